Source: an optimization exercise on an open RTL-to-GDS flow (aim: a short achievable clock period and few clock cycles). Production flows keep margins and buffers that such runs may drop. RTL that was checked went through simulation tests only; none was proved equivalent to the original. Runs are listed by start time; runs that overlapped did not see each other's results, and the first one shown may already differ from the original design. The series may have gaps, and a smaller design here may also do less where the tests do not look. For runs 3 to 6, only the layout was checked, not whether the RTL still works. The clock port is modelled as an ideal driver; clocking choices that lean on that would not hold on a real chip.

<file path="flow/run.sh">
#!/bin/bash
# synth_recipe.tcl (not shown) runs the flow's synth.tcl, then flattens the netlist and writes it again
# the make line also repeats each setting of config.mk as NAME=value (left out here)
make -C /OpenROAD-flow-scripts/flow DESIGN_CONFIG=/design/flow/config.mk WORK_HOME=/design/flow/orfs CLKGATE_MAP_FILE= SYNTH_SCRIPT=/design/flow/synth_recipe.tcl finish
</file>
<file path="flow/constraint.sdc">
create_clock -name core_clock -period 180.0 [get_ports {clk}]
set_input_delay 36.0000 -clock core_clock [delete_from_list [all_inputs] [get_ports {clk}]]
set_output_delay 36.0000 -clock core_clock [all_outputs]
set_load 0.01 [all_outputs]
</file>
<file path="flow/config.mk">
export PLATFORM = sky130hd
export DESIGN_NAME = trading_core
export DESIGN_NICKNAME = trading_core
export VERILOG_FILES = /design/flow/design.v
export SDC_FILE = /design/flow/constraint.sdc
export NUM_CORES = 4
export LEC_CHECK = 0
export CAP_MARGIN = 20
export CORE_MARGIN = 2
export CORE_UTILIZATION = 40
export SLEW_MARGIN = 20
</file>
<file path="flow/design.v">
module trading_core #(
    parameter RSI_PERIOD = 14
)(
    input  logic        clk,
    input  logic        rst,
    input  logic [31:0] price_in,
    input  logic        price_valid,
    output logic [1:0]  action,
    output logic        action_valid,
    output logic [15:0] rsi_value
);
    localparam int SPLIT = 8;         
    logic [3:0]  cnt;                 
    logic [31:0] p0;                  
    logic [31:0] chg [0:11];          
    logic [31:0] sg, sl;              
    logic accept;
    assign accept = price_valid;      
    logic [31:0] c_new;
    logic        c_pos, c_neg;
    assign c_new = price_in - p0;
    assign c_neg = c_new[31];
    assign c_pos = !c_new[31] && (price_in != p0);
    logic [31:0] d_pos, d_neg;        
    assign d_pos = (!chg[11][31] && chg[11] != 32'd0) ? chg[11] : 32'd0;
    assign d_neg = chg[11][31] ? (32'd0 - chg[11]) : 32'd0;
    logic [31:0] g, l;                
    assign g = c_pos ? sg + c_new : sg;
    assign l = c_neg ? sl - c_new : sl;
    logic first;
    assign first = (cnt == 4'd0);
    always_ff @(posedge clk) begin
        if (rst) begin
            cnt <= 4'd0;
            sg  <= 32'd0;
            sl  <= 32'd0;
            for (int i = 0; i < 12; i++) chg[i] <= 32'd0;
        end else if (accept) begin
            p0 <= price_in;
            if (cnt != 4'd14) cnt <= cnt + 4'd1;
            if (!first) begin
                chg[0] <= c_new;
                for (int i = 1; i < 12; i++) chg[i] <= chg[i-1];
                sg <= g - d_pos;
                sl <= l - d_neg;
            end
        end
    end
    logic [27:0] ag, al;
    logic [28:0] den;
    assign ag  = g[31:4];
    assign al  = l[31:4];
    assign den = {1'b0, ag} + {1'b0, al};
    logic [28:0] rem_a [0:SPLIT];
    logic [SPLIT-1:0] q_hi;
    always_comb begin
        rem_a[0] = {1'b0, ag};
        for (int i = 0; i < SPLIT; i++) begin
            logic [29:0] t;
            t = {rem_a[i], 1'b0};
            if (t >= {1'b0, den}) begin
                q_hi[SPLIT-1-i] = 1'b1;
                rem_a[i+1] = 29'(t - {1'b0, den});
            end else begin
                q_hi[SPLIT-1-i] = 1'b0;
                rem_a[i+1] = t[28:0];
            end
        end
    end
    logic        r_valid;
    logic        r_al0, r_ag0;
    logic [28:0] r_rem, r_den;
    logic [SPLIT-1:0] r_qhi;
    logic        holding;
    always_ff @(posedge clk) begin
        if (rst) begin
            r_valid <= 1'b0;
        end else begin
            r_valid <= accept && (cnt == 4'd14);
        end
        r_al0 <= (al == 28'd0);
        r_ag0 <= (ag == 28'd0);
        r_rem <= rem_a[SPLIT];
        r_den <= den;
        r_qhi <= q_hi;
    end
    logic [28:0] rem_b [0:16-SPLIT];
    logic [15-SPLIT:0] q_lo;
    always_comb begin
        rem_b[0] = r_rem;
        for (int i = 0; i < 16 - SPLIT; i++) begin
            logic [29:0] t;
            t = {rem_b[i], 1'b0};
            if (t >= {1'b0, r_den}) begin
                q_lo[15-SPLIT-i] = 1'b1;
                rem_b[i+1] = 29'(t - {1'b0, r_den});
            end else begin
                q_lo[15-SPLIT-i] = 1'b0;
                rem_b[i+1] = t[28:0];
            end
        end
    end
    logic [15:0] ratio;
    logic [29:0] prod;
    logic [15:0] rsi;
    assign ratio = {r_qhi, q_lo};
    assign prod  = ratio * 30'd10000;
    assign rsi   = r_al0 ? 16'd10000 : r_ag0 ? 16'd0 : prod[29:16];
    logic buy, sell;
    assign buy  = !holding && rsi < 16'd3000;
    assign sell =  holding && rsi > 16'd7000;
    always_ff @(posedge clk) begin
        if (rst)          holding <= 1'b0;
        else if (r_valid) holding <= buy ? 1'b1 : sell ? 1'b0 : holding;
    end
    assign action_valid = r_valid;
    assign action       = buy ? 2'b01 : sell ? 2'b10 : 2'b00;
    assign rsi_value    = rsi;
endmodule
</file>
==> results of run 1 <==
metal layers:
metal	wire length (microns)	vias up	track usage
li1	-	27580	-
met1	81820	25900	0.3129
met2	86050	1399	0.4148
met3	10090	363	0.03572
met4	8628	2	0.1059
met5	13	-	0
layout make-up:
type / instances / area [sq um] / share of cell area
clock inverters: 22 / 366.6 / 0.005886
clock buffers: 96 / 1988 / 0.03192
inverters: 558 / 2097 / 0.03367
flip-flops and latches: 554 / 11410 / 0.1832
well taps: 1903 / 2381 / 0.03823
multi-input cells: 6449 / 42920 / 0.6891
repair buffers: 125 / 1116 / 0.01792
per-stage QoR:
step,util,worst slack [ns]
after global placement,0.4180,94.96
after floorplan,-,100.43
final,0.4346,94.34
after global routing,0.4346,90.38
after CTS,0.4344,94.65
after detailed placement,0.4180,94.24
Yosys cell counts, types with 16 or more instances:
library cell and n:
a211oi_1 47, o21ai_0 385, o2111ai_1 21, nand3_1 144, nor3_1 137, o31a_1 22, a31oi_1 40, nand2_1 1304
a21boi_0 86, and3_1 62, buf_2 20, and2_1 48, or2_2 28, edfxtp_1 32, dfxtp_1 522, buf_1 38
or3_1 55, fa_1 41, nand4_1 91, a221oi_1 16, xor2_1 130, a21oi_1 954, a21o_1 241, inv_1 540
mux2i_1 34, nor3b_1 22, o211ai_1 47, xnor2_1 314, nand2b_1 81, o31ai_1 76, o21a_1 106, nor2b_1 58
nor2_1 582, ha_1 674, clkbuf_1 231, o21ai_1 17, a211o_1 17, nor4_1 37, o21bai_1 66, mux2_2 112
worst max path at each step:
stage | start | to | slack, ns | depth (start not counted)
3_3_place_gp | price_in[4] | r_rem[12]$_DFF_P_ | 94.96 | 217
2_1_floorplan | price_in[4] | r_rem[13]$_DFF_P_ | 100.43 | 238
4_1_cts | price_in[4] | r_rem[12]$_DFF_P_ | 94.65 | 215
3_5_place_dp | price_in[4] | r_rem[11]$_DFF_P_ | 94.24 | 215
5_1_grt | price_in[14] | r_rem[12]$_DFF_P_ | 90.38 | 219
6_report | price_in[4] | r_rem[12]$_DFF_P_ | 94.34 | 219
logic make-up (layout without fill, tap and decap cells):
logic type,Yosys count,in the layout,synth area share
buffers and inverters,859,801,0.05778
and+or+nand+nor,2729,2729,0.2131
muxes,169,169,0.03319
DFF,554,554,0.1981
xor gates and xnor gates,465,465,0.07554
adders and majority gates,732,732,0.1637
AOI/OAI and AO/OA,2352,2352,0.2585
other,1,2,0.00006510
sequential cells by signal, summed over array words and instances (netlist names):
signal   flops
sl          32
r_den       29
sg          32
holding      1
r_rem       29
cnt          4
r_al0        1
p0          32
r_ag0        1
r_valid      1
r_qhi        8
chg        384
worst register-to-register path, delay by kind of cell (launching register included):
family	cells	cell delay, ns
AO/OA/AOI/OAI	166	34.24
adder cells (fa/ha/maj)	10	3.54
multiplexers	6	2.05
flip-flops	1	0.32
AND/OR/NAND/NOR	23	5.71
buffers and inverters	14	4.19
==> results.ini, run 1 <==
[synth]
netlist_top_cells_area=dfxtp_1, ha_1, nand2_1
synth-seq-cells=554
synth-main-ff-cell=dfxtp_1
synth.distinct_cells=132
synth-async-reset-ratio=0
ys_seq_area_frac=0.1981
synthCells=7861
yosys_warnings=4
synth_top_area_frac=0.1814
syn_avg_cell_area_sq_um=7.328
synth_edf_count=32
syn-cell-area_sq_um=57600
yosysTopAreaCell=dfxtp_1

[cts]
cts-root-buf=clkbuf_16
cts_setup_buffers=0
clock_path_buffers=3
htreeDepth=3
cts_repair_resize_count=0
path_clk_slew_ns=0.06
insertion_delay_ns=0.66
cts_buffers=67
cts_num_sinks=554
cts_tree=done
holdBufCountCts=0

[sta]
fin_skew_ns=0.03994
finalSetupTns_ns=0
fmax_ghz=0.01167
slew_viol_final=0
slew_headroom=0.2956
setup_viol=0
rsz0062_at_grt=no
period_share=0.4759
hold_viol_final=0
holdWs_ns=0.4330
worst_pin_slew_ns=1.057
fin_crit_ns=85.66

[placement]
placed_cell_area_sq_um=59900
dpl.hpwl_microns=144500
io_buffer_count=51
gp_congestion=0.9878
dp.cells=9588

[hold_path]
hold_end=chg[9][20]$_SDFFE_PP0P_
min_from=chg[8][20]$_SDFFE_PP0P_
min_path_type=reg2reg
hold_depth=2

[global_routing]
grt_pass1_vias=51890
overflow=0
grt_max_degree=232
grtUsageTotal=0.2466
grt_pass1_wl_microns=291400
grt_antenna_before_repair=3

[floorplanning]
dieArea_sq_um=147100
initial_core_util=0.4020
die_h_microns=383.5
core_sq_um=143300
rows=139
die_w_microns=383.5
ios=54

[final_layout]
mostFrequentLayoutCell=nand2_1
diodes=0
drive_gt1_frac=0.05882
finalNonFillerCells=9707
mostFrequentLayoutCells=nand2_1, a21oi_1, ha_1
final.fill_count=14860
design_area_sq_um=62280
area_delta_synth_final_pct=8.117
fin_nets=8505

[worst_setup_path]
reg2reg_to=r_rem[12]$_DFF_P_
max_stage_delay_ns=0.67
r2r-start=p0[4]$_DFFE_PP_
cp_slowest_cell=o21a_1
critical_path_class=in2reg
cp_data_arrival_time_ns=86.20
crit_top_cell=o21a_1
worstRegToRegCells=219
cp-end-kind=flip-flop
path_max_fanout=46
required_ns=180.54
crit_buf_inv=14
critPathLaunchType=input port
worst_path_dominant_cell_family=compound AO/OA/AOI/OAI gates
r2r_slack_ns=129.85

[route]
drtIter0Drc=3829
wl_per_cell_microns=19.22
viasPerCell=5.691
first_pass_iters=6
drc_errors=0
vias=55240
ant_nets=0
drt_wl_total_microns=186600

[status]
outcome=no timing/DRC/antenna violations

[job]
drv_cap=0

Testbench counts, summed over its fixed seeds: cycles 3,312.
Power of run 1 is left out: the tool's default activity adds up to more than one toggle a clock period on the data nets, which glitch-free logic cannot reach.
==> inputs of run 2 (changes only) <==
--- a/flow/config.mk
+++ b/flow/config.mk
@@ -5,6 +5,7 @@
 export SDC_FILE = /design/flow/constraint.sdc
 export NUM_CORES = 4
 export LEC_CHECK = 0
+export ABC_CLOCK_PERIOD_IN_PS = 1000
 export CAP_MARGIN = 20
 export CORE_MARGIN = 2
 export CORE_UTILIZATION = 40
==> run 2 against run 1 <==
  * Setup slack stayed put
  * Flip-flop and latch count unchanged
  * Synthesized cell count stayed put
  * Count of clock-buffer cells in the layout unchanged
  * Die area unchanged
  * Final area did not move
  * Sequential share of layout area is the same
  * Hold slack unchanged
  * Utilization unchanged
  * Largest cell class unchanged
  * Highest routed layer unchanged
==> results.ini, run 2 <==
[status]
outcome=no timing/DRC/antenna violations

[cts]
cts_num_sinks=554  ; unchanged
cts_setup_buffers=0  ; unchanged
cts-root-buf=clkbuf_16
htreeDepth=3  ; unchanged
path_clk_slew_ns=0.06  ; about the same
cts_tree=done
holdBufCountCts=0  ; unchanged
cts_repair_resize_count=0  ; unchanged
cts_buffers=67  ; unchanged
insertion_delay_ns=0.66  ; about the same
clock_path_buffers=3  ; unchanged

[route]
first_pass_iters=6  ; unchanged
drc_errors=0  ; unchanged
drt_wl_total_microns=186600  ; unchanged
vias=55240  ; unchanged
wl_per_cell_microns=19.22  ; unchanged
viasPerCell=5.691  ; unchanged
ant_nets=0  ; unchanged
drtIter0Drc=3829  ; unchanged

[global_routing]
grt_antenna_before_repair=3  ; unchanged
grt_pass1_wl_microns=291400  ; unchanged
grtUsageTotal=0.2466  ; unchanged
overflow=0  ; unchanged
grt_pass1_vias=51890  ; unchanged
grt_max_degree=232  ; unchanged

[synth]
synth.distinct_cells=132  ; unchanged
synthTopCellsByCount=nand2_1, a21oi_1, ha_1
synth_top_area_frac=0.1814  ; unchanged
synth-main-ff-cell=dfxtp_1
synth-seq-cells=554  ; unchanged
netlist_top_cells_area=dfxtp_1, ha_1, nand2_1
syn_avg_cell_area_sq_um=7.328  ; unchanged
synth-async-reset-ratio=0  ; unchanged
syn-cell-area_sq_um=57600  ; unchanged
yosys_warnings=4  ; unchanged
synthCells=7861  ; unchanged
yosysTopAreaCell=dfxtp_1
yosysMostFrequentCell=nand2_1
synth_edf_count=32  ; unchanged
ys_seq_area_frac=0.1981  ; unchanged

[sta]
slew_headroom=0.2956  ; unchanged
slew_viol_final=0  ; unchanged
hold_viol_final=0  ; unchanged
rsz0062_at_grt=no
fin_skew_ns=0.03994  ; unchanged
worst_pin_slew_ns=1.057  ; unchanged
setup_viol=0  ; unchanged
period_share=0.4759  ; unchanged
fin_crit_ns=85.66  ; unchanged
fmax_ghz=0.01167  ; unchanged
finalSetupTns_ns=0  ; unchanged

[worst_setup_path]
critPathLaunchType=input port
cp_data_arrival_time_ns=86.20  ; about the same
reg2reg_to=r_rem[12]$_DFF_P_
r2r-start=p0[4]$_DFFE_PP_
crit_top_cell=o21a_1
r2r_slack_ns=129.85  ; about the same
critical_path_class=in2reg
worstRegToRegCells=219  ; unchanged
cp_slowest_cell=o21a_1
path_max_fanout=46  ; unchanged
required_ns=180.54  ; about the same
cp-end-kind=flip-flop
max_stage_delay_ns=0.67  ; about the same

[final_layout]
mostFrequentLayoutCell=nand2_1
drive_gt1_frac=0.05882  ; unchanged
mostFrequentLayoutCells=nand2_1, a21oi_1, ha_1
largest-register=chg
diodes=0  ; unchanged
largest_reg_flops=384  ; unchanged
fin_nets=8505  ; unchanged
final.fill_count=14860  ; unchanged
area_delta_synth_final_pct=8.117  ; unchanged

[floorplanning]
ios=54  ; unchanged
rows=139  ; unchanged
initial_core_util=0.4020  ; unchanged
die_w_microns=383.5  ; unchanged
core_sq_um=143300  ; unchanged
dieArea_sq_um=147100  ; unchanged
die_h_microns=383.5  ; unchanged

[hold_path]
min_path_type=reg2reg
hold_end=chg[9][20]$_SDFFE_PP0P_
hold_depth=2  ; unchanged
min_from=chg[8][20]$_SDFFE_PP0P_

[placement]
dpl.hpwl_microns=144500  ; unchanged
gp_congestion=0.9878  ; unchanged
io_buffer_count=51  ; unchanged

[job]
drv_cap=0  ; unchanged

==> run 2: worst max-delay path: cells and delay by family <==
kind	cells	cell delay, ns
and+or+nand+nor	23	5.67
adders and majority gates	10	3.58
buffers and inverters	14	4.59
muxes	6	2.00
AOI/OAI and AO/OA	166	34.21
==> run 2: layout make-up <==
type	count	area, sq um	share of cell area
well taps	1903	2381	0.03823
clock inverters	22	366.6	0.005886
repair buffers	125	1116	0.01792
clock buffers	96	1988	0.03192
flip-flops and latches	554	11410	0.1832
inverters	558	2097	0.03367
multi-input cells	6449	42920	0.6891
==> run 2: logic make-up (layout without fill, tap and decap cells) <==
| logic type | Yosys count | count (layout) | share of synthesized area |
|---|---|---|---|
| muxes | 169 | 169 | 0.03319 |
| other | 1 | 2 | 0.00006510 |
| xor gates and xnor gates | 465 | 465 | 0.07554 |
| and+or+nand+nor | 2729 | 2729 | 0.2131 |
| adders and majority gates | 732 | 732 | 0.1637 |
| DFF | 554 | 554 | 0.1981 |
| AOI/OAI and AO/OA | 2352 | 2352 | 0.2585 |
| buffers and inverters | 859 | 801 | 0.05778 |
==> run 2: worst max-delay path by stage <==
stage | start | slack [ns] | depth (start not counted) | endpoint
after floorplan | price_in[4] | 100.43 | 238 | r_rem[13]$_DFF_P_
after global placement | price_in[4] | 94.96 | 217 | r_rem[12]$_DFF_P_
after detailed placement | price_in[4] | 94.24 | 215 | r_rem[11]$_DFF_P_
after CTS | price_in[4] | 94.65 | 215 | r_rem[12]$_DFF_P_
after global routing | price_in[14] | 90.38 | 219 | r_rem[12]$_DFF_P_
final | price_in[4] | 94.34 | 219 | r_rem[12]$_DFF_P_
==> run 2: layer usage <==
metal,vias up,GRT usage,wire length [microns]
li1,27580,-,-
met1,25900,0.3129,81820
met2,1399,0.4148,86050
met3,363,0.03572,10090
met4,2,0.1059,8628
met5,-,0,13
==> run 2: through the flow <==
stage               cells    util  hold slack [ns]  instance area (sq um)  setup slack [ns]
finish               9707  0.4346           0.4330                  62280             94.34
global route         9707  0.4346           0.4533                  62280             90.38
CTS                  9706  0.4344           0.4455                  62250             94.65
detailed placement   9588  0.4180           0.4424                  59900             94.24
global placement     9588  0.4180           0.4362                  59900             94.96
floorplan            7862       -           0.4321                  57610            100.43
Power of run 2 is left out for the same reason.
==> inputs of run 3 (changes only) <==
==> flow/design.v (replaced) <==
module trading_core #(
    parameter RSI_PERIOD = 14
)(
    input  logic        clk,
    input  logic        rst,
    input  logic [31:0] price_in,
    input  logic        price_valid,
    output logic [1:0]  action,
    output logic        action_valid,
    output logic [15:0] rsi_value
);
    localparam int SPLIT = 2;         
    logic [3:0]  cnt;                 
    logic [31:0] p0;                  
    logic [31:0] chg [0:11];          
    logic [31:0] sg, sl;              
    logic [31:0] c_new;
    logic        c_pos, c_neg;
    assign c_new = price_in - p0;
    assign c_neg = c_new[31];
    assign c_pos = !c_new[31] && (price_in != p0);
    logic [31:0] d_pos, d_neg;        
    assign d_pos = (!chg[11][31] && chg[11] != 32'd0) ? chg[11] : 32'd0;
    assign d_neg = chg[11][31] ? (32'd0 - chg[11]) : 32'd0;
    logic [31:0] g, l;                
    assign g = c_pos ? sg + c_new : sg;
    assign l = c_neg ? sl - c_new : sl;
    always_ff @(posedge clk) begin
        if (rst) begin
            cnt <= 4'd0;
            sg  <= 32'd0;
            sl  <= 32'd0;
            for (int i = 0; i < 12; i++) chg[i] <= 32'd0;
        end else if (price_valid) begin
            p0 <= price_in;
            if (cnt != 4'd14) cnt <= cnt + 4'd1;
            if (cnt != 4'd0) begin
                chg[0] <= c_new;
                for (int i = 1; i < 12; i++) chg[i] <= chg[i-1];
                sg <= g - d_pos;
                sl <= l - d_neg;
            end
        end
    end
    logic [27:0] ag, al;
    logic [28:0] den;
    assign ag  = g[31:4];
    assign al  = l[31:4];
    assign den = {1'b0, ag} + {1'b0, al};
    logic [33*16-1:0] ma;             
    trading_mult u_mult (.d(den), .m(ma));
    logic [28:0] ra [0:SPLIT];
    logic [3:0]  qa [1:SPLIT];
    assign ra[0] = {1'b0, ag};
    for (genvar i = 0; i < SPLIT; i++) begin : g_a
        trading_step u (.r(ra[i]), .m(ma), .q(qa[i+1]), .ro(ra[i+1]));
    end
    logic        r_valid;
    logic        r_al0, r_ag0;
    logic [28:0] r_r;
    logic [33*16-1:0] r_m;
    logic [4*SPLIT-1:0] r_q;
    logic        holding;
    always_ff @(posedge clk) begin
        if (rst) r_valid <= 1'b0;
        else     r_valid <= price_valid && (cnt == 4'd14);
        r_al0 <= (al == 28'd0);
        r_ag0 <= (ag == 28'd0);
        r_r   <= ra[SPLIT];
        r_m   <= ma;
        for (int i = 0; i < SPLIT; i++) r_q[4*(SPLIT-1-i) +: 4] <= qa[i+1];
    end
    logic [28:0] rb [0:4-SPLIT];
    logic [3:0]  qb [1:4-SPLIT];
    assign rb[0] = r_r;
    for (genvar i = 0; i < 4 - SPLIT; i++) begin : g_b
        trading_step u (.r(rb[i]), .m(r_m), .q(qb[i+1]), .ro(rb[i+1]));
    end
    logic [15:0] ratio;
    always_comb begin
        ratio = {r_q, {(16-4*SPLIT){1'b0}}};
        for (int i = 0; i < 4 - SPLIT; i++) ratio[4*(3-SPLIT-i) +: 4] = qb[i+1];
    end
    logic [29:0] prod;
    logic [15:0] rsi;
    assign prod  = ratio * 30'd10000;
    assign rsi   = r_al0 ? 16'd10000 : r_ag0 ? 16'd0 : {2'b00, prod[29:16]};
    logic buy, sell;
    assign buy  = !holding && rsi < 16'd3000;
    assign sell =  holding && rsi > 16'd7000;
    always_ff @(posedge clk) begin
        if (rst)          holding <= 1'b0;
        else if (r_valid) holding <= buy ? 1'b1 : sell ? 1'b0 : holding;
    end
    assign action_valid = r_valid;
    assign action       = buy ? 2'b01 : sell ? 2'b10 : 2'b00;
    assign rsi_value    = rsi;
endmodule
module trading_mult (
    input  logic [28:0] d,
    output logic [33*16-1:0] m
);
    logic [32:0] d1;
    assign d1    = {4'd0, d};
    assign m[32:0] = '0;
    assign m[33*1 +: 33] = d1;
    assign m[33*2 +: 33] = d1 << 1;
    assign m[33*3 +: 33] = (d1 << 1) + d1;
    assign m[33*4 +: 33] = d1 << 2;
    assign m[33*5 +: 33] = (d1 << 2) + d1;
    assign m[33*6 +: 33] = ((d1 << 1) + d1) << 1;
    assign m[33*7 +: 33] = (d1 << 3) - d1;
    assign m[33*8 +: 33] = d1 << 3;
    assign m[33*9 +: 33] = (d1 << 3) + d1;
    assign m[33*10 +: 33] = ((d1 << 2) + d1) << 1;
    assign m[33*11 +: 33] = (d1 << 3) + (d1 << 1) + d1;
    assign m[33*12 +: 33] = ((d1 << 1) + d1) << 2;
    assign m[33*13 +: 33] = (d1 << 3) + (d1 << 2) + d1;
    assign m[33*14 +: 33] = ((d1 << 3) - d1) << 1;
    assign m[33*15 +: 33] = (d1 << 4) - d1;
endmodule
module trading_step (
    input  logic [28:0] r,
    input  logic [33*16-1:0] m,
    output logic [3:0]  q,
    output logic [28:0] ro
);
    logic [33:0] df [0:15];
    logic [15:0] t;                   
    logic [15:0] sel;                 
    assign df[0] = {1'b0, r, 4'd0};
    assign t[0]  = 1'b1;
    for (genvar k = 1; k < 16; k++) begin : g_k
        assign df[k] = {1'b0, r, 4'd0} - {1'b0, m[33*k +: 33]};
        assign t[k]  = !df[k][33];
    end
    always_comb begin
        for (int k = 0; k < 15; k++) sel[k] = t[k] && !t[k+1];
        sel[15] = t[15];
    end
    always_comb begin
        logic [28:0] a;
        logic [3:0]  b;
        a = '0;
        b = '0;
        for (int k = 0; k < 16; k++) begin
            a = a | ({29{sel[k]}} & df[k][28:0]);
            b = b | ({4{sel[k]}} & 4'(k));
        end
        ro = a;
        q  = b;
    end
endmodule
==> flow/flow/run.sh (new file) <==
#!/bin/bash
# The standard layout (standard.sh), with two synthesis changes: full adders
# are left to ABC instead of being mapped to adder cells first, and ABC maps
# for delay with flow/abc.script. All output goes to flow_make.log.
set -euo pipefail
W=$(pwd)
export FLOW_ABC_SCRIPT=$W/flow/abc.script
bash standard.sh SYNTH_SCRIPT=$W/flow/synth.tcl ADDER_MAP_FILE= finish > $W/flow_make.log 2>&1
==> flow/flow/abc.script (new file) <==
strash
dch -f
map -D 1000
buffer -c
upsize -c -D 1000
dnsize -c -D 1000
==> flow/flow/synth.tcl (new file) <==
# The standard flow's synthesis script (synth_recipe.tcl), with ABC run on this flow's own
# mapping script (FLOW_ABC_SCRIPT) instead of ORFS's abc_speed.script.
proc synth {args} { yosys synth -nofsm -noshare {*}$args }
proc abc {args} {
  set i [lsearch -exact $args -script]
  if { $i >= 0 } { lset args [expr { $i + 1 }] $::env(FLOW_ABC_SCRIPT) }
  yosys abc {*}$args
}
source $::env(SCRIPTS_DIR)/synth.tcl
# left out here: clear keep_hierarchy, flatten, clean up, hide names made inside functions, write 1_2_yosys.v
==> flow/standard.sh (new file) <==
#!/bin/bash
# synth_recipe.tcl (not shown) runs the flow's synth.tcl, then flattens the netlist and writes it again
# the make line also repeats each setting of config.mk as NAME=value (left out here)
make -C /OpenROAD-flow-scripts/flow DESIGN_CONFIG=/design/flow/config.mk WORK_HOME=/design/flow/orfs CLKGATE_MAP_FILE= SYNTH_SCRIPT=/design/flow/synth_recipe.tcl "${@:-finish}"
--- a/flow/config.mk
+++ b/flow/config.mk
@@ -5,7 +5,6 @@
 export SDC_FILE = /design/flow/constraint.sdc
 export NUM_CORES = 4
 export LEC_CHECK = 0
-export ABC_CLOCK_PERIOD_IN_PS = 1000
 export CAP_MARGIN = 20
 export CORE_MARGIN = 2
 export CORE_UTILIZATION = 40
removed: flow/run.sh
==> run 3 against run 2 <==
  * Synthesized area grew to 2.8 times the previous value
  * The flow now stops in global routing
  * Synthesized cell count grew to 3.7 times the previous value
==> results.ini, run 3 <==
[floorplanning]
die_h_microns=634.8  ; +66%
ios=54  ; unchanged
die_w_microns=634.8  ; +66%
initial_core_util=0.4019  ; about the same
rows=231  ; +66%

[synth]
synth-async-reset-ratio=0  ; unchanged
ys_seq_area_frac=0.09825  ; -0.09984
yosysMostFrequentCell=nand2_1
synthTopCellsByCount=nand2_1, nor2_1, inv_1
synth.distinct_cells=130  ; -1.5%
syn_avg_cell_area_sq_um=5.530  ; -25%
synth-main-ff-cell=dfxtp_1
synthCells=28780  ; +270%
synth_edf_count=32  ; unchanged
yosysTopAreaCell=nand2_1
synth-seq-cells=765  ; +38%
synth_top_area_frac=0.1368  ; -0.04463
netlist_top_cells_area=nand2_1, nor2_1, dfxtp_1
yosys_warnings=11  ; +7
syn-cell-area_sq_um=159100  ; +180%

[placement]
dpl.hpwl_microns=1221000  ; +740%
gp_congestion=1.463  ; +48%
dp_slack_ns=125.96  ; +31.72 ns
io_buffer_count=51  ; unchanged

[global_routing]
grtUsageTotal=0.8121
grt_max_degree=204
overflow=2005
grt_pass1_wl_microns=2344000
grt_pass1_vias=257200

[cts]
cts_buffers=101  ; +51%
cts_setup_buffers=0  ; unchanged
cts_repair_resize_count=0  ; unchanged
cts_num_sinks=765  ; +38%
htreeDepth=3  ; unchanged
clock_path_buffers=4  ; +1
holdBufCountCts=0  ; unchanged
cts-root-buf=clkbuf_16

[status]
outcome=aborted with a tool error
tool.error=[ERROR GRT-0116] Global routing finished with congestion. Check the congestion regions in the DRC Viewer.
failing_step=global routing

-- run 3: cell types whose count changed after synthesis, moves of 1139 or more --
cell,delta
a21oi_1,+1139
inv_1,+1817
nand2_1,+4495
nand3_1,+2084
nand4_1,+2034
nor2_1,+4206
o21ai_0,+1475
-- run 3: how the worst max path moves through the flow --
stage            startpoint              end  slack (ns)  cells past startpoint
2_1_floorplan   price_in[6]  r_r[17]$_DFF_P_      136.00                     43
3_3_place_gp   price_in[29]  r_r[26]$_DFF_P_      125.15                     49
3_5_place_dp    price_in[0]  r_r[26]$_DFF_P_      125.96                     54
4_1_cts         price_in[0]  r_r[26]$_DFF_P_      126.80                     54
-- run 3: per-layer routing --
metal  GRT usage  GRT overflow
met4      0.7837           760
met2      0.9285          1135
met1      0.8146            42
met5      0.5097             6
met3      0.7124            62
-- run 3: logic make-up after synthesis --
logic type	Yosys count	share of synthesized area
adder cells (fa/ha/maj)	3	0.0001887
other	1	0.00002356
XOR/XNOR	926	0.06377
AO/OA/AOI/OAI	7108	0.2773
flip-flops	765	0.09825
AND/OR/NAND/NOR	16600	0.4757
buffers and inverters	3375	0.08481
-- run 3: per-stage QoR --
step	area, sq um	hold slack, ns	std cells	utilization
after CTS	172300	0.4528	34090	0.4351
after detailed placement	168800	0.4478	33910	0.4263
after global placement	168600	0.4427	33900	0.4259
after floorplan	159100	0.4302	28780	-
==> inputs of run 4 (changes only) <==
--- a/flow/config.mk
+++ b/flow/config.mk
@@ -8,4 +8,5 @@
 export CAP_MARGIN = 20
 export CORE_MARGIN = 2
 export CORE_UTILIZATION = 40
+export GPL_TIMING_DRIVEN = 0
 export SLEW_MARGIN = 20
==> run 4 against run 3 <==
  * Synthesized area unchanged
  * The run again fails in global routing
  * Synthesized cell count unchanged
==> results.ini, run 4 <==
[status]
outcome=aborted with a tool error
failing_step=global routing
tool.error=[ERROR GRT-0116] Global routing finished with congestion. Check the congestion regions in the DRC Viewer.

[cts]
clock_path_buffers=4  ; unchanged
cts-root-buf=clkbuf_16
cts_buffers=101  ; unchanged
htreeDepth=3  ; unchanged
cts_num_sinks=765  ; unchanged
holdBufCountCts=0  ; unchanged
cts_setup_buffers=0  ; unchanged
cts_repair_resize_count=0  ; unchanged

[global_routing]
overflow=5684
grtUsageTotal=0.8589
grt_pass1_vias=266600
grt_max_degree=28
grt_pass1_wl_microns=2484000

[synth]
synth_edf_count=32  ; unchanged
syn-cell-area_sq_um=159100  ; unchanged
syn_avg_cell_area_sq_um=5.530  ; unchanged
synth-main-ff-cell=dfxtp_1
yosysMostFrequentCell=nand2_1
ys_seq_area_frac=0.09825  ; unchanged
synthCells=28780  ; unchanged
synth.distinct_cells=130  ; unchanged
synth_top_area_frac=0.1368  ; unchanged
yosys_warnings=11  ; unchanged
yosysTopAreaCell=nand2_1
synth-async-reset-ratio=0  ; unchanged
netlist_top_cells_area=nand2_1, nor2_1, dfxtp_1
synth-seq-cells=765  ; unchanged
synthTopCellsByCount=nand2_1, nor2_1, inv_1

[floorplanning]
initial_core_util=0.4019  ; unchanged
ios=54  ; unchanged
die_h_microns=634.8  ; unchanged
die_w_microns=634.8  ; unchanged
rows=231  ; unchanged

[placement]
dpl.hpwl_microns=1303000  ; +6.7%
dp_slack_ns=124.08  ; -1.882 ns
io_buffer_count=50  ; -2.0%
gp_congestion=1.544  ; +5.5%

==> run 4: cell counts after synthesis <==
No cell type changed its count.
==> run 4: how the worst max path moves through the flow <==
| stage | startpoint | end | cells past startpoint | slack [ns] |
|---|---|---|---|---|
| after floorplan | price_in[6] | r_r[17]$_DFF_P_ | 43 | 136.00 |
| after global placement | price_in[27] | r_r[28]$_DFF_P_ | 50 | 120.98 |
| after detailed placement | price_in[27] | r_r[7]$_DFF_P_ | 51 | 124.08 |
| after CTS | price_in[27] | r_r[7]$_DFF_P_ | 51 | 124.90 |
==> run 4: kinds of logic after synthesis <==
kind of cell	share of synthesized area
AND/OR/NAND/NOR	0.4757
AO/OA/AOI/OAI	0.2773
buffers and inverters	0.08481
XOR/XNOR	0.06377
flip-flops	0.09825
adder cells (fa/ha/maj)	0.0001887
other	0.00002356
==> run 4: stage by stage <==
step             util  hold WS (ns)  cell area, sq um  std cells
2_1_floorplan       -        0.4302            159100      28780
3_3_place_gp   0.4197        0.4398            166200      34070
3_5_place_dp   0.4334        0.4464            171600      34300
4_1_cts        0.4423        0.4490            175100      34480
==> run 4: layer usage <==
| metal | overflow | GRT usage |
|---|---|---|
| met5 | 48 | 0.6052 |
| met4 | 1580 | 0.8169 |
| met3 | 420 | 0.7782 |
| met2 | 3269 | 0.9674 |
| met1 | 367 | 0.8574 |
==> inputs of run 5 (changes only) <==
--- a/flow/config.mk
+++ b/flow/config.mk
@@ -7,6 +7,6 @@
 export LEC_CHECK = 0
 export CAP_MARGIN = 20
 export CORE_MARGIN = 2
-export CORE_UTILIZATION = 40
+export CORE_UTILIZATION = 25
 export GPL_TIMING_DRIVEN = 0
 export SLEW_MARGIN = 20
==> run 5 against run 4 <==
  * The flow again stops in global routing
  * Synthesized cell count did not move
  * Synthesized area did not move
==> results.ini, run 5 <==
[global_routing]
grt_pass1_vias=295700
grt_max_degree=28
grt_pass1_wl_microns=2809000
grtUsageTotal=0.6120
overflow=6568

[status]
failing_step=global routing
outcome=aborted with a tool error
tool.error=[ERROR GRT-0116] Global routing finished with congestion. Check the congestion regions in the DRC Viewer.

[cts]
cts_num_sinks=765  ; unchanged
holdBufCountCts=0  ; unchanged
cts_buffers=97  ; -4.0%
htreeDepth=3  ; unchanged
cts_repair_resize_count=0  ; unchanged
clock_path_buffers=4  ; unchanged
cts-root-buf=clkbuf_16
cts_setup_buffers=0  ; unchanged

[synth]
synth-seq-cells=765  ; unchanged
synth_fa_ha_area_frac=0.0001887  ; unchanged
yosysMostFrequentCell=nand2_1
syn-cell-area_sq_um=159100  ; unchanged
synth.distinct_cells=130  ; unchanged
ys_seq_area_frac=0.09825  ; unchanged
yosys_warnings=11  ; unchanged
netlist_top_cells_area=nand2_1, nor2_1, dfxtp_1
synth_edf_count=32  ; unchanged
yosysTopAreaCell=nand2_1
synthSimpleGateAreaFrac=0.4757  ; unchanged
synth_xor_area_frac=0.06377  ; unchanged
synthTopCellsByCount=nand2_1, nor2_1, inv_1
synth-main-ff-cell=dfxtp_1
synthCells=28780  ; unchanged
synth_top_family_by_area=simple AND/OR/NAND/NOR gates
syn_avg_cell_area_sq_um=5.530  ; unchanged
synth-async-reset-ratio=0  ; unchanged
synth_compound_area_frac=0.2773  ; unchanged
synthMuxAreaShare=0  ; unchanged
synth_top_area_frac=0.1368  ; unchanged

[placement]
io_buffer_count=50  ; unchanged
dpl.hpwl_microns=1066000  ; -18%
dp.cells=37330  ; +8.8%
gp_congestion=1.798  ; +16%

[floorplanning]
initial_core_util=0.2505  ; -0.1514
die_w_microns=801.8  ; +26%
ios=54  ; unchanged
die_h_microns=801.8  ; +26%
rows=293  ; +27%

==> run 5: cell counts after synthesis <==
Identical to the previous run, type by type.
==> run 5: cells by family after synthesis <==
family                     count (synthesis)
AOI/OAI and AO/OA                       7108
xor gates and xnor gates                 926
adders and majority gates                  3
buffers and inverters                   3375
DFF                                      765
other                                      1
and+or+nand+nor                        16600
==> run 5: worst min path at each step <==
stage / startpoint / endpoint / slack [ns] / cells after the start
2_1_floorplan: chg[8][0]$_SDFFE_PP0P_ / chg[8][0]$_SDFFE_PP0P_ / 0.43 / 2
3_3_place_gp: chg[8][31]$_SDFFE_PP0P_ / chg[8][31]$_SDFFE_PP0P_ / 0.45 / 2
3_5_place_dp: chg[9][7]$_SDFFE_PP0P_ / chg[9][7]$_SDFFE_PP0P_ / 0.45 / 2
4_1_cts: chg[9][7]$_SDFFE_PP0P_ / chg[9][7]$_SDFFE_PP0P_ / 0.46 / 2
==> run 5: routing by layer <==
| metal | overflow | track usage |
|---|---|---|
| met1 | 1123 | 0.6518 |
| met2 | 2803 | 0.6918 |
| met3 | 975 | 0.5246 |
| met4 | 1514 | 0.5245 |
| met5 | 153 | 0.3965 |
==> run 5: through the flow <==
step	worst slack [ns]	cell area (sq um)
3_3_place_gp	125.06	170200
4_1_cts	127.12	175500
3_5_place_dp	126.22	172200
2_1_floorplan	136.00	159100
==> inputs of run 6 (changes only) <==
==> flow/design.v (replaced) <==
module trading_core #(
    parameter RSI_PERIOD = 14
)(
    input  logic        clk,
    input  logic        rst,
    input  logic [31:0] price_in,
    input  logic        price_valid,
    output logic [1:0]  action,
    output logic        action_valid,
    output logic [15:0] rsi_value
);
    logic [3:0]  cnt;                 
    logic [31:0] p0;                  
    logic [31:0] chp [0:11];          
    logic [31:0] chn [0:11];          
    logic [31:0] sg, sl;              
    logic [31:0] kg, kl;              
    logic [28:0] e_pos;               
    logic [28:0] f_neg;               
    logic [28:0] d0;                  
    logic [31:0] p;
    assign p = price_in;
    logic [31:0] c;                   
    logic        first, c_pos, c_neg;
    assign c     = p - p0;
    assign first = (cnt == 4'd0);
    assign c_pos = !first && !c[31] && (p != p0);
    assign c_neg = !first && c[31];
    logic [31:0] a_g, a_l, u_g, u_l;
    assign a_g = sg - chp[11];        
    assign a_l = sl - chn[11];        
    assign u_g = kg - chp[11];        
    assign u_l = kl - chn[11];        
    logic [31:0] sg_n, sl_n, kg_n, kl_n;
    assign sg_n = c_pos ? p + u_g : a_g;
    assign kg_n = c_pos ? u_g     : a_g - p;
    assign sl_n = c_neg ? u_l - p : a_l;
    assign kl_n = c_neg ? u_l     : a_l + p;
    always_ff @(posedge clk) begin
        if (rst) begin
            cnt <= 4'd0;
            sg  <= 32'd0;
            sl  <= 32'd0;
            for (int i = 0; i < 12; i++) begin
                chp[i] <= 32'd0;
                chn[i] <= 32'd0;
            end
        end else if (price_valid) begin
            if (cnt != 4'd14) cnt <= cnt + 4'd1;
            chp[0] <= c_pos ? c : 32'd0;
            chn[0] <= c_neg ? 32'd0 - c : 32'd0;
            for (int i = 1; i < 12; i++) begin
                chp[i] <= chp[i-1];
                chn[i] <= chn[i-1];
            end
            sg <= sg_n;
            sl <= sl_n;
        end
    end
    always_ff @(posedge clk) begin
        if (price_valid) begin
            p0    <= p;
            kg    <= kg_n;
            kl    <= kl_n;
            e_pos <= {1'b0, kg_n[31:4]} + {1'b0, sl_n[31:4]};
            f_neg <= {1'b0, kl_n[31:4]} + {1'b0, sg_n[31:4]};
            d0    <= {1'b0, sg_n[31:4]} + {1'b0, sl_n[31:4]};
        end
    end
    logic [32:0] gsum;
    logic        cy4;
    logic [28:0] dps;
    logic [28:0] den_pos;
    assign gsum    = {1'b0, p} + {1'b0, kg};
    assign cy4     = ({1'b0, p[3:0]} + {1'b0, kg[3:0]}) >= 5'd16;
    assign dps     = {1'b0, p[31:4]} + e_pos + {28'd0, cy4};
    assign den_pos = {dps[28] ^ gsum[32], dps[27:0]};
    logic [32:0] lsub;
    logic        bw4;
    logic [28:0] dns;
    logic [28:0] den_neg;
    assign lsub    = {1'b0, kl} - {1'b0, p};
    assign bw4     = kl[3:0] < p[3:0];
    assign dns     = f_neg + ~{1'b0, p[31:4]} + {28'd0, !bw4};
    assign den_neg = {dns[28] ^ lsub[32], dns[27:0]};
    logic [27:0] num;
    logic [28:0] den;
    logic        al0, ag0;
    assign num = c_pos ? gsum[31:4] : sg[31:4];
    assign den = c_pos ? den_pos : c_neg ? den_neg : d0;
    assign al0 = c_neg ? (lsub[31:4] == 28'd0) : (sl[31:4] == 28'd0);
    assign ag0 = c_pos ? (gsum[31:4] == 28'd0) : (sg[31:4] == 28'd0);
    localparam int W = 35;
    logic [W-1:0] n16, d1, d2, d4, d8, d16;
    assign n16 = {3'd0, num, 4'd0};
    assign d1  = {6'd0, den};
    assign d2  = d1 << 1;
    assign d4  = d1 << 2;
    assign d8  = d1 << 3;
    assign d16 = d1 << 4;
    logic [W-1:0] s1 [1:15];
    trading_add2 #(W) k01 (.a(n16 | 35'd1), .b(~d1),  .y(s1[1]));
    trading_add2 #(W) k02 (.a(n16 | 35'd1), .b(~d2),  .y(s1[2]));
    trading_add3 #(W) k03 (.a(n16 | 35'd1), .b(~d4),  .c(d1),  .y(s1[3]));
    trading_add2 #(W) k04 (.a(n16 | 35'd1), .b(~d4),  .y(s1[4]));
    trading_add3 #(W) k05 (.a(n16 | 35'd2), .b(~d4),  .c(~d1), .y(s1[5]));
    trading_add3 #(W) k06 (.a(n16 | 35'd1), .b(~d8),  .c(d2),  .y(s1[6]));
    trading_add3 #(W) k07 (.a(n16 | 35'd1), .b(~d8),  .c(d1),  .y(s1[7]));
    trading_add2 #(W) k08 (.a(n16 | 35'd1), .b(~d8),  .y(s1[8]));
    trading_add3 #(W) k09 (.a(n16 | 35'd2), .b(~d8),  .c(~d1), .y(s1[9]));
    trading_add3 #(W) k10 (.a(n16 | 35'd2), .b(~d8),  .c(~d2), .y(s1[10]));
    trading_add4 #(W) k11 (.a(n16 | 35'd1), .b(~d16), .c(d4),  .d(d1), .y(s1[11]));
    trading_add3 #(W) k12 (.a(n16 | 35'd1), .b(~d16), .c(d4),  .y(s1[12]));
    trading_add4 #(W) k13 (.a(n16 | 35'd1), .b(~d16), .c(d2),  .d(d1), .y(s1[13]));
    trading_add3 #(W) k14 (.a(n16 | 35'd1), .b(~d16), .c(d2),  .y(s1[14]));
    trading_add3 #(W) k15 (.a(n16 | 35'd1), .b(~d16), .c(d1),  .y(s1[15]));
    logic [15:0]  t1;
    logic [29*16-1:0] r1c;
    assign t1[0] = 1'b1;
    assign r1c[28:0] = n16[28:0];
    for (genvar k = 1; k < 16; k++) begin : g_t1
        assign t1[k] = !s1[k][W-1];
        assign r1c[29*k +: 29] = s1[k][28:0];
    end
    logic [15:0] o1;
    logic [28:0] r1;
    logic [3:0]  q1;
    trading_pick u_p1 (.t(t1), .cand(r1c), .o(o1), .r(r1), .q(q1));
    logic [32:0] m [1:15];
    logic [32:0] e1;
    assign e1    = {4'd0, den};
    assign m[1]  = e1;
    assign m[2]  = e1 << 1;
    assign m[4]  = e1 << 2;
    assign m[8]  = e1 << 3;
    assign m[3]  = (e1 << 1) + e1;
    assign m[5]  = (e1 << 2) + e1;
    assign m[7]  = (e1 << 3) - e1;
    assign m[9]  = (e1 << 3) + e1;
    trading_add3 #(33) u_m11 (.a(e1 << 3), .b(e1 << 1), .c(e1), .y(m[11]));
    trading_add3 #(33) u_m13 (.a(e1 << 3), .b(e1 << 2), .c(e1), .y(m[13]));
    assign m[15] = (e1 << 4) - e1;
    assign m[6]  = m[3] << 1;
    assign m[10] = m[5] << 1;
    assign m[12] = m[3] << 2;
    assign m[14] = m[7] << 1;
    logic [33*16-1:0] mp, s_mp;
    always_comb begin
        mp[32:0] = '0;
        for (int k = 1; k < 16; k++) mp[33*k +: 33] = m[k];
    end
    logic [15:0]      t2;
    logic [29*16-1:0] r2c;
    trading_cmp u_c2 (.r(r1), .m(mp), .t(t2), .cand(r2c));
    logic        s_valid, s_al0, s_ag0;
    logic [15:0] s_t2;
    logic [29*16-1:0] s_r2c;
    logic [3:0]  s_q1;
    logic        holding;
    always_ff @(posedge clk) begin
        if (rst) s_valid <= 1'b0;
        else     s_valid <= price_valid && (cnt == 4'd14);
        s_al0 <= al0;
        s_ag0 <= ag0;
        s_t2  <= t2;
        s_r2c <= r2c;
        s_q1  <= q1;
        s_mp  <= mp;
    end
    logic [15:0] o2, o3;
    logic [28:0] r2, r3;
    logic [3:0]  q2, q3;
    trading_pick u_p2 (.t(s_t2), .cand(s_r2c), .o(o2), .r(r2), .q(q2));
    logic [15:0]      t3;
    logic [29*16-1:0] r3c;
    trading_cmp  u_c3 (.r(r2), .m(s_mp), .t(t3), .cand(r3c));
    trading_pick u_p3 (.t(t3), .cand(r3c), .o(o3), .r(r3), .q(q3));
    logic [15:0]      t4;
    logic [29*16-1:0] r4c;
    trading_cmp  u_c4 (.r(r3), .m(s_mp), .t(t4), .cand(r4c));
    logic [25:0] b1, b2;
    always_comb begin
        b1 = 26'd2560000 * 26'(s_q1);
        b2 = '0;
        for (int j = 0; j < 16; j++) if (o2[j]) b2 = b2 | 26'(160000 * j);
    end
    logic [25:0] ac [0:15];
    logic [25:0] a;
    always_comb begin
        for (int j = 0; j < 16; j++) ac[j] = b1 + (b2 | 26'(0)) + 26'(10000 * j);
    end
    always_comb begin
        logic [25:0] x;
        x = '0;
        for (int j = 0; j < 16; j++) if (o3[j]) x = x | ac[j];
        a = x;
    end
    logic [1:0]  cy [0:15];
    always_comb begin
        for (int k = 0; k < 16; k++) begin
            logic [13:0] v;
            v = {2'b00, a[11:0]} + 14'(625 * k);
            cy[k] = v[13:12];
        end
    end
    logic [15:0] o4;
    always_comb begin
        for (int k = 0; k < 15; k++) o4[k] = t4[k] && !t4[k+1];
        o4[15] = t4[15];
    end
    logic [1:0]  cs;
    always_comb begin
        logic [1:0] x;
        x = '0;
        for (int k = 0; k < 16; k++) if (o4[k]) x = x | cy[k];
        cs = x;
    end
    logic [13:0] ahi, rsi_r;
    assign ahi   = a[25:12];
    assign rsi_r = ahi + 14'(cs);
    logic [11:0] hi;
    logic        lt, gt;
    assign hi = {s_q1, q2, q3};
    assign lt = (hi < 12'h4CC) || (hi == 12'h4CC && !t4[13]);
    assign gt = (hi > 12'hB33) || (hi == 12'hB33 && t4[10]);
    logic buy, sell;
    assign buy  = !holding && !s_al0 && (s_ag0 || lt);
    assign sell =  holding && (s_al0 || (!s_ag0 && gt));
    always_ff @(posedge clk) begin
        if (rst)          holding <= 1'b0;
        else if (s_valid) holding <= buy ? 1'b1 : sell ? 1'b0 : holding;
    end
    assign action_valid = s_valid;
    assign action       = {sell, buy};
    assign rsi_value    = s_al0 ? 16'd10000 : s_ag0 ? 16'd0 : {2'b00, rsi_r};
endmodule
module trading_add2 #(parameter int W = 32) (
    input  logic [W-1:0] a, b,
    output logic [W-1:0] y
);
    assign y = a + b;
endmodule
module trading_add3 #(parameter int W = 32) (
    input  logic [W-1:0] a, b, c,
    output logic [W-1:0] y
);
    logic [W-1:0] s, k;
    assign s = a ^ b ^ c;
    assign k = {((a & b) | (a & c) | (b & c)), 1'b0};
    assign y = s + k;
endmodule
module trading_add4 #(parameter int W = 32) (
    input  logic [W-1:0] a, b, c, d,
    output logic [W-1:0] y
);
    logic [W-1:0] s1, k1, s2, k2;
    assign s1 = a ^ b ^ c;
    assign k1 = {((a & b) | (a & c) | (b & c)), 1'b0};
    assign s2 = s1 ^ k1 ^ d;
    assign k2 = {((s1 & k1) | (s1 & d) | (k1 & d)), 1'b0};
    assign y  = s2 + k2;
endmodule
module trading_cmp (
    input  logic [28:0]       r,
    input  logic [33*16-1:0]  m,         
    output logic [15:0]       t,
    output logic [29*16-1:0]  cand
);
    logic [33:0] r16;
    assign r16 = {1'b0, r, 4'd0};
    assign t[0] = 1'b1;
    assign cand[28:0] = r16[28:0];
    for (genvar k = 1; k < 16; k++) begin : g_k
        logic [33:0] df;
        assign df = r16 - {1'b0, m[33*k +: 33]};
        assign t[k] = !df[33];
        assign cand[29*k +: 29] = df[28:0];
    end
endmodule
module trading_pick (
    input  logic [15:0]      t,
    input  logic [29*16-1:0] cand,
    output logic [15:0]      o,
    output logic [28:0]      r,
    output logic [3:0]       q
);
    always_comb begin
        for (int k = 0; k < 15; k++) o[k] = t[k] && !t[k+1];
        o[15] = t[15];
    end
    always_comb begin
        logic [28:0] x;
        logic [3:0]  y;
        x = '0;
        y = '0;
        for (int k = 0; k < 16; k++) begin
            x = x | ({29{o[k]}} & cand[29*k +: 29]);
            y = y | ({4{o[k]}} & 4'(k));
        end
        r = x;
        q = y;
    end
endmodule
--- a/flow/config.mk
+++ b/flow/config.mk
@@ -8,5 +8,4 @@
 export CAP_MARGIN = 20
 export CORE_MARGIN = 2
 export CORE_UTILIZATION = 25
-export GPL_TIMING_DRIVEN = 0
 export SLEW_MARGIN = 20
==> run 6 against run 5 <==
  * The flow again stops in global routing
  * Synthesized area up 40%
  * Synthesized cell count increased by 34%
==> results.ini, run 6 <==
[status]
outcome=aborted with a tool error
failing_step=global routing
tool.error=[ERROR GRT-0116] Global routing finished with congestion. Check the congestion regions in the DRC Viewer.

[synth]
synth-seq-cells=1693  ; +120%
synth_edf_count=183  ; +470%
synth-main-ff-cell=dfxtp_1
yosys_warnings=13  ; +2
yosysTopAreaCell=nand2_1
synth_top_area_frac=0.1607  ; +0.02396
synthCells=38620  ; +34%
synth-async-reset-ratio=0  ; unchanged
synthTopCellsByCount=nand2_1, nor2_1, nand4_1
syn_avg_cell_area_sq_um=5.764  ; +4.2%
netlist_top_cells_area=nand2_1, dfxtp_1, nand4_1
syn-cell-area_sq_um=222600  ; +40%
ys_seq_area_frac=0.1605  ; +0.06223
yosysMostFrequentCell=nand2_1
synth.distinct_cells=133  ; +2.3%

[cts]
cts_setup_buffers=0  ; unchanged
cts-root-buf=clkbuf_16
cts_repair_resize_count=0  ; unchanged
htreeDepth=4  ; +1
clock_path_buffers=4  ; unchanged
holdBufCountCts=0  ; unchanged
cts_num_sinks=1693  ; +120%
cts_buffers=229  ; +140%

[floorplanning]
die_w_microns=947.6  ; +18%
ios=54  ; unchanged
die_h_microns=947.6  ; +18%
rows=346  ; +18%
initial_core_util=0.2508  ; +0.0003563

[global_routing]
grt_pass1_vias=355100
grt_pass1_wl_microns=4080000
overflow=1085
grt_max_degree=181
grtUsageTotal=0.6732

[placement]
gp_congestion=1.283  ; -29%
dpl.hpwl_microns=2345000  ; +120%
dp.cells=50730  ; +36%
io_buffer_count=51  ; +2.0%

run 6: changes by cell type after synthesis, moves of 144 or more:
cell	previous run	this run
a21oi_1	2093	3063
a31oi_1	350	567
buf_2	210	446
dfxtp_1	733	1510
edfxtp_1	32	183
inv_1	2357	3073
nand2_1	5799	9533
nand3_1	2228	2714
nand4_1	2125	3133
nor2_1	4788	4405
nor4_1	182	326
o2111ai_1	149	372
o211ai_1	251	421
o21ai_0	1860	2223
run 6: how the worst min path moves through the flow:
stage | from | slack (ns) | end | cells after the start
2_1_floorplan | chp[0][31]$_SDFFE_PP0P_ | 0.42 | chp[0][31]$_SDFFE_PP0P_ | 2
3_3_place_gp | chp[0][31]$_SDFFE_PP0P_ | 0.43 | chp[0][31]$_SDFFE_PP0P_ | 2
3_5_place_dp | chp[0][31]$_SDFFE_PP0P_ | 0.43 | chp[0][31]$_SDFFE_PP0P_ | 2
4_1_cts | chn[3][10]$_SDFFE_PP0P_ | 0.37 | chn[4][10]$_SDFFE_PP0P_ | 2
run 6: kinds of logic after synthesis:
| group | after synthesis | synth area share |
|---|---|---|
| other | 1 | 0.00001685 |
| XOR/XNOR | 980 | 0.03930 |
| buffers and inverters | 4563 | 0.08354 |
| adder cells (fa/ha/maj) | 2 | 0.00008993 |
| multiplexers | 1 | 0.00004497 |
| AND/OR/NAND/NOR | 21680 | 0.4437 |
| flip-flops | 1693 | 0.1605 |
| AO/OA/AOI/OAI | 9698 | 0.2728 |
run 6: per-layer routing:
| metal | global-route usage | overflow |
|---|---|---|
| met1 | 0.7145 | 3 |
| met2 | 0.8222 | 634 |
| met3 | 0.5126 | 9 |
| met4 | 0.5928 | 439 |
| met5 | 0.2789 | 0 |
run 6: stage by stage:
stage               instance area [sq um]  setup WS, ns  hold WS, ns
detailed placement                 247400        129.27       0.4339
CTS                                255600        128.46       0.3659
floorplan                          222600        138.23       0.4155
global placement                   247100        129.16       0.4274
==> inputs of run 7 (changes only) <==
--- a/flow/design.v
+++ b/flow/design.v
@@ -11,8 +11,8 @@
 );
     logic [3:0]  cnt;                 
     logic [31:0] p0;                  
-    logic [31:0] chp [0:11];          
-    logic [31:0] chn [0:11];          
+    logic [31:0] chg [0:11];          
+    logic [31:0] dp, dn;              
     logic [31:0] sg, sl;              
     logic [31:0] kg, kl;              
     logic [28:0] e_pos;               
@@ -27,10 +27,12 @@
     assign c_pos = !first && !c[31] && (p != p0);
     assign c_neg = !first && c[31];
     logic [31:0] a_g, a_l, u_g, u_l;
-    assign a_g = sg - chp[11];        
-    assign a_l = sl - chn[11];        
-    assign u_g = kg - chp[11];        
-    assign u_l = kl - chn[11];        
+    assign a_g = sg - dp;             
+    assign a_l = sl - dn;             
+    assign u_g = kg - dp;             
+    assign u_l = kl - dn;             
+    logic [31:0] c10;                 
+    assign c10 = chg[10];
     logic [31:0] sg_n, sl_n, kg_n, kl_n;
     assign sg_n = c_pos ? p + u_g : a_g;
     assign kg_n = c_pos ? u_g     : a_g - p;
@@ -41,18 +43,15 @@
             cnt <= 4'd0;
             sg  <= 32'd0;
             sl  <= 32'd0;
-            for (int i = 0; i < 12; i++) begin
-                chp[i] <= 32'd0;
-                chn[i] <= 32'd0;
-            end
+            dp  <= 32'd0;
+            dn  <= 32'd0;
+            for (int i = 0; i < 12; i++) chg[i] <= 32'd0;
         end else if (price_valid) begin
             if (cnt != 4'd14) cnt <= cnt + 4'd1;
-            chp[0] <= c_pos ? c : 32'd0;
-            chn[0] <= c_neg ? 32'd0 - c : 32'd0;
-            for (int i = 1; i < 12; i++) begin
-                chp[i] <= chp[i-1];
-                chn[i] <= chn[i-1];
-            end
+            chg[0] <= (c_pos || c_neg) ? c : 32'd0;
+            for (int i = 1; i < 12; i++) chg[i] <= chg[i-1];
+            dp <= (!c10[31] && c10 != 32'd0) ? c10 : 32'd0;
+            dn <= c10[31] ? 32'd0 - c10 : 32'd0;
             sg <= sg_n;
             sl <= sl_n;
         end
@@ -145,10 +144,27 @@
     assign m[12] = m[3] << 2;
     assign m[14] = m[7] << 1;
     logic [33*16-1:0] mp, s_mp;
+    logic [32:0]      s_mo [0:7];     
     always_comb begin
         mp[32:0] = '0;
         for (int k = 1; k < 16; k++) mp[33*k +: 33] = m[k];
     end
+    assign s_mp[32:0] = '0;
+    assign s_mp[33*1 +: 33] = s_mo[0];
+    assign s_mp[33*2 +: 33] = s_mo[0] << 1;
+    assign s_mp[33*3 +: 33] = s_mo[1];
+    assign s_mp[33*4 +: 33] = s_mo[0] << 2;
+    assign s_mp[33*5 +: 33] = s_mo[2];
+    assign s_mp[33*6 +: 33] = s_mo[1] << 1;
+    assign s_mp[33*7 +: 33] = s_mo[3];
+    assign s_mp[33*8 +: 33] = s_mo[0] << 3;
+    assign s_mp[33*9 +: 33] = s_mo[4];
+    assign s_mp[33*10 +: 33] = s_mo[2] << 1;
+    assign s_mp[33*11 +: 33] = s_mo[5];
+    assign s_mp[33*12 +: 33] = s_mo[1] << 2;
+    assign s_mp[33*13 +: 33] = s_mo[6];
+    assign s_mp[33*14 +: 33] = s_mo[3] << 1;
+    assign s_mp[33*15 +: 33] = s_mo[7];
     logic [15:0]      t2;
     logic [29*16-1:0] r2c;
     trading_cmp u_c2 (.r(r1), .m(mp), .t(t2), .cand(r2c));
@@ -165,7 +181,7 @@
         s_t2  <= t2;
         s_r2c <= r2c;
         s_q1  <= q1;
-        s_mp  <= mp;
+        for (int i = 0; i < 8; i++) s_mo[i] <= m[2*i+1];
     end
     logic [15:0] o2, o3;
     logic [28:0] r2, r3;
--- a/flow/config.mk
+++ b/flow/config.mk
@@ -7,5 +7,5 @@
 export LEC_CHECK = 0
 export CAP_MARGIN = 20
 export CORE_MARGIN = 2
-export CORE_UTILIZATION = 25
+export CORE_UTILIZATION = 15
 export SLEW_MARGIN = 20
==> run 7 against run 6 <==
  * The flow again stops in global routing
  * Synthesized cell count up 0.34%
  * Synthesized area down 2.0%
==> results.ini, run 7 <==
[synth]
synth.distinct_cells=123  ; -7.5%
synthTopCellsByCount=nand2_1, nor2_1, nand4_1
synth-async-reset-ratio=0  ; unchanged
synth_top_area_frac=0.1684  ; +0.007694
yosysMostFrequentCell=nand2_1
syn-cell-area_sq_um=218200  ; -2.0%
netlist_top_cells_area=nand2_1, dfxtp_1, nand4_1
synthCells=38760  ; +0.34%
yosysTopAreaCell=nand2_1
synth-seq-cells=1341  ; -21%
ys_seq_area_frac=0.1315  ; -0.02902
synth_edf_count=183  ; unchanged
syn_avg_cell_area_sq_um=5.629  ; -2.3%
synth-main-ff-cell=dfxtp_1
yosys_warnings=13  ; unchanged

[status]
outcome=aborted with a tool error
failing_step=global routing
tool.error=[ERROR GRT-0116] Global routing finished with congestion. Check the congestion regions in the DRC Viewer.

[cts]
htreeDepth=4  ; unchanged
cts_buffers=232  ; +1.3%
cts_repair_resize_count=0  ; unchanged
holdBufCountCts=0  ; unchanged
cts_setup_buffers=0  ; unchanged
cts-root-buf=clkbuf_16
clock_path_buffers=5  ; +1
cts_num_sinks=1341  ; -21%

[floorplanning]
die_h_microns=1210  ; +28%
initial_core_util=0.1502  ; -0.1007
rows=443  ; +28%
die_w_microns=1210  ; +28%
ios=54  ; unchanged

[global_routing]
grt_pass1_wl_microns=4963000
grt_max_degree=169
grtUsageTotal=0.5281
overflow=11
grt_pass1_vias=370100

[placement]
dp.cells=59070  ; +16%
io_buffer_count=51  ; unchanged
dpl.hpwl_microns=3282000  ; +40%
gp_congestion=1.172  ; -8.7%

## run 7: logic make-up after synthesis
logic type / Yosys count / share of synthesized area
compound gates: 9691 / 0.2794
simple gates: 22410 / 0.4704
xor+xnor: 866 / 0.03550
other cells: 1 / 0.00001719
buf+inv: 4444 / 0.08317
flops: 1341 / 0.1315
## run 7: stage by stage
stage | setup slack (ns) | instance area, sq um
2_1_floorplan | 138.33 | 218200
3_3_place_gp | 127.60 | 258500
3_5_place_dp | 127.71 | 259400
4_1_cts | 127.58 | 267500
## run 7: worst max path at each step
stage	startpoint	end	slack [ns]
after CTS	s_t2[10]$_DFF_P_	rsi_value[12]	127.58
after detailed placement	price_in[28]	s_t2[1]$_DFF_P_	127.71
after floorplan	s_t2[5]$_DFF_P_	rsi_value[5]	138.33
after global placement	price_in[28]	s_r2c[303]$_DFF_P_	127.60
## run 7: per-layer routing
metal / global-route usage / GRT overflow
met1: 0.5380 / 0
met3: 0.2177 / 0
met5: 0.02373 / 0
met2: 0.7854 / 4
met4: 0.5689 / 7
Testbench counts for the RTL of run 7, summed over its fixed seeds: cycles 3,312.
==> inputs of run 8 (changes only) <==
==> flow/flow/run.sh (replaced) <==
#!/bin/bash
# The standard layout (standard.sh) with these changes:
# - synthesis: adders keep Yosys's Brent-Kung carry network (not ORFS's
#   Kogge-Stone) and are not mapped to full-adder cells first; ABC maps for
#   delay with flow/abc.script (flow/synth.tcl is synth_recipe.tcl with that
#   script swapped in).
# - after the post-placement repair, flow/repair.tcl sizes and buffers gates
#   on the worst paths.
# All of make's output goes to flow_make.log.
set -euo pipefail
W=$(pwd)
export FLOW_ABC_SCRIPT=$W/flow/abc.script
export FLOW_SETUP_TARGET=${FLOW_SETUP_TARGET:-136}
export FLOW_REPAIR_ITERS=${FLOW_REPAIR_ITERS:-3000}
bash standard.sh SYNTH_SCRIPT=$W/flow/synth.tcl ADDER_MAP_FILE= \
  SYNTH_OPERATIONS_ARGS=-nofsm POST_RESIZE_TCL=$W/flow/repair.tcl finish \
  > $W/flow_make.log 2>&1
==> flow/flow/repair.tcl (new file) <==
# Gate sizing and buffering for delay after the standard post-placement
# repair: the design meets the 180 ns clock with a wide margin, so ORFS's own
# repair_timing never runs; this asks it to improve the worst paths.
estimate_parasitics -placement
report_worst_slack -max
repair_timing -setup -setup_margin $::env(FLOW_SETUP_TARGET) -repair_tns 0 \
  -max_iterations $::env(FLOW_REPAIR_ITERS) -skip_pin_swap -verbose
estimate_parasitics -placement
report_worst_slack -max
--- a/flow/config.mk
+++ b/flow/config.mk
@@ -7,5 +7,6 @@
 export LEC_CHECK = 0
 export CAP_MARGIN = 20
 export CORE_MARGIN = 2
-export CORE_UTILIZATION = 15
+export CORE_UTILIZATION = 25
+export PLACE_DENSITY = 0.45
 export SLEW_MARGIN = 20
==> run 8 against run 7 <==
  * Synthesized cell count shrank 29%
  * Synthesized area fell by 27%
  * The run now finishes clean
==> results.ini, run 8 <==
[route]
drtIter0Drc=23150
wl_per_cell_microns=27.80
drc_errors=0
viasPerCell=5.656
drt_wl_total_microns=1016000
vias=206700
ant_nets=0
first_pass_iters=9

[cts]
holdBufCountCts=0  ; unchanged
cts-root-buf=clkbuf_16
cts_repair_resize_count=0  ; unchanged
htreeDepth=4  ; unchanged
cts_setup_buffers=0  ; unchanged
insertion_delay_ns=0.95
cts_tree=done
cts_num_sinks=1341  ; unchanged
clock_path_buffers=4  ; -1
path_clk_slew_ns=0.06
cts_buffers=178  ; -23%

[sta]
finalSetupTns_ns=0
rsz0062_at_grt=no
period_share=0.2570
fin_crit_ns=46.27
fin_skew_ns=0.07035
slew_headroom=0.1875
worst_pin_slew_ns=1.214
hold_viol_final=0
fmax_ghz=0.02161
setup_viol=0
slew_viol_final=0

[synth]
syn_avg_cell_area_sq_um=5.789  ; +2.8%
yosysMostFrequentCell=nand2_1
synthCells=27380  ; -29%
synth_top_area_frac=0.1499  ; -0.01855
syn-cell-area_sq_um=158500  ; -27%
synth.distinct_cells=127  ; +3.3%
synth-async-reset-ratio=0  ; unchanged
ys_seq_area_frac=0.1809  ; +0.04947
yosysTopAreaCell=nand2_1
synth-main-ff-cell=dfxtp_1
synthTopCellsByCount=nand2_1, nor2_1, inv_1
synth_edf_count=183  ; unchanged
netlist_top_cells_area=nand2_1, dfxtp_1, nor2_1
synth-seq-cells=1341  ; unchanged
yosys_warnings=13  ; unchanged

[final_layout]
drive_gt1_frac=0.1269
area_delta_synth_final_pct=22.67
mostFrequentLayoutCells=nand2_1, nor2_1, inv_1
largest-register=s_r2c
fin_nets=28030
finalNonFillerCells=36540
mostFrequentLayoutCell=nand2_1
top_regs=s_r2c: 411 flops, chg: 352 flops, s_mo: 240 flops
largest_reg_flops=411

[worst_setup_path]
cp_slowest_cell=nand4_1
r2r-start=p0[3]$_DFFE_PP_
crit_buf_inv=13
r2r_slack_ns=170.73
max_stage_delay_ns=0.61
reg2reg_to=s_t2[14]$_DFF_P_
worstRegToRegCells=38
path_max_fanout=28
critical_path_class=reg2out
required_ns=144.00
worst_path_dominant_cell_family=compound AO/OA/AOI/OAI gates
cp_data_arrival_time_ns=10.27
critPathLaunchType=flip-flop
cp-end-kind=output port
crit_top_cell=nand4_1

[status]
outcome=no timing/DRC/antenna violations

[floorplanning]
dieArea_sq_um=640400
die_w_microns=800.3  ; -34%
initial_core_util=0.2508  ; +0.1006
rows=292  ; -34%
core_sq_um=632100
die_h_microns=800.3  ; -34%
ios=54  ; unchanged

[global_routing]
overflow=0
grt_pass1_vias=192000
grt_pass1_wl_microns=1407000
grtUsageTotal=0.3022
grt_max_degree=165
grt_antenna_before_repair=45

[hold_path]
hold_end=chg[5][13]$_SDFFE_PP0P_
hold_depth=2
min_from=chg[4][13]$_SDFFE_PP0P_
min_path_type=reg2reg

[placement]
io_buffer_count=51  ; unchanged
dpl.hpwl_microns=829500  ; -75%
dp.cells=36190  ; -39%
gp_congestion=1.041  ; -11%

[job]
drv_cap=0

==> run 8: changes by cell type after synthesis, sizes merged, moves of 171 or more <==
cell	change
o21ai	-1089
a31oi	-304
inv	-524
buf	-209
nand2	-3453
nand3	-818
a21oi	-977
o211ai	-307
o2111ai	-330
nor4	-224
nand4	-2493
clkbuf	-171
==> run 8: metrics by stage <==
| step | setup WS, ns | instance area [sq um] | utilization | hold WS (ns) |
|---|---|---|---|---|
| floorplan | 137.88 | 158500 | - | 0.4305 |
| global placement | 129.83 | 169100 | 0.2675 | 0.4443 |
| detailed placement | 135.08 | 188100 | 0.2976 | 0.4502 |
| CTS | 134.11 | 194300 | 0.3075 | 0.4267 |
| global route | 133.41 | 194400 | 0.3075 | 0.4649 |
| finish | 133.73 | 194400 | 0.3076 | 0.4320 |
==> run 8: worst min-delay path, stage by stage, from the launching register on <==
cell and delay, ns:
dfxtp_1 0.31, nand2_1 0.06, a21oi_1 0.06
==> run 8: cell families (layout without fill, tap and decap cells) <==
family          count (synthesis)  count (layout)  synth area share
compound gates               6206            6208            0.2479
buf+inv                      3548            4281           0.09192
other cells                     1              36        0.00002366
flops                        1341            1341            0.1809
fa+ha+maj                      10              10         0.0006315
xor+xnor                      982             982           0.05557
simple gates                15290           15310            0.4230
mux                             1               1        0.00006315
==> run 8: cell type report <==
| class | count | area (sq um) |
|---|---|---|
| antenna | 33 | 82.58 |
| clock buffer | 236 | 5190 |
| clock inverter | 85 | 1031 |
| fill | 70210 | 437600 |
| inverter | 2517 | 9671 |
| multi-input combinational | 22510 | 123800 |
| sequential | 1341 | 28710 |
| tap | 8379 | 10480 |
| timing repair buffer | 1441 | 15410 |
| timing repair inverter | 2 | 12.51 |
==> run 8: layer usage <==
layer  track usage  share of wire  vias to the layer above
met5             0        0.00011                        -
met4        0.2436          0.099                       18
met3       0.05397          0.085                     2733
met2        0.4718           0.43                    10680
met1        0.3646           0.39                    97730
li1              -              -                    95540
==> run 8: worst max-delay path by stage <==
stage	from	end	cells past startpoint	slack [ns]
after CTS	s_t2[8]$_DFF_P_	rsi_value[10]	45	134.11
after floorplan	s_t2[15]$_DFF_P_	rsi_value[3]	35	137.88
after global placement	price_in[6]	s_t2[14]$_DFF_P_	37	129.83
after global routing	s_t2[8]$_DFF_P_	rsi_value[10]	45	133.41
final	s_t2[12]$_DFF_P_	rsi_value[10]	45	133.73
after detailed placement	s_t2[8]$_DFF_P_	rsi_value[10]	45	135.08
Power of run 8 is left out for the same reason.
==> inputs of run 9 (changes only) <==
--- a/flow/design.v
+++ b/flow/design.v
@@ -183,27 +183,48 @@
         s_q1  <= q1;
         for (int i = 0; i < 8; i++) s_mo[i] <= m[2*i+1];
     end
+    logic buy, sell;
+    trading_out u_out (.t2(s_t2), .r2c(s_r2c), .mp(s_mp), .q1(s_q1), .al0(s_al0), .ag0(s_ag0),
+                       .holding(holding), .buy(buy), .sell(sell), .rsi_value(rsi_value));
+    always_ff @(posedge clk) begin
+        if (rst)          holding <= 1'b0;
+        else if (s_valid) holding <= buy ? 1'b1 : sell ? 1'b0 : holding;
+    end
+    assign action_valid = s_valid;
+    assign action       = {sell, buy};
+endmodule
+module trading_out (
+    input  logic [15:0]      t2,
+    input  logic [29*16-1:0] r2c,
+    input  logic [33*16-1:0] mp,
+    input  logic [3:0]       q1,
+    input  logic             al0, ag0, holding,
+    output logic             buy, sell,
+    output logic [15:0]      rsi_value
+);
     logic [15:0] o2, o3;
     logic [28:0] r2, r3;
     logic [3:0]  q2, q3;
-    trading_pick u_p2 (.t(s_t2), .cand(s_r2c), .o(o2), .r(r2), .q(q2));
+    trading_pick u_p2 (.t(t2), .cand(r2c), .o(o2), .r(r2), .q(q2));
     logic [15:0]      t3;
     logic [29*16-1:0] r3c;
-    trading_cmp  u_c3 (.r(r2), .m(s_mp), .t(t3), .cand(r3c));
+    trading_cmp  u_c3 (.r(r2), .m(mp), .t(t3), .cand(r3c));
     trading_pick u_p3 (.t(t3), .cand(r3c), .o(o3), .r(r3), .q(q3));
     logic [15:0]      t4;
     logic [29*16-1:0] r4c;
-    trading_cmp  u_c4 (.r(r3), .m(s_mp), .t(t4), .cand(r4c));
+    trading_cmp  u_c4 (.r(r3), .m(mp), .t(t4), .cand(r4c));
     logic [25:0] b1, b2;
     always_comb begin
-        b1 = 26'd2560000 * 26'(s_q1);
+        b1 = 26'd2560000 * 26'(q1);
         b2 = '0;
         for (int j = 0; j < 16; j++) if (o2[j]) b2 = b2 | 26'(160000 * j);
     end
+    logic [25:0] b12;
+    assign b12 = b1 + b2;
     logic [25:0] ac [0:15];
     logic [25:0] a;
     always_comb begin
-        for (int j = 0; j < 16; j++) ac[j] = b1 + (b2 | 26'(0)) + 26'(10000 * j);
+        for (int j = 0; j < 16; j++) ac[j] = b12 + 26'(10000 * j);
     end
     always_comb begin
         logic [25:0] x;
@@ -236,19 +257,12 @@
     assign rsi_r = ahi + 14'(cs);
     logic [11:0] hi;
     logic        lt, gt;
-    assign hi = {s_q1, q2, q3};
+    assign hi = {q1, q2, q3};
     assign lt = (hi < 12'h4CC) || (hi == 12'h4CC && !t4[13]);
     assign gt = (hi > 12'hB33) || (hi == 12'hB33 && t4[10]);
-    logic buy, sell;
-    assign buy  = !holding && !s_al0 && (s_ag0 || lt);
-    assign sell =  holding && (s_al0 || (!s_ag0 && gt));
-    always_ff @(posedge clk) begin
-        if (rst)          holding <= 1'b0;
-        else if (s_valid) holding <= buy ? 1'b1 : sell ? 1'b0 : holding;
-    end
-    assign action_valid = s_valid;
-    assign action       = {sell, buy};
-    assign rsi_value    = s_al0 ? 16'd10000 : s_ag0 ? 16'd0 : {2'b00, rsi_r};
+    assign buy  = !holding && !al0 && (ag0 || lt);
+    assign sell =  holding && (al0 || (!ag0 && gt));
+    assign rsi_value = al0 ? 16'd10000 : ag0 ? 16'd0 : {2'b00, rsi_r};
 endmodule
 module trading_add2 #(parameter int W = 32) (
     input  logic [W-1:0] a, b,
==> flow/flow/run.sh (replaced) <==
#!/bin/bash
# The standard layout (standard.sh) with these changes:
# - synthesis: adders keep Yosys's Brent-Kung carry network (not ORFS's
#   Kogge-Stone) and are not mapped to full-adder cells first; ABC maps for
#   delay with flow/abc.script (flow/synth.tcl is synth_recipe.tcl with that
#   script swapped in).
# - trading_out (the output cycle's logic) is mapped by ABC on its own, so
#   that it is mapped for its own critical path, then flattened like the rest.
# - after the post-placement repair, flow/repair.tcl sizes and buffers gates
#   on the worst paths; after clock tree synthesis flow/repair_cts.tcl does so
#   again.
# - the input and output ports are buffered with buf_4 cells.
# All of make's output goes to flow_make.log.
set -euo pipefail
W=$(pwd)
export FLOW_ABC_SCRIPT=$W/flow/abc.script
export SYNTH_KEEP_MODULES="trading_out"
export FLOW_SETUP_TARGET=${FLOW_SETUP_TARGET:-136}
export FLOW_REPAIR_ITERS=${FLOW_REPAIR_ITERS:-3000}
bash standard.sh SYNTH_SCRIPT=$W/flow/synth.tcl ADDER_MAP_FILE= \
  SYNTH_OPERATIONS_ARGS=-nofsm POST_RESIZE_TCL=$W/flow/repair.tcl \
  POST_CTS_TCL=$W/flow/repair_cts.tcl \
  "BUFFER_PORTS_ARGS=-buffer_cell sky130_fd_sc_hd__buf_4" finish \
  > $W/flow_make.log 2>&1
==> flow/flow/repair_cts.tcl (new file) <==
# After clock tree synthesis: size and buffer gates on the worst paths again,
# now with the clock tree in place, then legalise the placement.
estimate_parasitics -placement
report_worst_slack -max
repair_timing -setup -setup_margin $::env(FLOW_SETUP_TARGET) -repair_tns 0 \
  -max_iterations $::env(FLOW_REPAIR_ITERS) -skip_pin_swap -verbose
detailed_placement
check_placement -verbose
estimate_parasitics -placement
report_worst_slack -max
==> run 9 against run 8 <==
  * Still clean on timing, DRC and antenna
  * Synthesized cell count rose by 5.9%
  * Die area rose by 7.2%
  * Utilization rose by 0.66 points
  * Synthesized area rose by 7.2%
  * First-iteration DRC count rose by 17%
  * Count of clock-buffer cells in the layout fell by 3
  * Via count rose by 10%
  * Cell count rose by 7.2%
  * Critical path depth fell by 6
==> results.ini, run 9 <==
[synth]
synthCells=29010  ; +5.9%
yosysTopAreaCell=nand2_1
yosysMostFrequentCell=nand2_1
synth-main-ff-cell=dfxtp_1
synth_top_area_frac=0.1550  ; +0.005115
synthTopCellsByCount=nand2_1, nor2_1, nand3_1
synth.distinct_cells=133  ; +4.7%
synthMuxAreaShare=0.0001252  ; +0.00006202
netlist_top_cells_area=nand2_1, dfxtp_1, nand3_1
syn_avg_cell_area_sq_um=5.858  ; +1.2%
synth-seq-cells=1341  ; unchanged
ys_seq_area_frac=0.1688  ; -0.01217
synth_edf_count=183  ; unchanged
synth_compound_area_frac=0.2380  ; -0.009894
synth-async-reset-ratio=0  ; unchanged
synthSimpleGateAreaFrac=0.4491  ; +0.02609
synth_top_family_by_area=simple AND/OR/NAND/NOR gates
syn-cell-area_sq_um=169900  ; +7.2%
synth_xor_area_frac=0.04943  ; -0.006146
synth_fa_ha_area_frac=0.0004712  ; -0.0001603
yosys_warnings=12  ; -1

[status]
outcome=no timing/DRC/antenna violations

[job]
drv_cap=0  ; unchanged

[worst_setup_path]
crit_top_cell=nand2_1
cp-end-kind=output port
max_stage_delay_ns=0.36  ; -0.25 ns
critical_path_class=reg2out
critPathLaunchType=flip-flop
cp_data_arrival_time_ns=9.03  ; -1.24 ns
path_max_fanout=30  ; +7.1%
required_ns=144.00  ; about the same
crit_start=s_t2[3]$_DFF_P_
r2r-start=p0[2]$_DFFE_PP_
cp_slowest_cell=o221a_2

[route]
drt_wl_total_microns=1212000  ; +19%
viasPerCell=5.803  ; +2.6%
first_pass_iters=9  ; unchanged
drtIter0Drc=26990  ; +17%
wl_per_cell_microns=30.95  ; +11%
ant_nets=0  ; unchanged
drc_errors=0  ; unchanged
vias=227400  ; +10%

[global_routing]
grt_pass1_wl_microns=1650000  ; +17%
grtUsageTotal=0.3341  ; +0.03191
grt_max_degree=159  ; -3.6%
grt_antenna_before_repair=58  ; +29%
grt_pass1_vias=212200  ; +11%
overflow=0  ; unchanged

[placement]
gp_congestion=1.014  ; -2.6%
io_buffer_count=51  ; unchanged
dpl.hpwl_microns=952400  ; +15%

[hold_path]
min_path_type=reg2reg
min_from=chg[9][14]$_SDFFE_PP0P_

[floorplanning]
die_w_microns=828.5  ; +3.5%
initial_core_util=0.2511  ; +0.0003287
dieArea_sq_um=686400  ; +7.2%
die_h_microns=828.5  ; +3.5%
rows=302  ; +3.4%
core_sq_um=676800  ; +7.1%
ios=54  ; unchanged

[final_layout]
mostFrequentLayoutCells=nand2_1, nor2_1, nand3_1
drive_gt1_frac=0.1435  ; +0.01661
mostFrequentLayoutCell=nand2_1
area_delta_synth_final_pct=25.15
multiInputGateArea_sq_um=136100  ; +9.9%
largest_reg_flops=411  ; unchanged
final.fill_count=75110  ; +7.0%
largest-register=s_r2c
register_area_sq_um=28720  ; about the same
top_regs=s_r2c: 411 flops, chg: 352 flops, s_mo: 240 flops
fin_nets=30050  ; +7.2%

[sta]
fmax_ghz=0.02221  ; +2.8%
rsz0062_at_grt=no
slew_headroom=0.1411  ; -0.04645
setup_viol=0  ; unchanged
period_share=0.2501  ; -0.006889
hold_viol_final=0  ; unchanged
fin_crit_ns=45.03  ; -1.240 ns
slew_viol_final=0  ; unchanged
fin_skew_ns=0.09636  ; +0.02601 ns
holdWs_ns=0.4267  ; -0.005227 ns
worst_pin_slew_ns=1.282  ; +0.06818 ns
finalSetupTns_ns=0  ; unchanged

[cts]
cts_num_sinks=1341  ; unchanged
cts_tree=done
insertion_delay_ns=0.98  ; +0.03 ns
path_clk_slew_ns=0.06  ; about the same

-- run 9: cell types whose count changed after synthesis, moves of 95 or more --
cell,delta
nand3_1,+646
buf_2,+104
nand3b_1,+176
nand4_1,+606
inv_1,+129
nand2_1,+688
nor2_1,-882
nor3_1,-95
-- run 9: Yosys stat by module (local to each module, per instance) --
module	cell area, sq um	times used	flops+latches	cells
trading_core	120300	1	1341	19600
trading_out	49650	1	0	9410
-- run 9: path summary, 6_finish.rpt --
check,endpoint,cells after the start,slack [ns]
worst max register to register,s_r2c[198]$_DFF_P_,42,170.55
worst min-delay path,chg[10][14]$_SDFFE_PP0P_,2,0.43
worst max-delay path,rsi_value[10],39,134.97
worst min register to register,chg[10][14]$_SDFFE_PP0P_,2,0.43
-- run 9: metal layers --
layer  wire length (microns)  vias to the layer above  global-route usage  part of all wire
met5                     153                        -                   0           0.00013
met4                  119500                       22              0.2664             0.099
met3                   97070                     3049             0.04949             0.080
met2                  522400                    12320              0.5249              0.43
met1                  473400                   108800              0.4076              0.39
li1                        -                   103200                   -                 -
-- run 9: cells by family after synthesis --
family / count (synthesis)
flops: 1341
fa+ha+maj: 8
simple gates: 16600
compound gates: 6360
mux: 2
other cells: 3
buf+inv: 3755
xor+xnor: 937
-- run 9: area by class of cell --
class                      instances  share of cell area
antenna                           47           0.0005530
clock buffer                     233             0.02416
clock inverter                    96            0.006024
inverter                        2620             0.04680
multi-input combinational      24040              0.6400
sequential                      1341              0.1350
tap                             8968             0.05276
timing repair buffer            1836             0.09467
-- run 9: critical path: cells and delay by family, from the launching register on --
kind                   cells  cell delay, ns
DFF                        1            0.33
AOI/OAI and AO/OA         12            2.41
buffers and inverters     10            2.31
and+or+nand+nor           17            2.90
-- run 9: metrics by stage --
step	area [sq um]	cells	worst slack, ns	utilization
6_report	212700	39180	134.97	0.3143
5_1_grt	212600	39150	134.75	0.3142
3_5_place_dp	196500	38240	135.08	0.2904
3_3_place_gp	181100	37610	129.01	0.2676
2_1_floorplan	170300	29100	138.09	-
Testbench counts for the RTL of run 9, summed over its fixed seeds: cycles 3,312.
Power of run 9 is left out for the same reason.
==> inputs of run 10 (changes only) <==
--- a/flow/design.v
+++ b/flow/design.v
@@ -245,16 +245,26 @@
         for (int k = 0; k < 15; k++) o4[k] = t4[k] && !t4[k+1];
         o4[15] = t4[15];
     end
-    logic [1:0]  cs;
+    logic [13:0] ahi;
+    logic [13:0] rc [0:3];
+    assign ahi = a[25:12];
     always_comb begin
-        logic [1:0] x;
+        for (int j = 0; j < 4; j++) rc[j] = ahi + 14'(j);
+    end
+    logic [3:0]  cs;                  
+    always_comb begin
+        for (int j = 0; j < 4; j++) begin
+            cs[j] = 1'b0;
+            for (int k = 0; k < 16; k++) cs[j] = cs[j] | (o4[k] && cy[k] == 2'(j));
+        end
+    end
+    logic [13:0] rsi_r;
+    always_comb begin
+        logic [13:0] x;
         x = '0;
-        for (int k = 0; k < 16; k++) if (o4[k]) x = x | cy[k];
-        cs = x;
+        for (int j = 0; j < 4; j++) x = x | ({14{cs[j]}} & rc[j]);
+        rsi_r = x;
     end
-    logic [13:0] ahi, rsi_r;
-    assign ahi   = a[25:12];
-    assign rsi_r = ahi + 14'(cs);
     logic [11:0] hi;
     logic        lt, gt;
     assign hi = {q1, q2, q3};
==> flow/flow/run.sh (replaced) <==
#!/bin/bash
# The standard layout (standard.sh, with its synthesis unchanged) with these
# additions:
# - after the post-placement repair, flow/repair.tcl sizes and buffers gates
#   on the worst paths; after clock tree synthesis flow/repair_cts.tcl does so
#   again.
# - the input and output ports are buffered with buf_4 cells.
# All of make's output goes to flow_make.log.
set -euo pipefail
W=$(pwd)
export FLOW_SETUP_TARGET=${FLOW_SETUP_TARGET:-136}
export FLOW_REPAIR_ITERS=${FLOW_REPAIR_ITERS:-3000}
bash standard.sh POST_RESIZE_TCL=$W/flow/repair.tcl \
  POST_CTS_TCL=$W/flow/repair_cts.tcl \
  "BUFFER_PORTS_ARGS=-buffer_cell sky130_fd_sc_hd__buf_4" finish \
  > $W/flow_make.log 2>&1
removed: flow/flow/abc.script
removed: flow/flow/synth.tcl
==> run 10 against run 9 <==
  * Synthesized cell count fell by 32%
  * Global-route usage fell by 11 points
  * Count of clock-buffer cells in the layout fell by 5
  * Clock skew rose by 0.024 ns
  * Synthesized area fell by 6.1%
  * Final area fell by 13%
  * Still clean on timing, DRC and antenna
  * Highest routed layer unchanged
  * Critical path depth rose by 12
  * Fmax fell by 5.0%
  * First-iteration DRC count fell by 49%
  * Utilization fell by 2.3 points
==> results.ini, run 10 <==
[status]
outcome=no timing/DRC/antenna violations

[cts]
cts_num_sinks=1341  ; unchanged
path_clk_slew_ns=0.06  ; about the same
cts_tree=done
insertion_delay_ns=0.93  ; -0.05 ns

[floorplanning]
core_sq_um=636100  ; -6.0%
rows=293  ; -3.0%
dieArea_sq_um=644400  ; -6.1%
die_w_microns=802.8  ; -3.1%
initial_core_util=0.2508  ; -0.0003331
ios=54  ; unchanged
die_h_microns=802.8  ; -3.1%

[synth]
syn_avg_cell_area_sq_um=8.091  ; +38%
synth-main-ff-cell=dfxtp_1
synth.distinct_cells=115  ; -14%
ys_seq_area_frac=0.1798  ; +0.01104
synthTopCellsByCount=ha_1, inv_1, nor2_1
synth-async-reset-ratio=0  ; unchanged
yosysTopAreaCell=ha_1
yosys_warnings=13  ; +1
netlist_top_cells_area=ha_1, dfxtp_1, xnor2_1
yosysMostFrequentCell=ha_1
synth_edf_count=183  ; unchanged
synthCells=19710  ; -32%
synth_top_area_frac=0.1991  ; +0.04409
syn-cell-area_sq_um=159500  ; -6.1%
synth-seq-cells=1341  ; unchanged

[worst_setup_path]
cp_slowest_cell=xnor2_1
max_stage_delay_ns=0.67  ; +0.31 ns
critical_path_class=in2reg
cp_data_arrival_time_ns=48.22  ; +39.19 ns
critPathLaunchType=input port
crit_top_cell=o21a_1
required_ns=180.81  ; +36.81 ns
cp-end-kind=flip-flop
path_max_fanout=16  ; -47%

[global_routing]
grt_pass1_vias=154500  ; -27%
grt_pass1_wl_microns=1078000  ; -35%
grtUsageTotal=0.2263  ; -0.1079
overflow=0  ; unchanged
grt_antenna_before_repair=32  ; -45%
grt_max_degree=124  ; -22%

[sta]
fmax_ghz=0.02109  ; -5.0%
fin_crit_ns=47.41  ; +2.385 ns
finalSetupTns_ns=0  ; unchanged
rsz0062_at_grt=no
setup_viol=0  ; unchanged
period_share=0.2634  ; +0.01325
hold_viol_final=0  ; unchanged
worst_pin_slew_ns=1.252  ; -0.03058 ns
fin_skew_ns=0.1200  ; +0.02360 ns
slew_headroom=0.1439  ; +0.002800
slew_viol_final=0  ; unchanged

[final_layout]
largest_reg_flops=411  ; unchanged
drive_gt1_frac=0.08711  ; -0.05644
mostFrequentLayoutCells=ha_1, inv_1, nor2_1
final.fill_count=68290  ; -9.1%
fin_nets=23130  ; -23%
design_area_sq_um=185100  ; -13%
mostFrequentLayoutCell=ha_1
largest-register=s_r2c
area_delta_synth_final_pct=16.05
top_regs=s_r2c: 411 flops, chg: 352 flops, s_mo: 240 flops

[job]
drv_cap=0  ; unchanged

[placement]
placed_cell_area_sq_um=176900  ; -10%
dpl.hpwl_microns=620800  ; -35%
gp_congestion=0.9591  ; -5.4%
io_buffer_count=51  ; unchanged

[route]
drc_errors=0  ; unchanged
drt_wl_total_microns=763300  ; -37%
wl_per_cell_microns=26.55  ; -14%
first_pass_iters=12  ; +3
drtIter0Drc=13790  ; -49%
viasPerCell=5.421  ; -6.6%
ant_nets=0  ; unchanged
vias=155900  ; -31%

[hold_path]
min_path_type=reg2reg

==> run 10: logic make-up (layout without fill, tap and decap cells) <==
logic type                 after synthesis  after routing  share of synthesized area
AOI/OAI and AO/OA                     5835           5836                     0.2433
muxes                                  383            384                    0.02414
adders and majority gates             2909           2909                     0.2457
other                                    1             28                 0.00002351
xor gates and xnor gates              1696           1696                    0.09313
DFF                                   1341           1341                     0.1798
buffers and inverters                 2193           2797                    0.05198
and+or+nand+nor                       5355           5355                     0.1620
==> run 10: path summary, 6_finish.rpt <==
| kind | from | to | slack [ns] | cells after the start |
|---|---|---|---|---|
| worst min-delay path | chg[0][21]$_SDFFE_PP0P_ | chg[0][21]$_SDFFE_PP0P_ | 0.46 | 2 |
| worst min register to register | chg[0][21]$_SDFFE_PP0P_ | chg[0][21]$_SDFFE_PP0P_ | 0.46 | 2 |
| worst max-delay path | price_in[5] | s_r2c[173]$_DFF_P_ | 132.59 | 51 |
| worst max register to register | kg[5]$_DFFE_PP_ | s_r2c[173]$_DFF_P_ | 167.53 | 50 |
==> run 10: area by class of cell <==
| class | instances | area, sq um | area share |
|---|---|---|---|
| multi-input cells | 16180 | 126200 | 0.6820 |
| flip-flops and latches | 1341 | 28690 | 0.1550 |
| well taps | 8407 | 10520 | 0.05682 |
| repair buffers | 744 | 7308 | 0.03948 |
| inverters | 1750 | 6615 | 0.03574 |
| clock buffers | 228 | 4722 | 0.02551 |
| clock inverters | 75 | 954.7 | 0.005157 |
| diodes | 26 | 65.06 | 0.0003515 |
==> run 10: routing by layer <==
layer  share of wire  GRT usage  vias to the layer above
met3           0.060    0.02631                     1321
met4           0.059     0.1103                        8
li1                -          -                    72510
met2            0.46     0.3785                     5486
met1            0.42     0.2885                    76560
met5        0.000066          0                        -
==> run 10: metrics by stage <==
step	cells	util	hold WS, ns	setup WS [ns]
3_3_place_gp	28130	0.2711	0.4484	127.46
6_report	28750	0.2910	0.4613	132.59
2_1_floorplan	19710	-	0.4248	128.44
5_1_grt	28740	0.2910	0.4898	131.97
3_5_place_dp	28310	0.2781	0.4540	131.74
==> run 10: critical path, delay by kind of cell <==
kind / cells / cell delay (ns)
adders and majority gates: 5 / 1.96
buffers and inverters: 6 / 1.37
and+or+nand+nor: 6 / 0.76
AOI/OAI and AO/OA: 32 / 7.22
xor gates and xnor gates: 2 / 0.80
Testbench counts for the RTL of run 10, summed over its fixed seeds: cycles 3,312.
Power of run 10 is left out for the same reason.
==> inputs of run 11 (changes only) <==
--- a/flow/design.v
+++ b/flow/design.v
@@ -169,7 +169,7 @@
     logic [29*16-1:0] r2c;
     trading_cmp u_c2 (.r(r1), .m(mp), .t(t2), .cand(r2c));
     logic        s_valid, s_al0, s_ag0;
-    logic [15:0] s_t2;
+    logic [15:0] s_o2;                
     logic [29*16-1:0] s_r2c;
     logic [3:0]  s_q1;
     logic        holding;
@@ -178,13 +178,14 @@
         else     s_valid <= price_valid && (cnt == 4'd14);
         s_al0 <= al0;
         s_ag0 <= ag0;
-        s_t2  <= t2;
+        for (int k = 0; k < 15; k++) s_o2[k] <= t2[k] && !t2[k+1];
+        s_o2[15] <= t2[15];
         s_r2c <= r2c;
         s_q1  <= q1;
         for (int i = 0; i < 8; i++) s_mo[i] <= m[2*i+1];
     end
     logic buy, sell;
-    trading_out u_out (.t2(s_t2), .r2c(s_r2c), .mp(s_mp), .q1(s_q1), .al0(s_al0), .ag0(s_ag0),
+    trading_out u_out (.o2(s_o2), .r2c(s_r2c), .mp(s_mp), .q1(s_q1), .al0(s_al0), .ag0(s_ag0),
                        .holding(holding), .buy(buy), .sell(sell), .rsi_value(rsi_value));
     always_ff @(posedge clk) begin
         if (rst)          holding <= 1'b0;
@@ -194,7 +195,7 @@
     assign action       = {sell, buy};
 endmodule
 module trading_out (
-    input  logic [15:0]      t2,
+    input  logic [15:0]      o2,
     input  logic [29*16-1:0] r2c,
     input  logic [33*16-1:0] mp,
     input  logic [3:0]       q1,
@@ -202,10 +203,10 @@
     output logic             buy, sell,
     output logic [15:0]      rsi_value
 );
-    logic [15:0] o2, o3;
+    logic [15:0] o3;
     logic [28:0] r2, r3;
     logic [3:0]  q2, q3;
-    trading_pick u_p2 (.t(t2), .cand(r2c), .o(o2), .r(r2), .q(q2));
+    trading_sel  u_s2 (.o(o2), .cand(r2c), .r(r2), .q(q2));
     logic [15:0]      t3;
     logic [29*16-1:0] r3c;
     trading_cmp  u_c3 (.r(r2), .m(mp), .t(t3), .cand(r3c));
@@ -328,6 +329,14 @@
         for (int k = 0; k < 15; k++) o[k] = t[k] && !t[k+1];
         o[15] = t[15];
     end
+    trading_sel u_s (.o(o), .cand(cand), .r(r), .q(q));
+endmodule
+module trading_sel (
+    input  logic [15:0]      o,
+    input  logic [29*16-1:0] cand,
+    output logic [28:0]      r,
+    output logic [3:0]       q
+);
     always_comb begin
         logic [28:0] x;
         logic [3:0]  y;
==> flow/flow/run.sh (replaced) <==
#!/bin/bash
# The standard layout (standard.sh) with these changes:
# - synthesis: adders keep Yosys's Brent-Kung carry network (not ORFS's
#   Kogge-Stone) and are not mapped to full-adder cells first; ABC maps for
#   delay with flow/abc.script (flow/synth.tcl is synth_recipe.tcl with that
#   script swapped in).
# - trading_out (the output cycle's logic) is mapped by ABC on its own, so
#   that it is mapped for its own critical path, then flattened like the rest.
# - after the post-placement repair, flow/repair.tcl sizes and buffers gates
#   on the worst paths; after clock tree synthesis flow/repair_cts.tcl does so
#   again.
# - the input and output ports are buffered with buf_4 cells.
# All of make's output goes to flow_make.log.
set -euo pipefail
W=$(pwd)
export FLOW_ABC_SCRIPT=$W/flow/abc.script
export SYNTH_KEEP_MODULES="trading_out"
export FLOW_SETUP_TARGET=${FLOW_SETUP_TARGET:-136}
export FLOW_REPAIR_ITERS=${FLOW_REPAIR_ITERS:-3000}
bash standard.sh SYNTH_SCRIPT=$W/flow/synth.tcl ADDER_MAP_FILE= \
  SYNTH_OPERATIONS_ARGS=-nofsm POST_RESIZE_TCL=$W/flow/repair.tcl \
  POST_CTS_TCL=$W/flow/repair_cts.tcl \
  "BUFFER_PORTS_ARGS=-buffer_cell sky130_fd_sc_hd__buf_4" finish \
  > $W/flow_make.log 2>&1
==> flow/flow/abc.script (new file) <==
strash
dch -f
map -D 1000
buffer -c
upsize -c -D 1000
dnsize -c -D 1000
==> flow/flow/synth.tcl (new file) <==
# The standard flow's synthesis script (synth_recipe.tcl), with ABC run on this flow's own
# mapping script (FLOW_ABC_SCRIPT) instead of ORFS's abc_speed.script.
proc synth {args} { yosys synth -nofsm -noshare {*}$args }
proc abc {args} {
  set i [lsearch -exact $args -script]
  if { $i >= 0 } { lset args [expr { $i + 1 }] $::env(FLOW_ABC_SCRIPT) }
  yosys abc {*}$args
}
source $::env(SCRIPTS_DIR)/synth.tcl
# left out here: clear keep_hierarchy, flatten, clean up, hide names made inside functions, write 1_2_yosys.v
--- a/flow/config.mk
+++ b/flow/config.mk
@@ -8,5 +8,5 @@
 export CAP_MARGIN = 20
 export CORE_MARGIN = 2
 export CORE_UTILIZATION = 25
-export PLACE_DENSITY = 0.45
+export PLACE_DENSITY = 0.5
 export SLEW_MARGIN = 20
==> run 11 against run 10 <==
  * First-iteration DRC count grew 140%
  * Global-route usage grew 7.3 points
  * Utilization is 1.9 points higher
  * Fmax up 5.3%
  * Non-clock buffer count increased by 978
  * Clock skew fell by 0.034 ns
  * Critical path depth is 19 lower
  * Critical path type is now reg2out
==> results.ini, run 11 <==
[worst_setup_path]
worstRegToRegCells=38  ; -24%
critPathLaunchType=flip-flop
cp-end-kind=output port
critical_path_class=reg2out
max_stage_delay_ns=0.90  ; +0.23 ns
r2r_slack_ns=171.07  ; +3.54 ns
cp_data_arrival_time_ns=9.01  ; -39.21 ns
cp_slowest_cell=o21ai_0
r2r-start=kl[3]$_DFFE_PP_
path_max_fanout=56  ; +40
required_ns=144.00  ; -36.81 ns
reg2reg_to=s_o2[9]$_DFF_P_

[final_layout]
area_delta_synth_final_pct=23.38
drive_gt1_frac=0.1396  ; +0.05249
finalNonFillerCells=39980  ; +39%
fin_nets=30610  ; +32%
mostFrequentLayoutCell=nand2_1
mostFrequentLayoutCells=nand2_1, nor2_1, inv_1
largest-register=s_r2c
top_regs=s_r2c: 411 flops, chg: 352 flops, s_mo: 240 flops
largest_reg_flops=411  ; unchanged

[synth]
synth-async-reset-ratio=0  ; unchanged
synth-main-ff-cell=dfxtp_1
syn_avg_cell_area_sq_um=5.837  ; -28%
synth_edf_count=183  ; unchanged
yosysTopAreaCell=nand2_1
synth_top_area_frac=0.1633  ; -0.03583
synthTopCellsByCount=nand2_1, nor2_1, inv_1
yosys_warnings=14  ; +1
ys_seq_area_frac=0.1655  ; -0.01434
synth-seq-cells=1342  ; +0.075%
syn-cell-area_sq_um=173400  ; +8.7%
synth.distinct_cells=141  ; +23%
netlist_top_cells_area=nand2_1, dfxtp_1, nor2_1
synthCells=29720  ; +51%
yosysMostFrequentCell=nand2_1

[sta]
rsz0062_at_grt=no
hold_viol_final=0  ; unchanged
fin_crit_ns=45.01  ; -2.402 ns
slew_headroom=0.1413  ; -0.002554
worst_pin_slew_ns=1.279  ; +0.02701 ns
period_share=0.2500  ; -0.01334
setup_slack_ns=134.99  ; +2.402 ns
finalSetupTns_ns=0  ; unchanged
fmax_ghz=0.02222  ; +5.3%
slew_viol_final=0  ; unchanged
fin_skew_ns=0.08579  ; -0.03417 ns
setup_viol=0  ; unchanged

[placement]
dp.cells=39330  ; +39%
io_buffer_count=51  ; unchanged
dp_slack_ns=135.71  ; +3.970 ns
dpl.hpwl_microns=885400  ; +43%
gp_congestion=1.075  ; +12%

[floorplanning]
die_w_microns=836.9  ; +4.3%
initial_core_util=0.2511  ; +0.0003361
die_h_microns=836.9  ; +4.3%
rows=305  ; +4.1%
core_sq_um=690700  ; +8.6%
ios=54  ; unchanged
dieArea_sq_um=700500  ; +8.7%

[job]
drv_cap=0  ; unchanged

[hold_path]
hold_depth=2  ; unchanged
min_from=chg[7][6]$_SDFFE_PP0P_
min_path_type=reg2reg
hold_end=chg[8][6]$_SDFFE_PP0P_

[route]
viasPerCell=5.862  ; +8.1%
drt_wl_total_microns=1113000  ; +46%
drtIter0Drc=33620  ; +140%
vias=234400  ; +50%
ant_nets=0  ; unchanged
drc_errors=0  ; unchanged
first_pass_iters=21  ; +9
wl_per_cell_microns=27.83  ; +4.8%

[cts]
path_clk_slew_ns=0.06  ; about the same
cts_num_sinks=1342  ; +0.075%
cts_tree=done
insertion_delay_ns=0.97  ; +0.04 ns

[global_routing]
grt_pass1_wl_microns=1544000  ; +43%
overflow=0  ; unchanged
grt_max_degree=135  ; +8.9%
grt_pass1_vias=214100  ; +39%
grt_antenna_before_repair=59  ; +84%
grtUsageTotal=0.2991  ; +0.07279

[status]
outcome=no timing/DRC/antenna violations

==> run 11: cell types whose count changed after synthesis, sizes merged, moves of 907 or more <==
cell,change
ha,-2538
xnor2,-907
inv,+914
nor2,+1928
nand4,+1692
nand3,+2294
nand2,+6464
==> run 11: worst max-delay path by stage <==
stage	startpoint	to	slack (ns)	cells after the start
5_1_grt	s_o2[15]$_DFF_P_	rsi_value[7]	135.03	34
3_3_place_gp	price_in[31]	s_r2c[114]$_DFF_P_	130.62	36
3_5_place_dp	price_in[7]	s_o2[2]$_DFF_P_	135.71	41
6_report	s_o2[7]$_DFF_P_	rsi_value[3]	134.99	32
2_1_floorplan	price_in[14]	s_r2c[258]$_DFF_P_	137.99	43
==> run 11: critical path, delay by kind of cell (launching register included) <==
family	cells	cell delay (ns)
buffers and inverters	9	1.66
AO/OA/AOI/OAI	14	3.95
flip-flops	1	0.33
AND/OR/NAND/NOR	9	1.79
==> run 11: cell type report <==
type / instances / area (sq um)
Clock inverter: 78 / 830.8
Sequential cell: 1342 / 28750
Multi-Input combinational cell: 24670 / 139300
Antenna cell: 69 / 172.7
Timing Repair Buffer: 1722 / 18610
Clock buffer: 222 / 4653
Fill cell: 76360 / 476700
Inverter: 2670 / 10140
Tap cell: 9210 / 11520
==> run 11: logic make-up after synthesis <==
| kind of cell | Yosys count | synth area share |
|---|---|---|
| adder cells (fa/ha/maj) | 10 | 0.0005771 |
| buffers and inverters | 3841 | 0.09501 |
| AND/OR/NAND/NOR | 17070 | 0.4470 |
| XOR/XNOR | 915 | 0.04784 |
| multiplexers | 1 | 0.00005771 |
| flip-flops | 1342 | 0.1655 |
| AO/OA/AOI/OAI | 6537 | 0.2440 |
| other | 2 | 0.00004330 |
==> run 11: stage by stage <==
| stage | hold slack [ns] | utilization | area [sq um] |
|---|---|---|---|
| after floorplan | 0.4305 | - | 173900 |
| after global placement | 0.4466 | 0.2661 | 183800 |
| after detailed placement | 0.4505 | 0.2941 | 203100 |
| after global routing | 0.4703 | 0.3096 | 213800 |
| final | 0.4454 | 0.3098 | 214000 |
==> run 11: layer usage <==
metal / vias up / wire [microns] / track usage
met4: 20 / 111700 / 0.2399
met5: - / 131 / 0
met3: 3715 / 130800 / 0.07312
li1: 105300 / - / -
met1: 109900 / 419700 / 0.3696
met2: 15370 / 450300 / 0.4416
==> run 11: modules after synthesis, one instance, submodules excluded <==
module	copies in the design	cell area, sq um	flip-flops and latches	cells inside
trading_core	1	122200	1342	19980
trading_out	1	51260	0	9742
Testbench counts for the RTL of run 11, summed over its fixed seeds: cycles 3,312.
Power of run 11 is left out for the same reason.

re-timing with driven ports:
The flow's constraints put no driver on any port. The routed layouts listed below were extracted and timed again, unchanged, in two steps. Step 1 sets driving cells, clkbuf_16 on the clock port and buf_2 on the other inputs (assumed; they add their load-dependent delay and slew). Step 2, shift: input delay + t, output delay - t, t = (earliest + latest rising clock arrival at the registers) / 2. This alone moves slack from input paths to output paths. Slacks: no drivers / after step 1 / after step 2; pairs: no drivers / after step 1.
run | shift t [ns] | setup WS [ns] | slew at the worst register clock pin (ns) | worst data-port slew with drivers (ns)
run 1 | 0.720 | 94.340 / 94.386 / 93.667 | 0.07 / 0.07 | 0.05
run 2 | 0.720 | 94.340 / 94.386 / 93.667 | 0.07 / 0.07 | 0.05
run 8 | 1.034 | 133.734 / 133.615 / 134.636 | 0.09 / 0.09 | 0.08
run 9 | 1.063 | 134.974 / 134.843 / 134.632 | 0.07 / 0.07 | 0.21
run 10 | 0.978 | 132.589 / 132.523 / 131.689 | 0.10 / 0.10 | 0.09
run 11 | 1.038 | 134.991 / 134.877 / 135.292 | 0.09 / 0.09 | 0.11
After both steps every run listed still meets setup and hold. For run 10, which loses most, drivers alone change the setup slack by -0.066 ns; drivers and shift together by -0.900 ns.
